From an optimization exercise on the open Yosys and OpenROAD flow, aimed at small area and a short achievable clock period; shortcuts taken in it are not production practice. In this exercise RTL edits were held to simulation tests only and were not proved equivalent to the original. The runs stand in the order in which they began. Some may have run side by side, so a run need not build on the results above it, and the first need not be the original design. The series may have gaps, and a smaller design here may also do less where the tests do not look. No activity file was given, so power comes from the tool's default toggle rates.

--- run.sh ---
#!/bin/bash
# synth_recipe.tcl (not shown) runs the flow's synth.tcl, then flattens the netlist and writes it again
# the make line also repeats each setting of config.mk as NAME=value (left out here)
make -C /OpenROAD-flow-scripts/flow DESIGN_CONFIG=/design/flow/config.mk WORK_HOME=/design/flow/orfs CLKGATE_MAP_FILE= SYNTH_SCRIPT=/design/flow/synth_recipe.tcl finish
--- config.mk ---
export PLATFORM = sky130hd
export DESIGN_NAME = fp_adder_top
export DESIGN_NICKNAME = fp_adder_top
export VERILOG_FILES = /design/flow/design.v
export SDC_FILE = /design/flow/constraint.sdc
export NUM_CORES = 4
export LEC_CHECK = 0
export CAP_MARGIN = 20
export CORE_MARGIN = 2
export CORE_UTILIZATION = 40
export SLEW_MARGIN = 20
--- constraint.sdc ---
create_clock -name core_clock -period 40.0 [get_ports {clk}]
set_input_delay 8.0000 -clock core_clock [delete_from_list [all_inputs] [get_ports {clk}]]
set_output_delay 8.0000 -clock core_clock [all_outputs]
set_load 0.01 [all_outputs]
--- design.v ---
module adder_floating_point(
							input logic signed [31:0]  operand_normalized_ieee_a , operand_normalized_ieee_b , 
							output logic signed [31:0]  final_sum , 
							output logic zero ,
							output logic overflow ,
							output logic underflow ,
							input logic op 
							);
logic carrynan;
logic signed [24:0]  fraction_a , fraction_b ; 
logic signed [24:0] sum ; 
logic [7:0] exponent_a , exponent_b , positive_difference , biggest_exponent;
logic signB;
always_comb
	begin
	sum = 0;
	carrynan = 0;
	overflow = 0;
	underflow = 0;
	signB=op^operand_normalized_ieee_b[31];
		fraction_a [22:0] = operand_normalized_ieee_a [22:0] ;
		fraction_a[23] = 1 ;
		fraction_a[24] = 0 ;
		exponent_a = operand_normalized_ieee_a [30:23] ;
		fraction_b [22:0] = operand_normalized_ieee_b [22:0] ;
		fraction_b[23] = 1 ;
		fraction_b[24] = 0 ;
		exponent_b = operand_normalized_ieee_b [30:23] ;
	if(exponent_a >= exponent_b)
		begin	
			positive_difference = exponent_a - exponent_b;
			fraction_b >>>= positive_difference ;
			biggest_exponent = exponent_a ; 
		end
	else 
		begin
			positive_difference = exponent_b - exponent_a;
			fraction_a>>>= positive_difference ;
			biggest_exponent = exponent_b;
		end
		if (&exponent_a & ~&exponent_b)
			final_sum = operand_normalized_ieee_a ;
		else if (&exponent_b & ~&exponent_a)
			begin	
			final_sum[30:0] = operand_normalized_ieee_b[30:0] ;
			final_sum[31] = signB ;
			end
		else if (&exponent_a & &exponent_b )
			begin
					if (operand_normalized_ieee_a[31] != signB)
							final_sum = 32'b01111111100000000000000000000001 ;
						else 
							begin
								{carrynan,final_sum[22:0]} = fraction_a + fraction_b ;
								final_sum[31] = operand_normalized_ieee_a[31];
								final_sum [30:23] = biggest_exponent ;
								if(carrynan)
									final_sum = 32'b01111111100000000000000000000001 ;
							end
			end
		else if ((operand_normalized_ieee_a==0)&(operand_normalized_ieee_b==0))
						final_sum = 32'b0;
		else if ((~&exponent_a & ~&exponent_b) & (operand_normalized_ieee_a[22:0] == operand_normalized_ieee_b[22:0]) & (operand_normalized_ieee_a[31] != signB) & (exponent_a == exponent_b) )
						final_sum = 32'b0;
			else
				begin
if(operand_normalized_ieee_a[31]==signB)
begin
		sum = fraction_a + fraction_b;	
		final_sum[31]=operand_normalized_ieee_a[31];
		if (sum[24] == 1 )
		begin
			biggest_exponent= biggest_exponent + 1 ;
			sum=sum>>1;
end					
end
else
if (exponent_a > exponent_b)
begin
			sum = fraction_a - fraction_b;	
      final_sum[31]=operand_normalized_ieee_a[31];
end
else if (exponent_a < exponent_b)
  begin
		sum = fraction_b - fraction_a;	
final_sum[31]=signB;
end
else if (fraction_a>=fraction_b)
  begin
		sum=fraction_a - fraction_b;
    final_sum[31]=operand_normalized_ieee_a[31];
end
else
  begin
		sum=fraction_b - fraction_a;
	final_sum[31]=signB;
	end
        if (sum[23]==0)
        for(int i =0 ; i<=23;i=i+1)	
        begin
          if(sum[23]==0)
          begin
            if (biggest_exponent>=1) 
            begin	
            biggest_exponent=biggest_exponent-1;
            sum=sum<<1;
            end
          end
        end
 if (sum[24] == 1 )
		begin
			biggest_exponent= biggest_exponent + 1 ;
			sum=sum>>1;
			end     
final_sum[30:23]=biggest_exponent;
final_sum[22:0]=sum[22:0];
		end
if (biggest_exponent == 0)
			begin
			underflow = 1 ; 
			end
else if (biggest_exponent > 8'd254)
			begin
			overflow = 1 ;
			end
zero = (~|final_sum);
end
endmodule
module fp_adder_top (
    input  logic        clk,
    input  logic        rst,
    input  logic        start,
    input  logic [31:0] operand_normalized_ieee_a,
    input  logic [31:0] operand_normalized_ieee_b,
    input  logic        op,
    output logic [31:0] final_sum,
    output logic        finish,
    output logic        zero,
    output logic        overflow,
    output logic        underflow
);
  logic [31:0] a_q, b_q;
  logic        op_q, valid_q;
  logic [31:0] sum_d;
  logic        zero_d, overflow_d, underflow_d;
  always_ff @(posedge clk) begin
    a_q  <= operand_normalized_ieee_a;
    b_q  <= operand_normalized_ieee_b;
    op_q <= op;
    if (rst) valid_q <= 1'b0;
    else     valid_q <= start;
  end
  adder_floating_point u_add (
      .operand_normalized_ieee_a(a_q),
      .operand_normalized_ieee_b(b_q),
      .final_sum(sum_d),
      .zero(zero_d),
      .overflow(overflow_d),
      .underflow(underflow_d),
      .op(op_q)
  );
  always_ff @(posedge clk) begin
    final_sum <= sum_d;
    zero      <= zero_d;
    overflow  <= overflow_d;
    underflow <= underflow_d;
    if (rst) finish <= 1'b0;
    else     finish <= valid_q;
  end
endmodule
==> results of run 1 <==
flip-flops by register name, summed over array words and instances (netlist names):
register / flops
underflow: 1
valid_q: 1
op_q: 1
finish: 1
overflow: 1
zero: 1
final_sum: 32
b_q: 32
a_q: 32
power breakdown:
group | switching [mW] | total [mW] | leakage [nW] | internal, mW
clock network | 0.0476 | 0.0926 | 0.146 | 0.0450
registers | 0.0205 | 0.144 | 0.859 | 0.124
logic | 2.02 | 3.21 | 11.7 | 1.19
cell type report:
type	count	area share, %
inverter	181	2.014
antenna	1	0.007416
clock inverter	7	0.2373
multi-input combinational	3859	79.34
tap	959	3.556
sequential	102	6.059
clock buffer	9	0.6675
timing repair buffer	316	8.117
layer usage:
metal	global-route usage, %	up-vias	part of all wire, %
li1	-	16594	-
met1	44.61	16269	47
met2	44.37	1543	41
met3	3.967	202	8.1
met4	9.346	2	3.3
met5	0	-	0.013
cell usage in the layout (no fill, tap or decap), types with 18 or more instances in the layout:
cell type        netlist  routed
a21o_1                62      60
nor2b_1               28      27
dfxtp_1              102     100
o22ai_1               29      28
a22o_1                40      39
nand3_1              105     101
and3_1                45      44
a211oi_1              49      46
mux2_2                81      81
o221ai_1              23      19
o21bai_1              29      29
o31a_1                19      19
o31ai_1               28      28
ha_1                 137     116
clkdlybuf4s50_1        0     103
a211o_1               29      29
mux2i_1              274     272
o2111ai_1             18      18
nor3_1                96      93
a31oi_1               61      57
o211ai_1              62      62
inv_1                169     164
or3_1                 21      21
nand2b_1              42      41
and2_1                52      49
nand4_1               57      57
a21oi_1              399     387
nor2_1               439     430
o21ai_0              278     272
o21a_1                42      42
nand2_1              550     544
a22oi_1               18      18
nor4_1                62      56
xor2_1                47      45
xnor2_1              108      87
o21ai_1               52      50
buf_4                 13     204
critical path, delay by kind of cell, from the launching register on:
family,cells,cell delay (ps)
compound gates,52,10980
xor+xnor,14,2910
fa+ha+maj,27,6260
buf+inv,33,4120
flops,1,380
mux,5,1550
simple gates,59,11330
how the worst min path moves through the flow:
stage / slack, ps / cells past startpoint / endpoint
after detailed placement: 430 / 1 / finish
after CTS: 450 / 1 / finish
after global routing: 470 / 1 / finish
after floorplan: 410 / 1 / finish
after global placement: 420 / 1 / finish
final: 450 / 1 / finish
Yosys cell counts, drive strengths merged, types with 19 or more instances:
cell,number
nand3,107
a211o,29
nand2b,43
o221ai,23
and3,46
mux2i,276
inv,179
o211ai,64
ha,137
buf,88
dfxtp,102
a211oi,62
a21o,62
xnor2,108
clkbuf,150
nor2,445
o31ai,34
nand2,552
mux2,86
a31oi,68
nor4,63
or3,25
and2,53
o21ai,335
xor2,48
nor3,104
o21a,43
o31a,19
a22o,40
a21oi,408
nor2b,28
o21bai,29
or2,33
nand4,59
o22ai,34
logic make-up after synthesis:
family | count (synthesis) | share of synthesized area (%)
fa+ha+maj | 142 | 6.159
simple gates | 1650 | 27.21
mux | 370 | 13.33
buf+inv | 419 | 5.700
flops | 102 | 6.932
compound gates | 1539 | 36.00
xor+xnor | 156 | 4.664
through the flow:
step	setup TNS, ps	cells	hold slack, ps	utilization (%)	area (µm²)
3_3_place_gp	0	5351	420.7	44.22	32260
2_1_floorplan	0	4378	413.8	-	30000
5_1_grt	-757.0	5433	465.1	46.24	33740
4_1_cts	0	5372	451.2	44.74	32640
6_report	0	5434	447.1	46.25	33740
3_5_place_dp	-1729	5351	432.2	44.22	32260
what timing repair did:
item                       4_1_cts  5_1_grt
setup endpoints to repair       10       34
resized for setup               10      108
gates cloned                     0        4
pin swaps                        2       41
buffers inserted                 5       57
==> reports/metrics.cfg, run 1 <==
[detailed_routing]
vias_per_cell=6.369
detail_route.wl_per_cell_um=22.07
drc_errors=0
drt_pass1_iterations=8
vias=34610
wl_mm=119.9
antenna_left=0
drt_first_iter_violations=3949

[setup_path]
critPathLaunchType=flip-flop
worstPathRequired_ps=40270
critPathMaxFanout=32
rr_worst_depth=190
arrival_ps=38020
cp_slowest_cell=or4_1
reg2reg_from=a_q[23]
r2r_setup_slack_ps=2250
critical_path_class=reg2reg
critical_path.endpoint_type=flip-flop
setup.worst_path.end=zero
cp_slowest_stage_delay_ps=560
crit_start=a_q[23]
r2r_end=zero

[sta]
max_freq_mhz=26.49
tightest_slew_ps=1222
setup_ws_ps=2249
clock_skew_ps=11.18
maxSlewHeadroom_pct=18.57
post-route-min-period_ps=37750
finalCritPeriodShare_pct=94.38
drv_slew=0
setup_viol=0
hold_viol=0

[grt]
grt_use_total_pct=30.04
grt_pass1_vias=30812
grt_first_pass_wirelength_mm=182.5
grt_overflow=0
antenna_found_initial=1
grt_max_degree=46

[layout]
syn_to_final_growth_pct=14.55
seq_area_um2=2044
drive_gt1_share_pct=13.75
fin_nets=4679
multi_input_area_um2=26770
fillerInstances=7563

[synthesis]
synthesis.area_um2=29460
synthFlopType=dfxtp_1
yosysUniqueCellTypes=141
yosys_warnings=2
synth_area_leader_cell=mux2i_1
synth_top_area_share_pct=9.311
synth_edf_count=0
synthesis.nets=4588
synthTopCellsByArea=mux2i_1, nand2_1, dfxtp_1
synthCells=4378
async_flop_share_pct=0
avgSynthCellArea_um2=6.728
synth_seq_area_share_pct=6.932
ys_ff_latch=102

[clocking]
clk_path_buf_depth=2
cts.sinks=102
cts_tree=done
cts_hold_buffers=0
clk_latency_ps=380
h-tree-depth=3
cts_buffers=9
clk_pin_slew_ps=80
root_buffer=clkbuf_16

[run]
cap_violations=0

[placed_design]
place_ws_ps=-608.7
dp_hpwl_mm=94.69
port_buffers=103
gp_congestion=0.9882

[power_and_ir_drop]
p_per_area_nw_per_um2=102.1
total_power_mw=3.445
leakage_nw=12.75
irDropWorstVdd_mv=0.05792

[floorplanning]
die_area_um2=75830
die_height_um=275.4
ios=104
start_util_pct=40.37
rows=99
core_region_area_um2=72960
die_w_um=275.4

[run_status]
outcome=no timing/DRC/antenna violations

[worst_hold_path]
hold_path.class=reg2reg
min_from=valid_q

==> run 2, diff against run 1 <==
==> design.v (replaced) <==
module adder_floating_point (
    input  logic [31:0] operand_normalized_ieee_a,
    input  logic [31:0] operand_normalized_ieee_b,
    output logic [31:0] final_sum,
    output logic        zero,
    output logic        overflow,
    output logic        underflow,
    input  logic        op
);
  logic        sa, sb, eff_sub;
  logic [7:0]  ea, eb;
  logic [22:0] ma, mb;
  assign sa = operand_normalized_ieee_a[31];
  assign sb = operand_normalized_ieee_b[31] ^ op;
  assign ea = operand_normalized_ieee_a[30:23];
  assign eb = operand_normalized_ieee_b[30:23];
  assign ma = operand_normalized_ieee_a[22:0];
  assign mb = operand_normalized_ieee_b[22:0];
  assign eff_sub = sa ^ sb;
  logic [8:0]  dab;
  logic        e_ge, e_eq, a_big;
  logic [7:0]  diff, e_big;
  assign dab   = {1'b0, ea} - {1'b0, eb};
  assign e_ge  = ~dab[8];
  assign e_eq  = (ea == eb);
  assign diff  = e_ge ? dab[7:0] : (eb - ea);
  assign e_big = e_ge ? ea : eb;
  assign a_big = (e_ge & ~e_eq) | (e_eq & (ma >= mb));
  logic a_inf, b_inf, both_inf, one_inf, zcase;
  assign a_inf    = &ea;
  assign b_inf    = &eb;
  assign both_inf = a_inf & b_inf;
  assign one_inf  = a_inf ^ b_inf;
  assign zcase    = ((operand_normalized_ieee_a == 32'd0) & (operand_normalized_ieee_b == 32'd0)) |
                    (e_eq & (ma == mb) & eff_sub);
  logic [23:0] mx, my, my_sh;
  logic        sign;
  assign mx   = a_big ? {1'b1, ma} : {1'b1, mb};
  assign my   = a_big ? {1'b1, mb} : {1'b1, ma};
  assign sign = a_big ? sa : sb;
  assign my_sh = (one_inf | (diff > 8'd23)) ? 24'd0 : (my >> diff[4:0]);
  logic [24:0] s;
  assign s = eff_sub ? ({1'b0, mx} - {1'b0, my_sh}) : ({1'b0, mx} + {1'b0, my_sh});
  logic [23:0] t;
  logic [4:0]  lz;
  always_comb begin
    t = s[23:0];
    if (e_big < 8'd24) t[5'd23 - e_big[4:0]] = 1'b1;
    lz = 5'd0;
    for (int i = 0; i <= 23; i++)
      if (t[i]) lz = 5'(23 - i);
  end
  logic [23:0] s_l;
  logic [22:0] frac;
  logic [7:0]  e_n;
  assign s_l = s[23:0] << lz;
  always_comb begin
    if (!eff_sub && s[24]) begin
      frac = s[23:1];
      e_n  = e_big + 8'd1;
    end else if (!eff_sub) begin
      frac = s[22:0];
      e_n  = e_big;
    end else begin
      frac = s_l[22:0];
      e_n  = e_big - {3'd0, lz};
    end
  end
  always_comb begin
    if (both_inf) begin
      if (eff_sub | s[23]) final_sum = 32'h7f800001;
      else                 final_sum = {sa, 8'hff, s[22:0]};
    end else begin
      final_sum[31]    = sign & ~zcase;
      final_sum[30:23] = zcase ? 8'd0 : e_n;
      final_sum[22:0]  = frac;
    end
    overflow  = &final_sum[30:23];
    underflow = (final_sum[30:23] == 8'd0) & ~(zcase & (ea != 8'd0));
    zero      = ~|final_sum;
  end
endmodule
module fp_adder_top (
    input  logic        clk,
    input  logic        rst,
    input  logic        start,
    input  logic [31:0] operand_normalized_ieee_a,
    input  logic [31:0] operand_normalized_ieee_b,
    input  logic        op,
    output logic [31:0] final_sum,
    output logic        finish,
    output logic        zero,
    output logic        overflow,
    output logic        underflow
);
  logic [31:0] a_q, b_q;
  logic        op_q, valid_q;
  logic [31:0] sum_d;
  logic        zero_d, overflow_d, underflow_d;
  always_ff @(posedge clk) begin
    a_q  <= operand_normalized_ieee_a;
    b_q  <= operand_normalized_ieee_b;
    op_q <= op;
    if (rst) valid_q <= 1'b0;
    else     valid_q <= start;
  end
  adder_floating_point u_add (
      .operand_normalized_ieee_a(a_q),
      .operand_normalized_ieee_b(b_q),
      .final_sum(sum_d),
      .zero(zero_d),
      .overflow(overflow_d),
      .underflow(underflow_d),
      .op(op_q)
  );
  always_ff @(posedge clk) begin
    final_sum <= sum_d;
    zero      <= zero_d;
    overflow  <= overflow_d;
    underflow <= underflow_d;
    if (rst) finish <= 1'b0;
    else     finish <= valid_q;
  end
endmodule
==> run 2 against run 1 <==
Compared with the run above:
- critical endpoint unchanged
- largest cell class unchanged
- power shrank 55%
- setup slack gained 23000 ps
- still clean
- sequential share of layout area grew 7.2 points
- clock power shrank 7.6%
- final area shrank 54%
- highest routed layer unchanged
- synthesized area shrank 54%
- cell count shrank 56%
- maximum frequency grew to 2.6 times the previous value
- non-clock buffer count shrank 167
- largest power group unchanged
- utilization shrank 0.33 points
==> reports/metrics.cfg, run 2 <==
[synthesis]
synthFlopType=dfxtp_1
synthCells=1888
synth_edf_count=0
avgSynthCellArea_um2=7.215
yosys_warnings=2
yosysMostFrequentCell=nand2_1
synth_area_leader_cell=dfxtp_1
synth_commonest_cells=nand2_1, nor2_1, a21oi_1
synthesis.area_um2=13620
async_flop_share_pct=0
synth_seq_area_share_pct=14.99
ys_ff_latch=102
synthTopCellsByArea=dfxtp_1, ha_1, nand2_1
synth_top_area_share_pct=14.99
synthesis.nets=2035
yosysUniqueCellTypes=118

[layout]
final_cells=2383
fillerInstances=3416
fin_nets=2077
drive_gt1_share_pct=8.992
final_common_cell=nand2_1
multi_input_area_um2=10810
syn_to_final_growth_pct=13.04
seq_area_um2=2042
layout_common_cells=nand2_1, nor2_1, a21oi_1
fin_util_pct=45.92
reg_top3=a_q: 32 flops, b_q: 32 flops, final_sum: 32 flops
stdcell_area_um2=15400
antennaDiodeCount=0

[detailed_routing]
drc_errors=0
detail_route.wl_per_cell_um=27.22
drt_first_iter_violations=2490
vias=16093
wl_mm=64.86
antenna_left=0
vias_per_cell=6.753
drt_pass1_iterations=7

[setup_path]
critical_path_class=reg2reg
critPathLaunchType=flip-flop
worstPathRequired_ps=40300
r2r_setup_slack_ps=25630
crit_top_cell=a21oi_1
critical_path.endpoint_type=flip-flop
arrival_ps=14670
rr_worst_depth=46
cp_slowest_stage_delay_ps=850
critPathMaxFanout=34
r2r_end=zero
reg2reg_from=a_q[28]
cp_slowest_cell=xnor2_1

[clocking]
clk_path_buf_depth=2
clk_latency_ps=380
root_buffer=clkbuf_16
h-tree-depth=3
clk_pin_slew_ps=70
post_cts_resized=0
postCtsSetupBuffers=0
cts.sinks=102
cts_tree=done
cts_hold_buffers=0
cts_buffers=9

[power_and_ir_drop]
total_power_mw=1.551
irDropWorstVdd_mv=0.07427
p_per_area_nw_per_um2=100.7
leakage_nw=5.945

[floorplanning]
core_region_area_um2=33530
die_height_um=188.5
ios=104
start_util_pct=40.62
die_w_um=188.5
rows=67
die_area_um2=35550

[grt]
grt_max_degree=57
grt_first_pass_wirelength_mm=96.66
antenna_found_initial=1
grt_pass1_vias=15009
grt_overflow=0
grt_use_total_pct=35.89

[worst_hold_path]
min_from=valid_q
hold_path.class=reg2reg
min_path_cells=1
min_to=finish

[placed_design]
place_area_um2=15110
placed_cells=2367
dp_hpwl_mm=50.41
place_ws_ps=26070
port_buffers=103
gp_congestion=1.028

[run_status]
outcome=no timing/DRC/antenna violations

[sta]
setup_viol=0
rsz0062_at_grt=no
hold_viol=0
maxSlewHeadroom_pct=21.58
finalCritPeriodShare_pct=35.93
drv_slew=0
hold_slack_ps=452.8
clock_skew_ps=8.487
max_freq_mhz=69.59
setup_ws_ps=25630
tightest_slew_ps=1164
post-route-min-period_ps=14370
fin_tns_setup_ps=0

[run]
cap_violations=0

-- run 2: cell count changes in the layout (fill, tap and decap cells not counted), moves of 83 or more --
cell and change:
mux2i_1 -200, buf_4 -159, o21ai_0 -143, inv_1 -83
nand2_1 -328, nor2_1 -298, a21oi_1 -257
-- run 2: logic make-up (layout without fill, tap and decap cells) --
logic type      Yosys count  count (layout)  share of synthesized area (%)
simple gates            697             697                          25.55
mux                     112             112                          9.351
flops                   102             102                          14.99
fa+ha+maj                79              79                          7.477
xor+xnor                 56              56                          3.601
compound gates          639             639                          32.67
buf+inv                 203             250                          6.356
-- run 2: routing by layer --
| layer | global-route usage [%] | part of all wire (%) |
|---|---|---|
| met1 | 49.93 | 42 |
| met2 | 52.22 | 41 |
| met3 | 8.475 | 12 |
| met4 | 16.29 | 4.7 |
| met5 | 0 | 0.020 |
-- run 2: worst max-delay path: cells and delay by family, from the launching register on --
kind            cells  cell delay (ps)
compound gates     16             4430
mux                 2              230
buf+inv             5             1410
simple gates       18             5520
flops               1              420
xor+xnor            2             1010
fa+ha+maj           3             1160
-- run 2: final cells by class --
class	count	area share (%)
inverters	85	2.072
flip-flops and latches	102	13.26
clock buffers	12	1.666
well taps	448	3.640
multi-input cells	1583	70.21
clock inverters	4	0.1869
repair buffers	149	8.962
-- run 2: where the power goes --
part / total (mW) / switching [mW] / internal [mW]
logic: 1.33 / 0.886 / 0.443
clock network: 0.0856 / 0.0400 / 0.0456
registers: 0.136 / 0.0115 / 0.125
-- run 2: how the worst max path moves through the flow --
stage               startpoint    to  slack, ps  depth (start not counted)
finish                 a_q[28]  zero      25630                         46
global route           a_q[28]  zero      24840                         46
CTS                    a_q[28]  zero      26020                         46
detailed placement     a_q[28]  zero      26070                         46
global placement       a_q[28]  zero      26290                         46
floorplan              a_q[26]  zero      29090                         52
==> run 3, diff against run 2 <==
==> design.v (replaced) <==
module adder_floating_point (
    input  logic [31:0] operand_normalized_ieee_a,
    input  logic [31:0] operand_normalized_ieee_b,
    input  logic        eff_sub,
    output logic [31:0] final_sum,
    output logic        zero,
    output logic        overflow,
    output logic        underflow
);
  logic        sa, sb;
  logic [7:0]  ea, eb;
  logic [22:0] ma, mb;
  assign sa = operand_normalized_ieee_a[31];
  assign ea = operand_normalized_ieee_a[30:23];
  assign eb = operand_normalized_ieee_b[30:23];
  assign ma = operand_normalized_ieee_a[22:0];
  assign mb = operand_normalized_ieee_b[22:0];
  assign sb = sa ^ eff_sub;
  logic [8:0]  q;
  logic        gt, e_eq, a_big;
  logic [7:0]  sh, e_big;
  assign q     = {1'b0, ea} + {1'b0, ~eb};
  assign gt    = q[8];
  assign e_eq  = &q[7:0];
  assign a_big = gt | (e_eq & (ma >= mb));
  assign e_big = gt ? ea : eb;
  assign sh    = q[7:0] ^ {8{~gt}};
  logic a_inf, b_inf, both_inf, one_inf;
  assign a_inf    = &ea;
  assign b_inf    = &eb;
  assign both_inf = a_inf & b_inf;
  assign one_inf  = a_inf ^ b_inf;
  logic [23:0] mx, my, my_sh;
  logic        sign;
  assign mx   = a_big ? {1'b1, ma} : {1'b1, mb};
  assign my   = gt ? {2'b01, mb[22:1]} : (a_big ? {1'b1, mb} : {1'b1, ma});
  assign sign = a_big ? sa : sb;
  logic drop;
  assign drop  = one_inf | (|sh[7:5]) | (&sh[4:3]);
  assign my_sh = drop ? 24'd0 : (my >> sh[4:0]);
  logic [24:0] s;
  logic [23:0] yb, p, g, c;
  assign yb = my_sh ^ {24{eff_sub}};
  assign p  = mx ^ yb;
  assign g  = mx & yb;
  always_comb begin
    logic [23:0] gg, pp;
    gg = g;
    pp = p;
    gg[0] = g[0] | (p[0] & eff_sub);
    for (int d = 1; d < 24; d = d * 2)
      for (int i = 2 * d - 1; i < 24; i += 2 * d) begin
        gg[i] = gg[i] | (pp[i] & gg[i-d]);
        pp[i] = pp[i] & pp[i-d];
      end
    for (int d = 8; d >= 1; d = d / 2)
      for (int i = 3 * d - 1; i < 24; i += 2 * d) begin
        gg[i] = gg[i] | (pp[i] & gg[i-d]);
        pp[i] = pp[i] & pp[i-d];
      end
    c = {gg[22:0], eff_sub};
    s = {gg[23], p ^ c};
  end
  logic [23:0] t;
  always_comb
    for (int i = 0; i < 24; i++)
      t[i] = s[i] | (e_big == 8'(23 - i));
  logic [4:0] lz;
  lzc24 u_lzc (.x(t), .n(lz));
  logic        carry;
  logic [23:0] s_l;
  logic [22:0] frac;
  logic [7:0]  e_n;
  assign carry = ~eff_sub & s[24] & ~both_inf;
  assign s_l   = s[23:0] << lz;
  always_comb begin
    if (carry) begin
      frac = s[23:1];
      e_n  = e_big + 8'd1;
    end else if (!eff_sub) begin
      frac = s[22:0];
      e_n  = e_big;
    end else begin
      frac = s_l[22:0];
      e_n  = e_big - {3'd0, lz};
    end
  end
  logic nan, zcase;
  assign nan   = both_inf & (eff_sub | s[23]);
  assign zcase = ~|s[23:0] & (eff_sub | ((e_big == 8'd0) & ~sa & ~operand_normalized_ieee_b[31]));
  always_comb begin
    final_sum[31]    = sign & ~zcase & ~nan;
    final_sum[30:23] = nan ? 8'hff : (zcase ? 8'd0 : e_n);
    final_sum[22:0]  = nan ? 23'd1 : frac;
    overflow  = &final_sum[30:23];
    underflow = (final_sum[30:23] == 8'd0) & ~(zcase & (e_big != 8'd0));
    zero      = ~|final_sum;
  end
endmodule
module lzc24 (
    input  logic [23:0] x,
    output logic [4:0]  n
);
  logic [31:0] w;
  logic [1:0]  c1 [16];
  logic        a1 [16];
  logic [1:0]  c2 [8];
  logic        a2 [8];
  logic [2:0]  c3 [4];
  logic        a3 [4];
  logic [3:0]  c4 [2];
  logic        a4 [2];
  assign w = {x, 8'hff};
  always_comb begin
    for (int i = 0; i < 16; i++) begin
      a1[i] = ~(w[2*i+1] | w[2*i]);
      c1[i] = {1'b0, ~w[2*i+1]};
    end
    for (int i = 0; i < 8; i++) begin
      a2[i] = a1[2*i+1] & a1[2*i];
      c2[i] = a1[2*i+1] ? {1'b1, c1[2*i][0]} : {1'b0, c1[2*i+1][0]};
    end
    for (int i = 0; i < 4; i++) begin
      a3[i] = a2[2*i+1] & a2[2*i];
      c3[i] = a2[2*i+1] ? {1'b1, c2[2*i]} : {1'b0, c2[2*i+1]};
    end
    for (int i = 0; i < 2; i++) begin
      a4[i] = a3[2*i+1] & a3[2*i];
      c4[i] = a3[2*i+1] ? {1'b1, c3[2*i]} : {1'b0, c3[2*i+1]};
    end
    n = a4[1] ? {1'b1, c4[0]} : {1'b0, c4[1]};
  end
endmodule
module fp_adder_top (
    input  logic        clk,
    input  logic        rst,
    input  logic        start,
    input  logic [31:0] operand_normalized_ieee_a,
    input  logic [31:0] operand_normalized_ieee_b,
    input  logic        op,
    output logic [31:0] final_sum,
    output logic        finish,
    output logic        zero,
    output logic        overflow,
    output logic        underflow
);
  logic [31:0] a_q, b_q;
  logic        eff_sub_q, valid_q;
  logic [31:0] sum_d;
  logic        zero_d, overflow_d, underflow_d;
  always_ff @(posedge clk) begin
    a_q       <= operand_normalized_ieee_a;
    b_q       <= operand_normalized_ieee_b;
    eff_sub_q <= operand_normalized_ieee_a[31] ^ operand_normalized_ieee_b[31] ^ op;
    if (rst) valid_q <= 1'b0;
    else     valid_q <= start;
  end
  adder_floating_point u_add (
      .operand_normalized_ieee_a(a_q),
      .operand_normalized_ieee_b(b_q),
      .eff_sub(eff_sub_q),
      .final_sum(sum_d),
      .zero(zero_d),
      .overflow(overflow_d),
      .underflow(underflow_d)
  );
  always_ff @(posedge clk) begin
    final_sum <= sum_d;
    zero      <= zero_d;
    overflow  <= overflow_d;
    underflow <= underflow_d;
    if (rst) finish <= 1'b0;
    else     finish <= valid_q;
  end
endmodule
==> run 3 against run 2 <==
Compared with the run above:
- power fell by 47%
- register-to-register slack better by 90 ps
- synthesized area shrank 24%
- sequential share of layout area up 3.7 points
- global-route usage decreased by 5.8 points
- synthesized cell count shrank 26%
- largest cell class unchanged
- highest routed layer is now met4
==> reports/metrics.cfg, run 3 <==
[setup_path]
crit_start=b_q[23]
critPathLaunchType=flip-flop
cp_top_family=compound AO/OA/AOI/OAI gates
arrival_ps=14550
crit_buf_inv=6
cp_slowest_stage_delay_ps=650
critPathMaxFanout=63
worstPathRequired_ps=40270
reg2reg_from=b_q[23]
cp_slowest_cell=nor4bb_1
crit_top_cell=o21ai_0
critical_path_class=reg2reg
critical_path.endpoint_type=flip-flop

[power_and_ir_drop]
p_per_area_nw_per_um2=67.85
switching_share_pct=53.50
total_power_mw=0.8173
clockPowerShare_pct=10.8
irDropWorstVdd_mv=0.03043
pwr-share-comb_pct=73.3
leakage_nw=4.880
internal-power_mw=0.3801
p_seq_share_pct=16.0
p_switching_mw=0.4372

[sta]
tightest_slew_ps=1024
hold_viol=0
post-route-min-period_ps=14280
max_freq_mhz=70.05
rsz0062_at_grt=no
setup_viol=0
finalCritPeriodShare_pct=35.69
setup_ws_ps=25720
fin_tns_setup_ps=0
maxSlewHeadroom_pct=30.75
drv_slew=0
clock_skew_ps=12.28

[synthesis]
async_flop_share_pct=0
synthFlopType=dfxtp_1
synth_area_leader_cell=dfxtp_1
synth_seq_area_share_pct=19.61
synth_commonest_cells=nand2_1, nor2_1, o21ai_0
synthesis.area_um2=10410
ys_ff_latch=102
synth_edf_count=0
synthesis.nets=1551
yosysMostFrequentCell=nand2_1
yosysUniqueCellTypes=95
avgSynthCellArea_um2=7.410
synthTopCellsByArea=dfxtp_1, ha_1, nand2_1
synthCells=1405
yosys_warnings=11
synth_top_area_share_pct=19.61

[placed_design]
port_buffers=103
dp_hpwl_mm=32.06
place_ws_ps=25990
gp_congestion=1.022
placed_cells=1793

[clocking]
h-tree-depth=3
cts_hold_buffers=0
clk_path_buf_depth=2
cts_tree=done
cts.sinks=102
clk_latency_ps=360
cts_buffers=9
postCtsSetupBuffers=0
clk_pin_slew_ps=80
post_cts_resized=0
root_buffer=clkbuf_16

[grt]
antenna_found_initial=0
grt_use_total_pct=30.12
grt_overflow=0
grt_first_pass_wirelength_mm=62.81
grt_pass1_vias=10910
grt_max_degree=64

[layout]
seq_area_um2=2043
final_common_cell=nand2_1
multi_input_area_um2=7766
reg_top3=a_q: 32 flops, b_q: 32 flops, final_sum: 32 flops
final_cells=1808
drive_gt1_share_pct=6.585
fin_nets=1615
antennaDiodeCount=0
syn_to_final_growth_pct=15.71
layout_common_cells=nand2_1, nor2_1, o21ai_0
fin_util_pct=46.62
fillerInstances=2629

[floorplanning]
die_height_um=165.3
rows=59
die_area_um2=27330
core_region_area_um2=25840
start_util_pct=40.30
ios=104
die_w_um=165.3

[detailed_routing]
drc_errors=0
detail_route.wl_per_cell_um=22.66
wl_mm=40.96
drt_first_iter_violations=1234
drt_pass1_iterations=6
vias_per_cell=6.268
vias=11333
antenna_left=0

[run]
cap_violations=0

[run_status]
outcome=no timing/DRC/antenna violations

[worst_hold_path]
min_from=valid_q
hold_path.class=reg2reg

-- run 3: cell types whose count changed in the layout (fill, tap and decap cells not counted), sizes merged, moves of 15 or more --
cell / delta
nand3: -25
nor3: -15
mux2i: -20
mux2: -19
nand2b: -18
nor4: -19
nand2: -58
o21ai: -25
a21oi: -58
buf: -20
-- run 3: stage by stage --
step	hold slack, ps	cell area, µm²
2_1_floorplan	413.8	10410
3_3_place_gp	427.1	11760
3_5_place_dp	430.9	11760
4_1_cts	449.0	12040
5_1_grt	451.2	12050
6_report	440.9	12050
-- run 3: per-layer routing --
layer  up-vias  part of all wire (%)  track usage (%)
met1      5304                    42            37.89
li1       5322                     -                -
met2       558                    45            49.56
met5         -                     0                0
met3       149                   6.5            4.720
met4         0                   6.3            16.07
-- run 3: power groups by stage --
stage	logic, mW	clock network (mW)	registers [mW]
2_1_floorplan	0.365	0	0.140
3_3_place_gp	0.583	0	0.133
3_5_place_dp	0.575	0	0.133
4_1_cts	0.578	0.0908	0.131
5_1_grt	0.639	0.0937	0.133
6_report	0.599	0.0880	0.130
-- run 3: path summary, 6_finish.rpt --
kind	end	slack [ps]	cells after the start
worst max-delay path	zero	25720	57
worst min-delay path	finish	440	1
worst max register to register	zero	25720	57
worst min register to register	finish	440	1
-- run 3: cell families after synthesis --
| family | Yosys count | share of synthesized area [%] |
|---|---|---|
| and+or+nand+nor | 495 | 22.34 |
| AOI/OAI and AO/OA | 441 | 28.95 |
| buffers and inverters | 158 | 6.117 |
| DFF | 102 | 19.61 |
| adders and majority gates | 78 | 10.38 |
| muxes | 69 | 7.247 |
| xor gates and xnor gates | 62 | 5.348 |
-- run 3: final cells by class --
| class | instances | share of cell area, % |
|---|---|---|
| clock inverter | 6 | 0.4882 |
| timing repair buffer | 129 | 10.18 |
| sequential | 102 | 16.96 |
| clock buffer | 9 | 1.870 |
| multi-input combinational | 1145 | 64.47 |
| inverter | 82 | 2.555 |
| tap | 335 | 3.479 |
==> run 4, diff against run 3 <==
--- a/config.mk
+++ b/config.mk
@@ -7,5 +7,6 @@
 export LEC_CHECK = 0
 export CAP_MARGIN = 20
 export CORE_MARGIN = 2
-export CORE_UTILIZATION = 40
+export CORE_UTILIZATION = 70
+export PLACE_DENSITY = 0.8
 export SLEW_MARGIN = 20
==> run 4 against run 3 <==
Compared with the run above:
- wire length decreased by 7.1%
- hold slack improved by 24 ps
- setup slack got worse by 29 ps
- cell count is 8.6% lower
- largest power group unchanged
==> reports/metrics.cfg, run 4 <==
[synthesis]
ys_ff_latch=102
synthCells=1405
synthTopCellsByArea=dfxtp_1, ha_1, nand2_1
synth_top_area_share_pct=19.61
synth_area_leader_cell=dfxtp_1
async_flop_share_pct=0
synthFlopType=dfxtp_1
yosys_warnings=11
synthesis.area_um2=10410
synth_seq_area_share_pct=19.61
synthesis.nets=1551
synth_edf_count=0
yosysUniqueCellTypes=95
synth_commonest_cells=nand2_1, nor2_1, o21ai_0
avgSynthCellArea_um2=7.410
yosysMostFrequentCell=nand2_1

[layout]
multi_input_area_um2=7764
seq_area_um2=2043
drive_gt1_share_pct=6.131
fin_nets=1609
fillerInstances=997
final_common_cell=nand2_1
final_cells=1653
stdcell_area_um2=11830
syn_to_final_growth_pct=13.63
layout_common_cells=nand2_1, nor2_1, o21ai_0
fin_util_pct=81.40
reg_top3=a_q: 32 flops, b_q: 32 flops, final_sum: 32 flops

[detailed_routing]
vias_per_cell=7.425
drc_errors=0
drt_pass1_iterations=10
drt_first_iter_violations=2570
wl_mm=38.05
detail_route.wl_per_cell_um=23.02
vias=12273
antenna_left=0

[worst_hold_path]
hold_path.class=reg2reg
min_path_cells=1
min_to=finish
min_from=valid_q

[floorplanning]
rows=44
die_area_um2=15860
start_util_pct=71.63
die_w_um=126.0
ios=104
core_region_area_um2=14530
die_height_um=126.0

[sta]
tightest_slew_ps=1022
post-route-min-period_ps=14310
max_freq_mhz=69.91
rsz0062_at_grt=no
hold_viol=0
clock_skew_ps=20.95
fin_tns_setup_ps=0
maxSlewHeadroom_pct=31.25
drv_slew=0
finalCritPeriodShare_pct=35.76
setup_viol=0

[setup_path]
worstPathRequired_ps=40290
cp_top_family=compound AO/OA/AOI/OAI gates
critical_path.endpoint_type=flip-flop
rr_worst_depth=56
critPathMaxFanout=63
reg2reg_from=b_q[23]
arrival_ps=14600
critical_path_class=reg2reg
r2r_setup_slack_ps=25700
cp_slowest_stage_delay_ps=650
crit_buf_inv=6
critPathLaunchType=flip-flop
crit_top_cell=o21ai_0
cp_slowest_cell=ha_4
r2r_end=zero

[grt]
grt_pass1_vias=11029
grt_use_total_pct=46.74
antenna_found_initial=0
grt_max_degree=64
grt_overflow=0
grt_first_pass_wirelength_mm=59.54

[clocking]
cts_tree=done
clk_pin_slew_ps=90
root_buffer=clkbuf_16
cts_hold_buffers=0
postCtsSetupBuffers=0
clk_path_buf_depth=2
clk_latency_ps=380
cts_buffers=9
post_cts_resized=0
h-tree-depth=3
cts.sinks=102

[placed_design]
dp_hpwl_mm=28.22
gp_congestion=1.152
port_buffers=103
placed_cells=1636
place_area_um2=11510

[power_and_ir_drop]
leakage_nw=4.859
total_power_mw=0.7927
p_per_area_nw_per_um2=67.00
irDropWorstVdd_mv=0.03880

[run]
cap_violations=0

[run_status]
outcome=no timing/DRC/antenna violations

==> run 4: layout make-up <==
type	count	area share, %
multi-input cells	1145	65.63
repair buffers	123	9.984
flip-flops and latches	102	17.27
well taps	184	1.946
clock buffers	10	2.020
clock inverters	6	0.5288
inverters	82	2.602
diodes	1	0.02115
==> run 4: cell families after synthesis <==
family          Yosys count  share of synthesized area, %
compound gates          441                         28.95
xor+xnor                 62                         5.348
fa+ha+maj                78                         10.38
buf+inv                 158                         6.117
flops                   102                         19.61
mux                      69                         7.247
simple gates            495                         22.34
==> run 4: power by group <==
| part | switching [mW] | internal, mW |
|---|---|---|
| combinational | 0.359 | 0.210 |
| clock | 0.0461 | 0.0457 |
| sequential | 0.00934 | 0.122 |
==> run 4: worst max path at each step <==
| stage | slack (ps) | cells past startpoint | endpoint | start |
|---|---|---|---|---|
| floorplan | 26960 | 66 | zero | b_q[23] |
| detailed placement | 25990 | 56 | zero | b_q[23] |
| global route | 24950 | 56 | zero | b_q[23] |
| global placement | 26530 | 57 | zero | b_q[23] |
| finish | 25700 | 56 | zero | b_q[23] |
| CTS | 25840 | 56 | zero | b_q[23] |
==> run 4: metrics by stage <==
| stage | worst slack (ps) | hold slack (ps) |
|---|---|---|
| after floorplan | 26960 | 413.8 |
| after global routing | 24950 | 481.9 |
| after CTS | 25840 | 466.4 |
| after detailed placement | 25990 | 442.2 |
| final | 25700 | 464.6 |
| after global placement | 26530 | 432.5 |
==> run 4: per-layer routing <==
metal  global-route usage, %  vias up  part of all wire (%)
li1                        -     5301                     -
met3                   18.22      293                    17
met2                   68.94     1243                    41
met5                       0        -                     0
met1                   60.94     5436                    36
met4                   20.04        0                   6.0
==> run 5, diff against run 4 <==
==> design.v (replaced) <==
module adder_floating_point (
    input  logic [22:0] x,           
    input  logic [22:0] y,           
    input  logic [7:0]  e_big,       
    input  logic [4:0]  sh,          
    input  logic        drop,        
    input  logic        gt,          
    input  logic        both_inf,    
    input  logic        sign_in,     
    input  logic        zc_en,       
    input  logic        eff_sub,     
    output logic [31:0] final_sum,
    output logic        underflow
);
  logic [23:0] mx, my, my_sh;
  assign mx    = {1'b1, x};
  assign my    = {~gt, y};
  assign my_sh = drop ? 24'd0 : (my >> sh);
  logic [24:0] s;
  logic [23:0] yb, p, g, gs, ps;
  logic        cin, neg, sign;
  assign yb = my_sh ^ {24{eff_sub}};
  assign p  = mx ^ yb;
  assign g  = mx & yb;
  always_comb begin
    logic [23:0] gg, pp;
    gg = g;
    pp = p;
    for (int d = 1; d < 24; d = d * 2)
      for (int i = 2 * d - 1; i < 24; i += 2 * d) begin
        gg[i] = gg[i] | (pp[i] & gg[i-d]);
        pp[i] = pp[i] & pp[i-d];
      end
    for (int d = 8; d >= 1; d = d / 2)
      for (int i = 3 * d - 1; i < 24; i += 2 * d) begin
        gg[i] = gg[i] | (pp[i] & gg[i-d]);
        pp[i] = pp[i] & pp[i-d];
      end
    gs = gg;
    ps = pp;
  end
  assign neg = eff_sub & ~(gs[23] | ps[23]);
  assign cin = eff_sub & ~neg;
  always_comb begin
    s[0] = p[0] ^ cin ^ neg;
    for (int i = 1; i < 24; i++)
      s[i] = p[i] ^ neg ^ (gs[i-1] | (ps[i-1] & cin));
    s[24] = gs[23];
  end
  assign sign = sign_in ^ neg;
  logic [23:0] t;
  always_comb
    for (int i = 0; i < 24; i++)
      t[i] = s[i] | (e_big == 8'(23 - i));
  logic [4:0] lz;
  lzc24 u_lzc (.x(t), .n(lz));
  logic        carry;
  logic [23:0] s_l;
  logic [22:0] frac;
  logic [7:0]  e_n;
  assign carry = ~eff_sub & s[24] & ~both_inf;
  assign s_l   = s[23:0] << lz;
  always_comb begin
    if (carry) begin
      frac = s[23:1];
      e_n  = e_big + 8'd1;
    end else if (!eff_sub) begin
      frac = s[22:0];
      e_n  = e_big;
    end else begin
      frac = s_l[22:0];
      e_n  = e_big - {3'd0, lz};
    end
  end
  logic nan, zcase;
  assign nan   = both_inf & (eff_sub | s[23]);
  assign zcase = ~|s[23:0] & zc_en;
  always_comb begin
    final_sum[31]    = sign & ~zcase & ~nan;
    final_sum[30:23] = nan ? 8'hff : (zcase ? 8'd0 : e_n);
    final_sum[22:0]  = nan ? 23'd1 : frac;
    underflow = (final_sum[30:23] == 8'd0) & ~(zcase & (e_big != 8'd0));
  end
endmodule
module lzc24 (
    input  logic [23:0] x,
    output logic [4:0]  n
);
  logic [31:0] w;
  logic [1:0]  c1 [16];
  logic        a1 [16];
  logic [1:0]  c2 [8];
  logic        a2 [8];
  logic [2:0]  c3 [4];
  logic        a3 [4];
  logic [3:0]  c4 [2];
  logic        a4 [2];
  assign w = {x, 8'hff};
  always_comb begin
    for (int i = 0; i < 16; i++) begin
      a1[i] = ~(w[2*i+1] | w[2*i]);
      c1[i] = {1'b0, ~w[2*i+1]};
    end
    for (int i = 0; i < 8; i++) begin
      a2[i] = a1[2*i+1] & a1[2*i];
      c2[i] = a1[2*i+1] ? {1'b1, c1[2*i][0]} : {1'b0, c1[2*i+1][0]};
    end
    for (int i = 0; i < 4; i++) begin
      a3[i] = a2[2*i+1] & a2[2*i];
      c3[i] = a2[2*i+1] ? {1'b1, c2[2*i]} : {1'b0, c2[2*i+1]};
    end
    for (int i = 0; i < 2; i++) begin
      a4[i] = a3[2*i+1] & a3[2*i];
      c4[i] = a3[2*i+1] ? {1'b1, c3[2*i]} : {1'b0, c3[2*i+1]};
    end
    n = a4[1] ? {1'b1, c4[0]} : {1'b0, c4[1]};
  end
endmodule
module fp_adder_top (
    input  logic        clk,
    input  logic        rst,
    input  logic        start,
    input  logic [31:0] operand_normalized_ieee_a,
    input  logic [31:0] operand_normalized_ieee_b,
    input  logic        op,
    output logic [31:0] final_sum,
    output logic        finish,
    output logic        zero,
    output logic        overflow,
    output logic        underflow
);
  logic        sa, sb, eff_sub;
  logic [7:0]  ea, eb;
  logic [22:0] ma, mb;
  assign sa      = operand_normalized_ieee_a[31];
  assign sb      = operand_normalized_ieee_b[31] ^ op;
  assign ea      = operand_normalized_ieee_a[30:23];
  assign eb      = operand_normalized_ieee_b[30:23];
  assign ma      = operand_normalized_ieee_a[22:0];
  assign mb      = operand_normalized_ieee_b[22:0];
  assign eff_sub = sa ^ sb;
  logic [8:0] q;
  logic       gt, a_inf, b_inf;
  logic [7:0] sh;
  assign q     = {1'b0, ea} + {1'b0, ~eb};
  assign gt    = q[8];
  assign a_inf = &ea;
  assign b_inf = &eb;
  assign sh    = q[7:0] ^ {8{~gt}};
  logic [22:0] x_d, y_d;
  logic [7:0]  e_big_d;
  logic [4:0]  sh_d;
  logic        drop_d, gt_d, both_inf_d, sign_d, zc_en_d;
  assign x_d        = gt ? ma : mb;
  assign y_d        = gt ? {1'b1, mb[22:1]} : ma;
  assign e_big_d    = gt ? ea : eb;
  assign sh_d       = sh[4:0];
  assign drop_d     = (a_inf ^ b_inf) | (|sh[7:5]) | (&sh[4:3]);
  assign both_inf_d = a_inf & b_inf;
  assign sign_d     = gt ? sa : sb;
  assign zc_en_d    = eff_sub | ((e_big_d == 8'd0) & ~sa & ~operand_normalized_ieee_b[31]);
  logic [22:0] x_q, y_q;
  logic [7:0]  e_big_q;
  logic [4:0]  sh_q;
  logic        drop_q, gt_q, both_inf_q, sign_q, zc_en_q, eff_sub_q, valid_q;
  always_ff @(posedge clk) begin
    x_q        <= x_d;
    y_q        <= y_d;
    e_big_q    <= e_big_d;
    sh_q       <= sh_d;
    drop_q     <= drop_d;
    gt_q       <= gt;
    both_inf_q <= both_inf_d;
    sign_q     <= sign_d;
    zc_en_q    <= zc_en_d;
    eff_sub_q  <= eff_sub;
    if (rst) valid_q <= 1'b0;
    else     valid_q <= start;
  end
  logic [31:0] sum_d;
  logic        underflow_d;
  adder_floating_point u_add (
      .x(x_q),
      .y(y_q),
      .e_big(e_big_q),
      .sh(sh_q),
      .drop(drop_q),
      .gt(gt_q),
      .both_inf(both_inf_q),
      .sign_in(sign_q),
      .zc_en(zc_en_q),
      .eff_sub(eff_sub_q),
      .final_sum(sum_d),
      .underflow(underflow_d)
  );
  always_ff @(posedge clk) begin
    final_sum <= sum_d;
    underflow <= underflow_d;
    if (rst) finish <= 1'b0;
    else     finish <= valid_q;
  end
  assign zero     = ~|final_sum;
  assign overflow = &final_sum[30:23];
endmodule
==> flow/run.sh (new file) <==
#!/bin/bash
# Own layout flow. the standard synthesis, except that ABC maps the
# combinational logic with an area-recovering script (flow/map.abc); the
# registers are mapped by dfflibmap before ABC runs, so their names and cells
# are the standard synthesis's. Then ORFS's layout, as standard.sh runs it.
# Each tool's output goes to a log file in the work folder.
set -euo pipefail
W=$(pwd)
F=$W/flow
R=$W/orfs/results/$FLOW_PLATFORM/fp_adder_top/base

# synth_recipe.tcl with abc's -script argument replaced by flow/map.abc
{
  head -n 1 synth_recipe.tcl
  echo "proc abc {args} { set i [lsearch -exact \$args -script]; if {\$i >= 0} { lset args [expr {\$i + 1}] {$F/map.abc} }; yosys abc {*}\$args }"
  tail -n +2 synth_recipe.tcl
} > own_synth.tcl

# the make command line standard.sh uses, with our synthesis script; extra
# settings for every step come from flow/make_vars and for the floorplan step
# (whose timing repair only resizes gates) from flow/fp_vars, one VAR=value
# per line
mk=$(grep -o 'make -C .*finish}"' standard.sh | sed 's/ "\${@:-finish}"$//' | sed "s#SYNTH_SCRIPT=[^ ]*#SYNTH_SCRIPT=$W/own_synth.tcl#")
vars() {
  local out=()
  if [[ -f $1 ]]; then
    while read -r kv; do [[ -n $kv && $kv != \#* ]] && out+=("$kv"); done < "$1"
  fi
  echo "${out[*]:-}"
}
eval "$mk $(vars $F/make_vars) synth" > make_synth.log 2>&1
eval "$mk $(vars $F/make_vars) $(vars $F/fp_vars) floorplan" > make_floorplan.log 2>&1
eval "$mk $(vars $F/make_vars) finish" > make_finish.log 2>&1

: # left out here: write the final layout as DEF
==> flow/fp_vars (new file) <==
SETUP_SLACK_MARGIN=31
==> flow/make_vars (new file) <==
# extra make variables for the layout
SKIP_CTS_REPAIR_TIMING=1
SKIP_INCREMENTAL_REPAIR=1
==> flow/map.abc (new file) <==
strash
dc2
dch -f
amap
==> standard.sh (new file) <==
#!/bin/bash
# synth_recipe.tcl (not shown) runs the flow's synth.tcl, then flattens the netlist and writes it again
# the make line also repeats each setting of config.mk as NAME=value (left out here)
make -C /OpenROAD-flow-scripts/flow DESIGN_CONFIG=/design/flow/config.mk WORK_HOME=/design/flow/orfs CLKGATE_MAP_FILE= SYNTH_SCRIPT=/design/flow/synth_recipe.tcl "${@:-finish}"
--- a/config.mk
+++ b/config.mk
@@ -7,6 +7,5 @@
 export LEC_CHECK = 0
 export CAP_MARGIN = 20
 export CORE_MARGIN = 2
-export CORE_UTILIZATION = 70
-export PLACE_DENSITY = 0.8
+export CORE_UTILIZATION = 40
 export SLEW_MARGIN = 20
removed: run.sh
==> run 5 against run 4 <==
Compared with the run above:
- still clean
- first-iteration DRC count decreased by 64%
- utilization decreased by 30 points
- cell count decreased by 15%
- sequential power increased by 9%
- largest cell class unchanged
==> reports/metrics.cfg, run 5 <==
[synthesis]
synthCells=1044
ys_ff_latch=100
yosysMostFrequentCell=nor2_1
synth_top_area_share_pct=26.97
yosysUniqueCellTypes=43
synth_seq_area_share_pct=26.97
synthesis.area_um2=7423
yosys_warnings=11
synthFlopType=dfxtp_1
synth_edf_count=0
synthesis.nets=1156
avgSynthCellArea_um2=7.111
synth_commonest_cells=nor2_1, clkinv_1, o22ai_1
synth_area_leader_cell=dfxtp_1
async_flop_share_pct=0
synthTopCellsByArea=dfxtp_1, o22ai_1, ha_1

[power_and_ir_drop]
internal-power_mw=0.3142
p_seq_share_pct=23.8
p_switching_mw=0.2916
leakage_nw=3.299
switching_share_pct=48.13
irDropWorstVdd_mv=0.02674
p_per_area_nw_per_um2=65.13
pwr-share-comb_pct=61.6
clockPowerShare_pct=14.6

[detailed_routing]
drt_first_iter_violations=925
vias=8597
drc_errors=0
detail_route.wl_per_cell_um=18.76
antenna_left=0
vias_per_cell=6.119
drt_pass1_iterations=5
wl_mm=26.36

[sta]
setup_viol=0
max_freq_mhz=87.83
drv_slew=0
post-route-min-period_ps=11390
finalCritPeriodShare_pct=28.46
fin_tns_setup_ps=0
hold_viol=0
hold_slack_ps=442.2
tightest_slew_ps=1199
maxSlewHeadroom_pct=19.20
clock_skew_ps=11.36

[setup_path]
rr_worst_depth=47
critPathMaxFanout=27
worstPathRequired_ps=40290
critPathLaunchType=flip-flop
crit_top_cell=nor2_1
cp_slowest_stage_delay_ps=620
cp_slowest_cell=dfxtp_2
arrival_ps=11670
critical_path_class=reg2reg
critical_path.endpoint_type=flip-flop

[floorplanning]
die_height_um=140.2
die_area_um2=19660
die_w_um=140.2
start_util_pct=41.04
ios=104
core_region_area_um2=18090
rows=49

[clocking]
cts_buffers=9
clk_pin_slew_ps=80
h-tree-depth=3
clk_path_buf_depth=2
cts.sinks=100
root_buffer=clkbuf_16
clk_latency_ps=360
cts_tree=done

[grt]
grt_first_pass_wirelength_mm=42.60
grt_overflow=0
grt_max_degree=65
grt_pass1_vias=7977
antenna_found_initial=0
grt_use_total_pct=27.03

[layout]
fillerInstances=1826
fin_nets=1283
reg_top3=final_sum: 32 flops, x_q: 23 flops, y_q: 23 flops
layout_common_cells=nor2_1, clkinv_1, o22ai_1
top_register=final_sum
largest_reg_flops=32
final_cells=1405
antennaDiodeCount=0
drive_gt1_share_pct=4.847
syn_to_final_growth_pct=25.30
final_common_cell=nor2_1

[run_status]
outcome=no timing/DRC/antenna violations

[worst_hold_path]
min_path_cells=1
hold_path.class=reg2reg

[placed_design]
placed_cells=1389
port_buffers=103
dp_hpwl_mm=20.64
gp_congestion=0.9974

[run]
cap_violations=0

## run 5: critical path, delay by kind of cell, from the launching register on
family,cells,cell delay [ps]
DFF,1,620
adders and majority gates,2,830
AOI/OAI and AO/OA,21,4810
buffers and inverters,4,1210
and+or+nand+nor,20,3800
## run 5: final timing paths
path,from,endpoint,slack [ps]
worst max register to register,sh_q[0],underflow,28610
worst max-delay path,sh_q[0],underflow,28610
worst min-delay path,valid_q,finish,440
worst min register to register,valid_q,finish,440
## run 5: kinds of logic (layout without fill, tap and decap cells)
group	after synthesis	after routing	share of synthesized area (%)
fa+ha+maj	44	44	7.618
flops	100	100	26.97
compound gates	458	458	40.11
simple gates	314	314	18.83
buf+inv	128	260	6.472
## run 5: routing by layer
| metal | global-route usage [%] | vias to the layer above | part of all wire, % |
|---|---|---|---|
| met5 | 0 | - | 0 |
| met4 | 12.92 | 0 | 4.5 |
| met3 | 3.487 | 82 | 7.2 |
| met2 | 39.91 | 415 | 41 |
| met1 | 38.89 | 3844 | 47 |
| li1 | - | 4256 | - |
## run 5: through the flow
stage	utilization, %	cell area [µm²]	power (mW)	setup WS (ps)
final	51.43	9301	0.6058	28610
after global routing	51.43	9301	0.6485	27480
after CTS	51.43	9301	0.5984	28670
after detailed placement	49.75	8997	0.5082	28300
after global placement	49.71	8990	0.5133	28300
after floorplan	-	7577	0.3809	28870
## run 5: final cells by class
class / instances / area (µm²) / area share, %
multi-input cells: 816 / 5057 / 54.37
flip-flops and latches: 100 / 2007 / 21.58
repair buffers: 116 / 1129 / 12.13
inverters: 128 / 518.0 / 5.569
well taps: 229 / 286.5 / 3.080
clock buffers: 9 / 225.2 / 2.421
clock inverters: 7 / 78.83 / 0.8475
## run 5: power groups by stage
stage                     combinational [mW]  clock (mW)  sequential (mW)
after floorplan                        0.232           0            0.149
after global placement                 0.367           0            0.147
after detailed placement               0.362           0            0.147
after CTS                              0.364      0.0904            0.144
after global routing                   0.407      0.0940            0.148
final                                  0.373      0.0885            0.144
==> run 6, diff against run 5 <==
--- a/design.v
+++ b/design.v
@@ -10,7 +10,7 @@
     input  logic        zc_en,       
     input  logic        eff_sub,     
     output logic [31:0] final_sum,
-    output logic        underflow
+    output logic        uf_kill      
 );
   logic [23:0] mx, my, my_sh;
   assign mx    = {1'b1, x};
@@ -48,30 +48,22 @@
     s[24] = gs[23];
   end
   assign sign = sign_in ^ neg;
-  logic [23:0] t;
-  always_comb
+  logic [24:0] w, t;
+  assign w = s;
+  always_comb begin
+    t[24] = w[24] & ~eff_sub & ~both_inf;
     for (int i = 0; i < 24; i++)
-      t[i] = s[i] | (e_big == 8'(23 - i));
-  logic [4:0] lz;
-  lzc24 u_lzc (.x(t), .n(lz));
-  logic        carry;
-  logic [23:0] s_l;
+      t[i] = w[i] | (e_big == 8'(23 - i));
+    t[23] = t[23] | both_inf;
+  end
+  logic [4:0] k;
+  lzc25 u_lzc (.x(t), .n(k));
+  logic [24:0] w_l;
   logic [22:0] frac;
   logic [7:0]  e_n;
-  assign carry = ~eff_sub & s[24] & ~both_inf;
-  assign s_l   = s[23:0] << lz;
-  always_comb begin
-    if (carry) begin
-      frac = s[23:1];
-      e_n  = e_big + 8'd1;
-    end else if (!eff_sub) begin
-      frac = s[22:0];
-      e_n  = e_big;
-    end else begin
-      frac = s_l[22:0];
-      e_n  = e_big - {3'd0, lz};
-    end
-  end
+  assign w_l  = w << k;
+  assign frac = w_l[23:1];
+  assign e_n  = e_big + 8'd1 - {3'd0, k};
   logic nan, zcase;
   assign nan   = both_inf & (eff_sub | s[23]);
   assign zcase = ~|s[23:0] & zc_en;
@@ -79,11 +71,11 @@
     final_sum[31]    = sign & ~zcase & ~nan;
     final_sum[30:23] = nan ? 8'hff : (zcase ? 8'd0 : e_n);
     final_sum[22:0]  = nan ? 23'd1 : frac;
-    underflow = (final_sum[30:23] == 8'd0) & ~(zcase & (e_big != 8'd0));
+    uf_kill = zcase & (e_big != 8'd0);
   end
 endmodule
-module lzc24 (
-    input  logic [23:0] x,
+module lzc25 (
+    input  logic [24:0] x,
     output logic [4:0]  n
 );
   logic [31:0] w;
@@ -95,7 +87,7 @@
   logic        a3 [4];
   logic [3:0]  c4 [2];
   logic        a4 [2];
-  assign w = {x, 8'hff};
+  assign w = {x, 7'h7f};
   always_comb begin
     for (int i = 0; i < 16; i++) begin
       a1[i] = ~(w[2*i+1] | w[2*i]);
@@ -142,7 +134,20 @@
   logic [8:0] q;
   logic       gt, a_inf, b_inf;
   logic [7:0] sh;
-  assign q     = {1'b0, ea} + {1'b0, ~eb};
+  always_comb begin
+    logic [7:0] g, p, gg, pp;
+    g  = ea & ~eb;
+    p  = ea ^ ~eb;
+    gg = g;
+    pp = p;
+    for (int d = 1; d < 8; d = d * 2)
+      for (int i = 0; i < 8; i++)
+        if ((i / d) % 2 == 1) begin
+          gg[i] = gg[i] | (pp[i] & gg[(i/d)*d - 1]);
+          pp[i] = pp[i] & pp[(i/d)*d - 1];
+        end
+    q = {gg[7], p ^ {gg[6:0], 1'b0}};
+  end
   assign gt    = q[8];
   assign a_inf = &ea;
   assign b_inf = &eb;
@@ -158,7 +163,7 @@
   assign drop_d     = (a_inf ^ b_inf) | (|sh[7:5]) | (&sh[4:3]);
   assign both_inf_d = a_inf & b_inf;
   assign sign_d     = gt ? sa : sb;
-  assign zc_en_d    = eff_sub | ((e_big_d == 8'd0) & ~sa & ~operand_normalized_ieee_b[31]);
+  assign zc_en_d    = eff_sub | ((ea == 8'd0) & (eb == 8'd0) & ~sa & ~operand_normalized_ieee_b[31]);
   logic [22:0] x_q, y_q;
   logic [7:0]  e_big_q;
   logic [4:0]  sh_q;
@@ -178,7 +183,7 @@
     else     valid_q <= start;
   end
   logic [31:0] sum_d;
-  logic        underflow_d;
+  logic        uf_kill_d, uf_kill_q;
   adder_floating_point u_add (
       .x(x_q),
       .y(y_q),
@@ -191,14 +196,15 @@
       .zc_en(zc_en_q),
       .eff_sub(eff_sub_q),
       .final_sum(sum_d),
-      .underflow(underflow_d)
+      .uf_kill(uf_kill_d)
   );
   always_ff @(posedge clk) begin
     final_sum <= sum_d;
-    underflow <= underflow_d;
+    uf_kill_q <= uf_kill_d;
     if (rst) finish <= 1'b0;
     else     finish <= valid_q;
   end
   assign zero     = ~|final_sum;
-  assign overflow = &final_sum[30:23];
+  assign overflow  = &final_sum[30:23];
+  assign underflow = ~|final_sum[30:23] & ~uf_kill_q;
 endmodule
==> flow/make_vars (replaced) <==
# extra make variables for the layout
BUFFER_PORTS_ARGS="-buffer_cell sky130_fd_sc_hd__buf_1"
CTS_BUF_LIST=sky130_fd_sc_hd__clkbuf_8
ADDER_MAP_FILE=
SETUP_SLACK_MARGIN=30
==> flow/map.abc (replaced) <==
strash
dch -f
amap
topo
stime -c
buffer -c
upsize -c
dnsize -c
==> run 6 against run 5 <==
Compared with the run above:
- synthesized area is 1.4% lower
- die area is 1.3% lower
- utilization is 5.5 points lower
- sequential power hardly changed
- final area is 11% lower
- first-iteration DRC count is 21% lower
- wire length is 13% lower
- register-to-register slack better by 2200 ps
- maximum frequency is 15% higher
- global-route usage is 3.6 points lower
==> reports/metrics.cfg, run 6 <==
[layout]
final_cells=1360
reg_top3=final_sum: 32 flops, x_q: 23 flops, y_q: 23 flops
antennaDiodeCount=0
largest_reg_flops=32
syn_to_final_growth_pct=12.63
fillerInstances=1892
top_register=final_sum
drive_gt1_share_pct=10.17
layout_common_cells=nor2_1, buf_1, dfxtp_1
fin_nets=1194
final_common_cell=nor2_1

[power_and_ir_drop]
clockPowerShare_pct=12.9
p_seq_share_pct=29.5
irDropWorstVdd_mv=0.03382
total_power_mw=0.4957
p_per_area_nw_per_um2=60.12
internal-power_mw=0.2560
p_switching_mw=0.2397
leakage_nw=3.046
switching_share_pct=48.36
pwr-share-comb_pct=57.5

[setup_path]
crit_buf_inv=3
worstPathRequired_ps=40290
cp_slowest_cell=o22ai_2
cp_top_family=compound AO/OA/AOI/OAI gates
critical_path_class=in2reg
critical_path.endpoint_type=flip-flop
crit_start=operand_normalized_ieee_b[24]
r2r_setup_slack_ps=30820
setup.worst_path.end=x_q[11]
crit_chain=clkbuf_4 -> o22ai_4 -> nor2_2 -> a21oi_2 -> nor2_2 -> a21oi_2 -> nor2_1 -> a21oi_2 -> nor2_2 -> a21oi_2 -> o22ai_2 -> o22ai_2 -> o22ai_4 -> buf_12 -> buf_4 -> o22a_1
crit_top_cell=a21oi_2
worstSetupPathDepth=16
r2r_end=final_sum[30]
critPathMaxFanout=8
arrival_ps=10200
reg2reg_from=sh_q[0]
critPathLaunchType=input port
cp_slowest_stage_delay_ps=200
rr_worst_depth=43

[clocking]
clk_latency_ps=390
cts_hold_buffers=0
root_buffer=clkbuf_8
h-tree-depth=3
cts.sinks=100
cts_buffers=9
cts_tree=done
clk_pin_slew_ps=110
clk_path_buf_depth=2

[floorplanning]
ios=104
core_region_area_um2=17960
rows=49
die_w_um=139.3
die_area_um2=19400
start_util_pct=40.75
die_height_um=139.3

[grt]
grt_pass1_vias=7215
grt_use_total_pct=23.44
grt_max_degree=62
antenna_found_initial=0
grt_first_pass_wirelength_mm=37.36
grt_overflow=0

[sta]
setup_viol=0
tightest_slew_ps=1011
clock_skew_ps=15.32
max_freq_mhz=100.9
hold_viol=0
fin_tns_setup_ps=0
finalCritPeriodShare_pct=24.77
drv_slew=0
post-route-min-period_ps=9910
maxSlewHeadroom_pct=32.44
rsz0062_at_grt=yes

[detailed_routing]
highest_layer=met4
drc_errors=0
met2_length_mm=9.909
drt_pass1_iterations=6
wl_met1_mm=10.96
vias=7999
vias_per_cell=5.882
met3_length_mm=1.722
antenna_left=0
detail_route.wl_per_cell_um=16.88
drt_first_iter_violations=727
wl_mm=22.96

[synthesis]
synthesis.area_um2=7321
avgSynthCellArea_um2=6.946
synth_commonest_cells=nor2_1, dfxtp_1, o22ai_1
ys_ff_latch=100
synth_area_leader_cell=dfxtp_1
synthesis.nets=1122
synth_edf_count=0
async_flop_share_pct=0
synth_seq_area_share_pct=27.35
yosys_warnings=11
synthTopCellsByArea=dfxtp_1, o22a_1, nor2_1
synthCells=1054
synthFlopType=dfxtp_1
yosysUniqueCellTypes=61
synth_top_area_share_pct=27.35
yosysMostFrequentCell=nor2_1

[placed_design]
placed_cells=1334
port_buffers=103
dp_hpwl_mm=17.46
gp_congestion=0.9225

[worst_hold_path]
hold_path.class=reg2reg
min_from=valid_q

[run]
cap_violations=0

[run_status]
outcome=no timing/DRC/antenna violations

==> run 6: cell types whose count changed after synthesis, moves of 18 or more <==
cell / delta
a211oi_1: -25
o22ai_1: -18
nor2_1: +38
o21ai_1: +25
clkinv_1: -123
or2_0: -18
ha_1: -42
o22a_1: +45
o21ai_0: -24
inv_1: +74
buf_2: +20
clkbuf_1: +31
==> run 6: worst min path at each step <==
stage               depth (start not counted)  endpoint  slack, ps
floorplan                                   1    finish        410
global placement                            1    finish        420
detailed placement                          1    finish        440
CTS                                         1    finish        470
global route                                1    finish        480
finish                                      1    finish        460
==> run 6: power by group through the flow <==
| stage | sequential [mW] | combinational, mW | clock [mW] |
|---|---|---|---|
| after floorplan | 0.147 | 0.208 | 0 |
| after global placement | 0.148 | 0.274 | 0 |
| after detailed placement | 0.148 | 0.273 | 0 |
| after CTS | 0.146 | 0.278 | 0.0658 |
| after global routing | 0.150 | 0.317 | 0.0695 |
| final | 0.146 | 0.285 | 0.0641 |
==> run 6: stage by stage <==
stage | util (%) | setup slack, ps | instance area (µm²) | hold WS [ps]
after floorplan | - | 30040 | 7497 | 413.8
after global placement | 43.83 | 28370 | 7873 | 418.3
after detailed placement | 43.83 | 28340 | 7873 | 435.2
after CTS | 45.35 | 30000 | 8147 | 465.7
after global routing | 45.90 | 29970 | 8245 | 481.7
final | 45.90 | 30090 | 8245 | 462.3
==> run 6: repair_timing <==
| action | CTS | global route |
|---|---|---|
| cloned | 1 | 3 |
| setup buffers | 1 | 5 |
| pin swaps | 1 | 5 |
| setup endpoints to repair | 61 | 89 |
| resized for setup | 9 | 12 |
==> run 6: per-layer routing <==
layer / global-route usage, % / up-vias
li1: - / 4100
met1: 33.93 / 3590
met2: 36.04 / 286
met3: 4.542 / 23
met4: 5.369 / 0
met5: 0 / -
==> run 6: cell families after synthesis <==
group           count (synthesis)  synth area share [%]
simple gates                  366                 22.80
compound gates                440                 41.43
flops                         100                 27.35
buf+inv                       148                 8.426
==> run 6: final cells by class <==
class / instances / area, µm² / area share [%]
multi-input combinational: 808 / 4808 / 58.32
clock buffer: 10 / 137.6 / 1.669
timing repair buffer: 119 / 565.5 / 6.859
sequential: 100 / 2006 / 24.32
inverter: 88 / 387.9 / 4.704
tap: 229 / 286.5 / 3.475
clock inverter: 6 / 53.80 / 0.6525
==> run 7, diff against run 6 <==
--- a/design.v
+++ b/design.v
@@ -155,7 +155,7 @@
   logic [22:0] x_d, y_d;
   logic [7:0]  e_big_d;
   logic [4:0]  sh_d;
-  logic        drop_d, gt_d, both_inf_d, sign_d, zc_en_d;
+  logic        drop_d, both_inf_d, sign_d, zc_en_d;
   assign x_d        = gt ? ma : mb;
   assign y_d        = gt ? {1'b1, mb[22:1]} : ma;
   assign e_big_d    = gt ? ea : eb;
==> flow/run.sh (replaced) <==
#!/bin/bash
# Own layout flow: the standard ORFS flow with these changes.
#  - Synthesis is synth_recipe.tcl unchanged except that ABC maps the
#    combinational logic with flow/map.abc (area-oriented mapping, then ABC's
#    own buffering and sizing) instead of ORFS's script, and Yosys does not
#    extract full/half-adder cells (ADDER_MAP_FILE empty), so the prefix
#    adders stay prefix adders. The registers are mapped by dfflibmap before
#    either step, so their names and cells are the standard synthesis's.
set -euo pipefail
W=$(pwd)
F=$W/flow
R=$W/orfs/results/$FLOW_PLATFORM/fp_adder_top/base

# synth_recipe.tcl with abc's -script argument replaced by flow/map.abc
{
  head -n 1 synth_recipe.tcl
  echo "proc abc {args} { set i [lsearch -exact \$args -script]; if {\$i >= 0} { lset args [expr {\$i + 1}] {$F/map.abc} }; yosys abc {*}\$args }"
  tail -n +2 synth_recipe.tcl
} > own_synth.tcl

# the make command line standard.sh uses, with our synthesis script and the
# extra settings, one VAR=value per line
mk=$(grep -o 'make -C .*finish}"' standard.sh | sed 's/ "\${@:-finish}"$//' | sed "s#SYNTH_SCRIPT=[^ ]*#SYNTH_SCRIPT=$W/own_synth.tcl#")
vars() {
  local out=()
  if [[ -f $1 ]]; then
    while read -r kv; do [[ -n $kv && $kv != \#* ]] && out+=("$kv"); done < "$1"
  fi
  echo "${out[*]:-}"
}
eval "$mk $(vars $F/make_vars) synth" > make_synth.log 2>&1
eval "$mk $(vars $F/make_vars) $(vars $F/fp_vars) floorplan" > make_floorplan.log 2>&1
eval "$mk $(vars $F/make_vars) finish" > make_finish.log 2>&1

: # left out here: write the final layout as DEF
==> flow/fp_vars (replaced) <==
# extra make variables for the floorplan step, whose repair only resizes gates
SETUP_SLACK_MARGIN=31
==> flow/make_vars (replaced) <==
# extra make variables for every step of the layout (one VAR=value per line)
# one buffer per port, the smallest one; timing repair upsizes where needed
BUFFER_PORTS_ARGS="-buffer_cell sky130_fd_sc_hd__buf_1"
# clock tree buffers
CTS_BUF_LIST=sky130_fd_sc_hd__clkbuf_8
# no full/half-adder cell extraction in synthesis
ADDER_MAP_FILE=
# timing repair after clock tree synthesis and global routing aims at this
# setup slack (ns) on the 40 ns clock
SETUP_SLACK_MARGIN=30
==> run 7 against run 6 <==
Compared with the run above:
- final area did not move
- sequential cell count stayed put
- critical path depth unchanged
- synthesized area unchanged
- sequential share of layout area unchanged
- synthesized cell count did not move
- wire length stayed put
- setup slack stayed put
- hold slack unchanged
- utilization unchanged
- maximum frequency stayed put
- register-to-register slack is essentially flat
==> reports/metrics.cfg, run 7 <==
[run_status]
outcome=no timing/DRC/antenna violations

[clocking]
clk_latency_ps=390
cts.sinks=100
cts_tree=done
cts_buffers=9
root_buffer=clkbuf_8
h-tree-depth=3
clk_pin_slew_ps=110
cts_hold_buffers=0
clk_path_buf_depth=2

[layout]
drive_gt1_share_pct=10.17
top_register=final_sum
fin_nets=1194
final_common_cell=nor2_1
fin_util_pct=45.90
reg_top3=final_sum: 32 flops, x_q: 23 flops, y_q: 23 flops
layout_common_cells=nor2_1, buf_1, dfxtp_1
final_cells=1360
largest_reg_flops=32
syn_to_final_growth_pct=12.63
stdcell_area_um2=8245
antennaDiodeCount=0

[run]
cap_violations=0

[placed_design]
place_ws_ps=28340
gp_congestion=0.9225
placed_cells=1334
place_area_um2=7873
port_buffers=103
dp_hpwl_mm=17.46

[floorplanning]
rows=49
die_height_um=139.3
die_w_um=139.3
start_util_pct=40.75
core_region_area_um2=17960
ios=104
die_area_um2=19400

[worst_hold_path]
hold_path.class=reg2reg
min_path_cells=1
min_to=finish
min_from=valid_q

[detailed_routing]
vias_per_cell=5.882
drc_errors=0
vias=7999
antenna_left=0
detail_route.wl_per_cell_um=16.88
drt_first_iter_violations=727
drt_pass1_iterations=6
wl_mm=22.96

[setup_path]
worstPathRequired_ps=40290
critPathLaunchType=input port
critical_path.endpoint_type=flip-flop
arrival_ps=10200
reg2reg_from=sh_q[0]
critPathMaxFanout=8
rr_worst_depth=43
r2r_setup_slack_ps=30820
cp_slowest_cell=o22ai_2
crit_chain=clkbuf_4 -> o22ai_4 -> nor2_2 -> a21oi_2 -> nor2_2 -> a21oi_2 -> nor2_1 -> a21oi_2 -> nor2_2 -> a21oi_2 -> o22ai_2 -> o22ai_2 -> o22ai_4 -> buf_12 -> buf_4 -> o22a_1
critical_path_class=in2reg
cp_slowest_stage_delay_ps=200
r2r_end=final_sum[30]
crit_top_cell=a21oi_2

[synthesis]
synthCells=1054
yosysMostFrequentCell=nor2_1
synth_commonest_cells=nor2_1, dfxtp_1, o22ai_1
async_flop_share_pct=0
yosysUniqueCellTypes=61
synthesis.nets=1122
synth_edf_count=0
synth_top_area_share_pct=27.35
avgSynthCellArea_um2=6.946
synthTopCellsByArea=dfxtp_1, o22a_1, nor2_1
ys_ff_latch=100
synth_area_leader_cell=dfxtp_1
yosys_warnings=11
synthesis.area_um2=7321
synth_seq_area_share_pct=27.35
synthFlopType=dfxtp_1

[sta]
maxSlewHeadroom_pct=32.44
setup_ws_ps=30090
tightest_slew_ps=1011
finalCritPeriodShare_pct=24.77
fin_tns_setup_ps=0
post-route-min-period_ps=9910
rsz0062_at_grt=yes
max_freq_mhz=100.9
hold_viol=0
drv_slew=0
setup_viol=0
clock_skew_ps=15.32
hold_slack_ps=462.3

[power_and_ir_drop]
leakage_nw=3.046
total_power_mw=0.4957
p_per_area_nw_per_um2=60.12
irDropWorstVdd_mv=0.03382

[grt]
antenna_found_initial=0
grt_overflow=0
grt_use_total_pct=23.44
grt_first_pass_wirelength_mm=37.36
grt_pass1_vias=7215
grt_max_degree=62

-- run 7: cell counts in the layout (fill, tap and decap cells not counted) --
No cell type changed its count.
-- run 7: worst max-delay path by stage --
| stage | to | start | depth (start not counted) | slack (ps) |
|---|---|---|---|---|
| global route | x_q[11] | operand_normalized_ieee_b[24] | 16 | 29970 |
| finish | x_q[11] | operand_normalized_ieee_b[24] | 16 | 30090 |
| detailed placement | x_q[12] | operand_normalized_ieee_b[24] | 16 | 28340 |
| floorplan | x_q[11] | operand_normalized_ieee_a[24] | 16 | 30040 |
| global placement | x_q[13] | operand_normalized_ieee_b[24] | 16 | 28370 |
| CTS | y_q[0] | operand_normalized_ieee_a[23] | 16 | 30000 |
-- run 7: critical path: cells and delay by family --
family	cells	cell delay, ps
simple gates	4	240
buf+inv	3	530
compound gates	9	1400
-- run 7: kinds of logic after synthesis --
family	share of synthesized area (%)
flip-flops	27.35
AND/OR/NAND/NOR	22.80
buffers and inverters	8.426
AO/OA/AOI/OAI	41.43
-- run 7: timing repair --
action,CTS,global route
buffers inserted,1,5
pin swaps,1,5
gates cloned,1,3
setup endpoints to repair,61,89
gates resized for setup,9,12
-- run 7: final cells by class --
type / instances / area, µm²
sequential: 100 / 2006
timing repair buffer: 119 / 565.5
clock inverter: 6 / 53.80
clock buffer: 10 / 137.6
inverter: 88 / 387.9
fill: 1892 / 9718
tap: 229 / 286.5
multi-input combinational: 808 / 4808
-- run 7: metal layers --
| metal | part of all wire [%] | track usage (%) |
|---|---|---|
| met5 | 0 | 0 |
| met4 | 1.6 | 5.369 |
| met3 | 7.5 | 4.542 |
| met2 | 43 | 36.04 |
| met1 | 48 | 33.93 |
-- run 7: power by group --
| part | total (mW) | leakage (nW) | switching (mW) | internal (mW) |
|---|---|---|---|---|
| clock | 0.0641 | 0.0954 | 0.0387 | 0.0254 |
| combinational | 0.285 | 2.11 | 0.180 | 0.105 |
| sequential | 0.146 | 0.842 | 0.0209 | 0.125 |

port drivers added, routing unchanged:
Ports are ideal in the flow. The routed layouts listed here were re-timed in OpenROAD.
Step 1 sets driving cells, clkbuf_16 on the clock port and buf_2 on the other inputs (assumed; they add their load-dependent delay and slew).
Step 2 moves the port delays by t, midway between the first and last clock arrival at a register: inputs arrive t later, outputs are due t later. That takes back most of the time a late clock gives input paths.
Slacks: ideal / step 1 / step 2; pairs: ideal / step 1.
run | t, ns | setup slack, ns | hold WS [ns] | clock arrival spread, ns
run 1 | 0.417 | 2.249 / 2.249 / 2.249 | 0.447 / 0.447 / 0.447 | 0.011 / 0.011
run 2 | 0.432 | 25.630 / 25.630 / 25.630 | 0.453 / 0.453 / 0.453 | 0.009 / 0.010
run 3 | 0.404 | 25.724 / 25.724 / 25.724 | 0.441 / 0.441 / 0.441 | 0.013 / 0.013
run 4 | 0.414 | 25.695 / 25.695 / 25.695 | 0.465 / 0.465 / 0.465 | 0.021 / 0.021
run 5 | 0.399 | 28.615 / 28.615 / 28.251 | 0.442 / 0.442 / 0.442 | 0.012 / 0.011
run 6 | 0.428 | 30.090 / 30.110 / 29.682 | 0.462 / 0.462 / 0.462 | 0.019 / 0.018
run 7 | 0.428 | 30.090 / 30.110 / 29.682 | 0.462 / 0.462 / 0.462 | 0.019 / 0.018
After both steps every run listed still meets setup and hold.
